What follows belongs to an exercise in optimizing a design on an open flow for small area; a production flow would make more cautious choices. Function was checked by simulation only, so behaviour that the tests miss may differ from the original. Runs are listed by start time; runs that overlapped did not see each other's results, and the first one shown may already differ from the original design. Some runs may be left out. An edit can pass the tests and still lose a function that they never use. Power is estimated from default activity; no workload was simulated.

**flow/config.mk**
```make
export PLATFORM = sky130hd
export DESIGN_NAME = flappy_core
export DESIGN_NICKNAME = flappy_core
export VERILOG_FILES = /design/flow/design.v
export SDC_FILE = /design/flow/constraint.sdc
export NUM_CORES = 4
export LEC_CHECK = 0
export CAP_MARGIN = 20
export CORE_MARGIN = 2
export CORE_UTILIZATION = 40
export SLEW_MARGIN = 20
```
**flow/constraint.sdc**
```tcl
create_clock -name core_clock -period 10.0 [get_ports {clk}]
set_input_delay 2.0000 -clock core_clock [delete_from_list [all_inputs] [get_ports {clk}]]
set_output_delay 2.0000 -clock core_clock [all_outputs]
set_load 0.01 [all_outputs]
```
**flow/design.v**
```verilog
`timescale 1ns / 1ps
module flappy_core(
	input clk,                   
	input rst,                   
	input clrn,                  
	input tick,                  
	input ps2_clk,               
	input ps2_data,              
	input [11:0] back_data,      
	input [11:0] bird_data,      
	output [18:0] rom_addr,      
	output hs,                   
	output vs,                   
	output [3:0] r,              
	output [3:0] g,              
	output [3:0] b,              
	output death,                
	output [11:0] wintime        
    );
	wire [8:0]vga_row;       
	wire [9:0]vga_col;       
	wire [9:0]getkey;        
	wire [11:0] vga_data;    
	wire rdn;
	wire ready;
	pic outpic(
		.clk(clk),.rst(rst),.tick(tick),.clrn(clrn),.rowaddr(vga_row),.coladdr(vga_col),.keydata(getkey),
		.bird(bird_data),.back(back_data),.romaddr(rom_addr),
		.outRGB(vga_data),.death(death),.wintime(wintime)
			);
	vgac forvga (
		.vga_clk(clk), .rst(rst), .d_in(vga_data), .row_addr(vga_row), .col_addr(vga_col), .rdn(rdn), .r(r), .g(g), .b(b), .hs(hs), .vs(vs)
	);
	ps2_ver2 outkey(.clk(clk),.rst(rst),.ps2_clk(ps2_clk),.ps2_data(ps2_data),.data_out(getkey),.ready(ready));
endmodule
`timescale 1ns / 1ps
module pic(
	input clk,
	input rst,                       
	input tick,                      
	input clrn,                      
	input wire [8:0]rowaddr,         
	input wire [9:0]coladdr,         
	input wire [9:0]keydata,         
	input wire [11:0]bird,           
	input wire [11:0]back,           
	output wire [18:0]romaddr,       
	output wire [11:0]outRGB,        
	output death,                    
	output wire [11:0]wintime        
    );
	reg judgedeath;
	reg [11:0]recordwintime;         
	reg [19:0]forcol;                
	reg [19:0]addr;                  
	reg [11:0] RGB;                  
	reg isbird;                      
	reg [11:0]birdy;                 
	reg [19:0]movepic;               
	reg [2:0]judgerestart;           
	reg judgepause;                  
	assign outRGB=RGB;
	assign wintime=recordwintime;
	assign death=judgedeath;
	assign romaddr=addr[18:0];
	always @(posedge clk) begin
		if(rst) begin
			birdy<=12'd0;
		end
		else if(tick) begin : birdmove
			reg [11:0] y;
			y=birdy;
			if(y==450) begin
				y=0;
			end
			else if(judgepause==0)begin
				y=y+1;           
			end
			if(keydata==10'b00_0001_1101) begin
				if(y>=10) begin
					y=y-3;       
				end
			end
			if(clrn==0||judgerestart==1) begin
				y=200;               
			end
			birdy<=y;
		end
	end
	always @(posedge clk) begin
		if(rst) begin
			RGB<=12'd0;
		end
		else if(isbird==1) begin
			RGB<=bird;
		end
		else begin
			RGB<=back;
		end
	end
	always @(posedge clk) begin
		if(rst) begin
			movepic<=20'd0;
		end
		else if(tick) begin : scroll
			reg [19:0] m;
			m=movepic;
			if(m==1920) begin
				m=0;						 
			end
			else if(judgepause==0)begin
				m=m+1'b1;			 
			end
			if(clrn==0||judgerestart==1) begin
				m=0;               
			end
			movepic<=m;
		end
	end
	always @(posedge clk) begin
		if(rst) begin
			forcol<=20'd0;
			addr<=20'd0;
			isbird<=1'b0;
		end
		else begin : pixaddr
			reg [19:0] forrow;
			reg [19:0] fc;
			reg [19:0] a;
			reg ib;
			forrow=20'd0;
			fc=forcol;
			a=addr;
			ib=isbird;
			if(judgerestart==1) begin
				forrow={11'b000_0000_0000,rowaddr/2};
				fc={10'b00_0000_0000,coladdr};
				forrow=forrow*320;
				a=forrow+fc/2;
				a=a+307200;
			end
			else if(judgedeath==1) begin
				forrow={11'b000_0000_0000,rowaddr/2};
				fc={10'b00_0000_0000,coladdr};
				forrow=forrow*320;
				a=forrow+fc/2;
				a=a+230402;
			end
			else begin
				if(coladdr>=0&&coladdr<=32&&rowaddr>=birdy&&rowaddr<birdy+32) begin
					if(bird!=12'hcc4) begin
						a[9:0]=({1'b0,rowaddr}-birdy)*32+coladdr%32;
						ib=1;
					end
					else begin
						forrow={11'b000_0000_0000,rowaddr/2};
						fc={10'b00_0000_0000,coladdr}+movepic;
						ib=0;
						if(fc>=19'd1280&&fc<19'd1920) begin
							fc=fc-19'd1280;
							forrow=forrow*320;
							a=forrow+fc/2;
							a=a+153600;
						end
						else if(fc>=19'd640&&fc<19'd1280) begin
							fc=fc-19'd640;
							forrow=forrow*320;
							a=forrow+fc/2;
							a=a+76800;
						end
						else if(fc>=19'd1920) begin
							fc=fc-19'd1920;
							forrow=forrow*320;
							a=forrow+fc/2;
						end
						else if(fc<19'd640) begin
							forrow=forrow*320;
							a=forrow+fc/2;
						end
					end
				end
				else begin
					forrow={11'b000_0000_0000,rowaddr/2};
					fc={10'b00_0000_0000,coladdr}+movepic;
					ib=0;
					if(fc>=19'd1280&&fc<19'd1920) begin
						fc=fc-19'd1280;
						forrow=forrow*320;
						a=forrow+fc/2;
						a=a+153600;
					end
					else if(fc>=19'd640&&fc<19'd1280) begin
						fc=fc-19'd640;
						forrow=forrow*320;
						a=forrow+fc/2;
						a=a+76800;
					end
					else if(fc>=19'd1920) begin
						fc=fc-19'd1920;
						forrow=forrow*320;
						a=forrow+fc/2;
					end
					else if(fc<19'd640) begin
						forrow=forrow*320;
						a=forrow+fc/2;
					end
				end
			end
			forcol<=fc;
			addr<=a;
			isbird<=ib;
		end
	end
	always @(posedge clk) begin
		if(rst) begin
			judgedeath<=1'b0;
			recordwintime<=12'd0;
			judgerestart<=3'd0;
			judgepause<=1'b0;
		end
		else begin : judge
			reg [19:0] judgecol;
			reg jd;
			reg [11:0] wt;
			reg [2:0] jr;
			reg jp;
			jd=judgedeath;
			wt=recordwintime;
			jr=judgerestart;
			jp=judgepause;
			judgecol={10'b00_0000_0000,coladdr}+movepic;
			if(coladdr>=0&&coladdr<32) begin
				if(judgecol>=19'd1280&&judgecol<19'd1920) begin
					judgecol=judgecol-19'd1280;
					if(judgecol>=120&&judgecol<=195) begin
						if((birdy+30>=360)||(birdy+2<=280))
								jd=1'b1;
					end
					if(forcol>=440&&forcol<=520)begin
						if((birdy+30>=400)||(birdy+2<=320))
							jd=1'b1;
					end
					if((judgecol==200||judgecol==520)&&rowaddr==1&&jd==0)begin
						wt=wt+1;
					end
				end
				else if(judgecol>=19'd640&&judgecol<19'd1280) begin
					judgecol=judgecol-19'd640;
					if(judgecol>=110&&judgecol<=200) begin
						if((birdy+30>=180)||(birdy+2<=100))
								jd=1'b1;
					end
					if(forcol>=440&&forcol<=520)begin
							if((birdy+30>=140)||(birdy+2<=60))
								jd=1'b1;
					end
					if((judgecol==200||judgecol==520)&&rowaddr==1&&jd==0)begin
						wt=wt+1;
					end
				end
				else if(judgecol>=19'd1920)begin
					judgecol=judgecol-19'd1920;
					if(judgecol>=120&&judgecol<=195)begin
						if((birdy+30>=280)||(birdy+2<=200))
							jd=1'b1;
					end
					if(judgecol>=440&&judgecol<=520)begin
						if((birdy+30>=340)||(birdy+2<=240))
							jd=1'b1;
					end
					if((judgecol==200||judgecol==520)&&rowaddr==1&&jd==0)begin
						wt=wt+1;
					end
				end
				else if(judgecol<19'd640) begin
					if(judgecol>=120&&judgecol<=195)begin
						if((birdy+30>=280)||(birdy+2<=200))
							jd=1'b1;
					end
					if(judgecol>=440&&judgecol<=520)begin
						if((birdy+30>=340)||(birdy+2<=240))
							jd=1'b1;
					end
					if((judgecol==200||judgecol==520)&&rowaddr==1&&jd==0)begin
						wt=wt+1;
				 end
				end
			end
			if(keydata==10'b00_0001_1011||clrn==0) begin
				wt=0;
				jd=1'b0;
				if(clrn==0) begin
					jr=1;
				end
			end
			if(keydata==10'b00_0001_1100) begin
				jr=0;
			end
			if(keydata==10'b00_0100_1101) begin
				jp=~jp;
			end
			judgedeath<=jd;
			recordwintime<=wt;
			judgerestart<=jr;
			judgepause<=jp;
		end
	end
endmodule
`timescale 1ns / 1ps
module vgac (vga_clk,rst,d_in,row_addr,col_addr,rdn,r,g,b,hs,vs);  
   input     [11:0] d_in;      
   input            vga_clk;   
   input            rst;       
   output reg [8:0] row_addr;  
   output reg [9:0] col_addr;  
   output reg [3:0] r,g,b;  
   output reg       rdn;       
   output reg       hs,vs;     
   reg [9:0] h_count;  
   always @ (posedge vga_clk) begin
       if (rst) begin
           h_count <= 10'h0;
       end else if (h_count == 10'd799) begin
           h_count <= 10'h0;
       end else begin
           h_count <= h_count + 10'h1;
       end
   end
   reg [9:0] v_count;  
   always @ (posedge vga_clk) begin
       if (rst) begin
           v_count <= 10'h0;
       end else if (h_count == 10'd799) begin
           if (v_count == 10'd524) begin
               v_count <= 10'h0;
           end else begin
               v_count <= v_count + 10'h1;
           end
       end
   end
    wire  [9:0] row    =  v_count - 10'd35;      
    wire  [9:0] col    =  h_count - 10'd153;     
    wire        h_sync = (h_count > 10'd95);     
    wire        v_sync = (v_count > 10'd1);      
    wire        read   = (h_count > 10'd142) &&  
                         (h_count < 10'd783) &&  
                         (v_count > 10'd34)  &&  
                         (v_count < 10'd515);    
    always @ (posedge vga_clk) begin
        row_addr <=  row[8:0];  
        col_addr <=  col;       
        rdn      <= ~read;      
        hs       <=  h_sync;    
        vs       <=  v_sync;    
        r        <=  rdn ? 4'h0 : d_in[3:0];  
        g        <=  rdn ? 4'h0 : d_in[7:4];  
        b        <=  rdn ? 4'h0 : d_in[11:8];  
    end
endmodule
`timescale 1ns / 1ps
module ps2_ver2 (
				input clk,
				input rst,
				input ps2_clk,
				input ps2_data,
				output [9:0] data_out,
				output ready
    );
    reg ps2_clk_flag0, ps2_clk_flag1, ps2_clk_flag2, ps2_clk_flag3;
    wire negedge_ps2_clk;
	always @ (posedge clk) begin
        if(rst) begin
            ps2_clk_flag0 <= 1'b0;
            ps2_clk_flag1 <= 1'b0;
            ps2_clk_flag2 <= 1'b0; 
				ps2_clk_flag3 <= 1'b0; 
        end
        else begin
            ps2_clk_flag0 <= ps2_clk;	
            ps2_clk_flag1 <= ps2_clk_flag0;
            ps2_clk_flag2 <= ps2_clk_flag1; 
				ps2_clk_flag3 <= ps2_clk_flag2;  
        end
    end  
    assign negedge_ps2_clk = !ps2_clk_flag0 & !ps2_clk_flag1 & ps2_clk_flag2 & ps2_clk_flag3;
    reg [3:0] num;
	 always @(posedge clk) begin
        if(rst)
            num <= 4'd0;
        else if(num == 4'd11)
            num <= 4'd0;
        else if(negedge_ps2_clk)
            num <= num + 1'b1;
    end
    reg negedge_ps2_clk_shift;
    always @ (posedge clk) begin
        negedge_ps2_clk_shift <= negedge_ps2_clk;
    end
    reg [7:0] temp_data;
    always @ (posedge clk) begin
        if(rst)
            temp_data <= 8'd0;
        else if(negedge_ps2_clk_shift) begin
            case(num)
                4'd2 : temp_data[0] <= ps2_data;
                4'd3 : temp_data[1] <= ps2_data;
                4'd4 : temp_data[2] <= ps2_data;
                4'd5 : temp_data[3] <= ps2_data;
                4'd6 : temp_data[4] <= ps2_data;
                4'd7 : temp_data[5] <= ps2_data;
                4'd8 : temp_data[6] <= ps2_data;
                4'd9 : temp_data[7] <= ps2_data;
                default : temp_data <= temp_data;
            endcase 
        end else
            temp_data <= temp_data;
    end
    reg data_break, data_done, data_expand;
    reg [9:0] data;
    always @ (posedge clk) begin
        if(rst) begin
            data_break <= 1'b0;
            data <= 10'd0;
            data_done <= 1'b0;
            data_expand <= 1'b0;
        end 
		  else if(num == 4'd11) begin
            if(temp_data == 8'hE0)
                data_expand <= 1'b1;
            else if(temp_data == 8'hF0)
                data_break <= 1'b1;
            else begin
                data <= {data_expand, data_break, temp_data};
                data_done <= 1'b1;
                data_expand <= 1'b0;
                data_break <= 1'b0;
            end  
        end 
		  else begin
            data <= data;
            data_done <= 1'b0;
            data_expand <= data_expand;
            data_break <= data_break;
        end
    end
    assign data_out = data;
    assign ready = data_done;
endmodule
```
**flow/run.sh**
```bash
#!/bin/bash
# synth_recipe.tcl (not shown) runs the flow's synth.tcl, then flattens the netlist and writes it again
# the make line also repeats each setting of config.mk as NAME=value (left out here)
make -C /OpenROAD-flow-scripts/flow DESIGN_CONFIG=/design/flow/config.mk WORK_HOME=/design/flow/orfs CLKGATE_MAP_FILE= SYNTH_SCRIPT=/design/flow/synth_recipe.tcl finish
```
==> results of run 1 <==
[kinds of logic (layout without fill, tap and decap cells)]
group,count (synthesis),in the layout,synth area share
and+or+nand+nor,719,719,0.2384
AOI/OAI and AO/OA,444,444,0.1974
xor gates and xnor gates,199,199,0.1191
DFF,182,182,0.2383
buffers and inverters,185,222,0.04869
adders and majority gates,149,149,0.1252
muxes,50,50,0.03281
[through the flow]
step                cell area [µm²]  setup WS, ns
floorplan                     15290         4.281
global placement              16440         3.498
detailed placement            16440         3.308
CTS                           17040         3.256
global route                  17050         2.534
finish                        17050         3.125
[worst max-delay path: cells and delay by family (launching register included)]
kind            cells  cell delay (ns)
flops               1             0.36
simple gates        3             0.81
compound gates     10             2.25
fa+ha+maj           5             1.67
xor+xnor            4             1.18
buf+inv             3             0.50
[Yosys cell counts (all sizes together) (13+ instances only)]
cell type | instances | area share
nor2 | 202 | 0.050
dfxtp | 182 | 0.24
nand2 | 154 | 0.038
ha | 137 | 0.11
a21oi | 128 | 0.043
xnor2 | 126 | 0.076
inv | 93 | 0.023
o21ai | 84 | 0.028
nand3 | 77 | 0.026
xor2 | 73 | 0.043
clkbuf | 60 | 0.015
nor3 | 55 | 0.020
mux2i | 49 | 0.032
nor2b | 34 | 0.014
a21o | 33 | 0.016
nand4 | 31 | 0.014
buf | 29 | 0.010
nor4 | 28 | 0.016
or3 | 27 | 0.011
a31oi | 26 | 0.011
nand2b | 25 | 0.010
and3 | 24 | 0.0098
a211oi | 20 | 0.012
o211ai | 15 | 0.0077
o31ai | 15 | 0.0083
o21bai | 14 | 0.0069
and2 | 13 | 0.0053
[metal layers]
layer,vias to the layer above,global-route usage
met4,0,0.08834
met3,109,0.03662
met5,-,0
li1,6954,-
met2,505,0.4153
met1,6856,0.3210
[sequential cells by signal, indices dropped and copies added (netlist names), 4 cells and up]
register / cells
forvga.b: 4
outpic.recordwintime: 12
outpic.forcol: 20
outpic.birdy: 12
forvga.col_addr: 10
forvga.g: 4
forvga.h_count: 10
forvga.row_addr: 9
forvga.r: 4
forvga.v_count: 10
outkey.num: 4
outpic.movepic: 20
outkey.temp_data: 8
outkey.data: 10
outpic.addr: 19
outpic.RGB: 12
[area by class of cell]
cell class,instances,area (µm²)
multi-input combinational,1561,10920
tap,511,639.4
inverter,96,360.3
clock buffer,17,425.4
clock inverter,15,172.7
sequential,182,3643
fill,3830,20620
timing repair buffer,94,888.4
[where the power goes]
group	internal (mW)	total (mW)	switching, mW	leakage (nW)
combinational	0.0617	0.149	0.0870	4.86
clock	0.339	0.699	0.360	0.289
sequential	0.742	0.760	0.0177	1.48
[path summary, 6_finish.rpt]
check | start | to | slack (ns)
setup / recovery | outpic.movepic[0]$_SDFFE_PP0P_ | outpic.addr[17]$_SDFFE_PP0P_ | 3.13
hold / removal | outpic.RGB[9]$_SDFF_PP0_ | forvga.b[1]$_SDFF_PP0_ | 0.44
setup reg to reg | outpic.movepic[0]$_SDFFE_PP0P_ | outpic.addr[17]$_SDFFE_PP0P_ | 3.13
hold reg to reg | outpic.RGB[9]$_SDFF_PP0_ | forvga.b[1]$_SDFF_PP0_ | 0.44
==> flow_metrics.py, run 1 <==
metrics = {
    "global_route": {
        "grt_pass1_wl_um": 76530,
        "antenna_found_initial": 0,
        "track_usage": 0.2471,
        "grt-ovfl-total": 0,
        "first_global_vias": 13720,
        "grt_max_degree": 48,
    },
    "min_path": {
        "hp-class": "reg2reg",
        "min_path_cells": 1,
    },
    "sta": {
        "relSlewSlack": 0.2577,
        "hold_viol": 0,
        "slew_viol_final": 0,
        "fmaxAchievable_mhz": 145.5,
        "finClkSkew_ns": 0.01465,
        "setup_viol": 0,
        "fin_crit_sh": 0.6875,
        "hold_ws_ns": 0.4409,
        "period_needed_ns": 6.875,
        "rsz0062_at_grt": "no",
        "final.setup.tns_ns": 0,
        "worstMarginPinSlew_ns": 1.109,
    },
    "synthesis": {
        "yosysUniqueCellTypes": 102,
        "synth-seq-cells": 182,
        "synth.cell_area_um2": 15290,
        "syn_inst": 1928,
        "avgSynthCellArea_um2": 7.931,
        "synth_warnings": 3,
        "yosysSeqAreaShare": 0.2383,
        "syn_nets": 2103,
        "synth_ff_type": "dfxtp_1",
        "synth_edf_count": 0,
        "synthArstFlopShare": 0,
    },
    "placement": {
        "port_buffers": 75,
        "hpwlAfterDp_um": 37160,
        "dp_cells": 2444,
        "finalWeightedCongestion": 0.9669,
    },
    "worst_setup_path": {
        "max_stage_delay_ns": 0.61,
        "crit_path_end_kind": "register",
        "path_max_fanout": 13,
        "cp.required_ns": 10.36,
        "crit_type": "reg2reg",
        "reg2reg_depth": 25,
        "cpMaxStageDelayCell": "xor2_1",
        "startpoint_type": "register",
        "critPathMostFrequentCell": "ha_1",
        "cp.arrival_ns": 7.24,
    },
    "clock_tree": {
        "cts_buffers": 17,
        "clk_pin_slew_ns": 0.09,
        "cts_setup_buffers": 0,
        "hold_buffers": 0,
        "cts_resized": 0,
        "worstSkewPairLatency_ns": 0.46,
        "cts-root-buf": "clkbuf_16",
        "htreeDepth": 4,
        "cts_sinks": 182,
        "cts_tree": "built",
        "clockBufferDepth": 2,
    },
    "routing": {
        "wl_met1_um": 21470,
        "wl_um": 48580,
        "wl_met2_um": 22700,
        "via_per_inst": 5.826,
        "via_count": 14420,
        "drcViolationCount": 0,
        "wl_per_cell_um": 19.62,
        "drt_iter0_drc": 1184,
        "ant_nets": 0,
        "met3_length_um": 2704,
        "top_layer": "met4",
        "drtPass1Iterations": 6,
    },
    "floorplan": {
        "core_area_um2": 37670,
        "die_w_um": 199.5,
        "initial_utilization": 0.4060,
        "ios": 76,
        "rows": 71,
        "die_area_um2": 39810,
        "fp.dieH_um": 199.5,
    },
    "cells_and_area": {
        "fin_util": 0.4526,
        "final_cell_mix": "nor2_1 (200), dfxtp_1 (182), nand2_1 (154)",
        "drive_gt1_frac": 0.05751,
        "n_antenna_cell": 0,
        "syn2layout_area_growth_pct": 11.49,
        "layoutNonFillerInstCount": 2476,
        "nets": 2127,
        "final_common_cell": "nor2_1",
    },
    "power_and_ir_drop": {
        "p_total_mw": 1.607,
        "vdd_ir_drop_max_uv": 103.6,
        "power_density_nw_per_um2": 94.27,
        "p_leak_nw": 6.633,
    },
    "run": {
        "cap_violations": 0,
    },
    "run_status": {
        "status": "timing/DRC/antenna clean",
    },
}
==> run 2, diff against run 1 <==
==> flow/design.v (replaced) <==
`timescale 1ns / 1ps
module flappy_core(
	input clk,                   
	input rst,                   
	input clrn,                  
	input tick,                  
	input ps2_clk,               
	input ps2_data,              
	input [11:0] back_data,      
	input [11:0] bird_data,      
	output [18:0] rom_addr,      
	output hs,                   
	output vs,                   
	output [3:0] r,              
	output [3:0] g,              
	output [3:0] b,              
	output death,                
	output [11:0] wintime        
    );
	wire [8:0] vga_row;
	wire [9:0] vga_col;
	wire [11:0] vga_data;
	wire kw, ks, ka, kp;
	pic outpic(
		.clk(clk), .rst(rst), .tick(tick), .clrn(clrn), .rowaddr(vga_row), .coladdr(vga_col),
		.kw(kw), .ks(ks), .ka(ka), .kp(kp),
		.bird(bird_data), .back(back_data), .romaddr(rom_addr),
		.outRGB(vga_data), .death(death), .wintime(wintime)
	);
	vgac forvga(
		.vga_clk(clk), .rst(rst), .d_in(vga_data), .row_addr(vga_row), .col_addr(vga_col),
		.r(r), .g(g), .b(b), .hs(hs), .vs(vs)
	);
	ps2_ver2 outkey(
		.clk(clk), .rst(rst), .ps2_clk(ps2_clk), .ps2_data(ps2_data),
		.kw(kw), .ks(ks), .ka(ka), .kp(kp)
	);
endmodule
`timescale 1ns / 1ps
module pic(
	input clk,
	input rst,
	input tick,
	input clrn,
	input [8:0] rowaddr,
	input [9:0] coladdr,
	input kw, ks, ka, kp,
	input [11:0] bird,
	input [11:0] back,
	output reg [18:0] romaddr,
	output reg [11:0] outRGB,
	output reg death,
	output reg [11:0] wintime
);
	reg [8:0]  by;        
	reg [10:0] mp;        
	reg jr, jp;           
	reg isbird;
	reg ff;               
	wire clr = !clrn || jr;
	always @(posedge clk) begin
		if (rst) begin
			by <= 9'd0;
			mp <= 11'd0;
		end else if (tick) begin : step
			reg [8:0] y;
			y = (by == 9'd450) ? 9'd0 : by + {8'd0, !jp};
			if (kw && y >= 9'd10) y = y - 9'd3;
			by <= clr ? 9'd200 : y;
			mp <= clr ? 11'd0 : (mp == 11'd1920) ? 11'd0 : mp + {10'd0, !jp};
		end
	end
	always @(posedge clk) outRGB <= isbird ? bird : back;
	wire [11:0] S = {2'b0, coladdr} + {1'b0, mp};
	wire [1:0] j = (S < 12'd640) ? 2'd0 : (S < 12'd1280) ? 2'd1 : (S < 12'd1920) ? 2'd2 : 2'd3;
	wire [9:0] xg = S - {j, 7'd0} * 12'd5;
	wire c32 = (coladdr < 10'd32);
	wire in_a = (j == 2'd2) ? (xg >= 10'd120 && xg <= 10'd195) :
	            (j == 2'd1) ? (xg >= 10'd110 && xg <= 10'd200) :
	                          (xg >= 10'd120 && xg <= 10'd195);
	wire y_a  = (j == 2'd2) ? (by >= 9'd330 || by <= 9'd278) :
	            (j == 2'd1) ? (by >= 9'd150 || by <= 9'd98) :
	                          (by >= 9'd250 || by <= 9'd198);
	wire in_b = (j == 2'd0 || j == 2'd3) ? (xg >= 10'd440 && xg <= 10'd520) : ff;
	wire y_b  = (j == 2'd2) ? (by >= 9'd370 || by <= 9'd318) :
	            (j == 2'd1) ? (by >= 9'd110 || by <= 9'd58) :
	                          (by >= 9'd310 || by <= 9'd238);
	wire hit = c32 && ((in_a && y_a) || (in_b && y_b));
	wire jd = death || hit;
	wire sc = c32 && !jd && rowaddr == 9'd1 && (xg == 10'd200 || xg == 10'd520);
	wire clear = ks || !clrn;
	always @(posedge clk) begin
		if (rst) begin
			death <= 1'b0;
			wintime <= 12'd0;
			jr <= 1'b0;
			jp <= 1'b0;
		end else begin
			death <= clear ? 1'b0 : jd;
			wintime <= clear ? 12'd0 : wintime + {11'd0, sc};
			jr <= ka ? 1'b0 : (!clrn ? 1'b1 : jr);
			jp <= jp ^ kp;
		end
	end
	wire game = !jr && !death;
	wire [9:0] D = {1'b0, rowaddr} - {1'b0, by};
	wire birdpix = game && coladdr <= 10'd32 && D[9:5] == 5'd0 && bird != 12'hcc4;
	wire [9:0] src = game ? xg : coladdr;
	wire [2:0] k = jr ? 3'd4 : death ? 3'd3 : (j == 2'd3) ? 3'd0 : {1'b0, j};
	wire [9:0] T = {1'b0, src[9:1]} + {8'd0, !jr && death, 1'b0};
	wire [18:0] A = {rowaddr[8:1], 8'd0} + {rowaddr[8:1], 6'd0} + k * 19'd76800 + {9'd0, T};
	always @(posedge clk) begin
		if (rst) begin
			romaddr <= 19'd0;
		end else if (birdpix) begin
			romaddr[9:0] <= {D[4:0], coladdr[4:0]};
		end else begin
			romaddr <= A;
		end
	end
	always @(posedge clk) begin
		if (birdpix) begin
			isbird <= 1'b1;
		end else begin
			if (game) isbird <= 1'b0;
			ff <= (src >= 10'd440 && src <= 10'd520);
		end
	end
endmodule
`timescale 1ns / 1ps
module vgac(
	input            vga_clk,
	input            rst,
	input     [11:0] d_in,
	output     [8:0] row_addr,
	output reg [9:0] col_addr,
	output reg [3:0] r, g, b,
	output           hs, vs
);
	reg [9:0] row;
	reg first;                  
	always @(posedge vga_clk) first <= rst;
	wire eol = (col_addr == 10'd646);
	always @(posedge vga_clk) begin
		if (rst) begin
			col_addr <= 10'd871;
			row      <= 10'd989;
		end else begin
			if (!first) col_addr <= eol ? 10'd871 : col_addr + 10'd1;
			if (eol)
				row <= (row == 10'd489) ? 10'd989 : row + 10'd1;
		end
	end
	assign row_addr = row[8:0];
	assign hs = !(col_addr >= 10'd871 && col_addr <= 10'd966);
	assign vs = !(row == 10'd989 || row == 10'd990);
	wire rdn = !((col_addr >= 10'd1014 || col_addr <= 10'd629) && row <= 10'd479);
	always @(posedge vga_clk) begin
		r <= rdn ? 4'h0 : d_in[3:0];
		g <= rdn ? 4'h0 : d_in[7:4];
		b <= rdn ? 4'h0 : d_in[11:8];
	end
endmodule
`timescale 1ns / 1ps
module ps2_ver2(
	input clk,
	input rst,
	input ps2_clk,
	input ps2_data,
	output reg kw, ks, ka, kp
);
	reg [3:0] f;
	always @(posedge clk) begin
		if (rst) f <= 4'd0;
		else     f <= {f[2:0], ps2_clk};
	end
	wire ne = !f[0] & !f[1] & f[2] & f[3];
	reg [3:0] num;
	always @(posedge clk) begin
		if (rst)              num <= 4'd0;
		else if (num == 4'd11) num <= 4'd0;
		else if (ne)           num <= num + 4'd1;
	end
	reg ne1;
	always @(posedge clk) ne1 <= ne;
	reg [7:0] temp;
	always @(posedge clk) begin
		if (ne1 && num >= 4'd2 && num <= 4'd9)
			temp <= {ps2_data, temp[7:1]};
	end
	reg brk, ext;
	always @(posedge clk) begin
		if (rst) begin
			brk <= 1'b0; ext <= 1'b0;
			kw <= 1'b0; ks <= 1'b0; ka <= 1'b0; kp <= 1'b0;
		end else if (num == 4'd11) begin
			if (temp == 8'hE0) ext <= 1'b1;
			else if (temp == 8'hF0) brk <= 1'b1;
			else begin
				kw <= !ext && !brk && temp == 8'h1D;
				ks <= !ext && !brk && temp == 8'h1B;
				ka <= !ext && !brk && temp == 8'h1C;
				kp <= !ext && !brk && temp == 8'h4D;
				ext <= 1'b0; brk <= 1'b0;
			end
		end
	end
endmodule
==> flow_metrics.py, run 2 <==
metrics = {
    "global_route": {
        "track_usage": 0.1991,
        "first_global_vias": 6619,
        "grt_max_degree": 51,
        "grt_pass1_wl_um": 34330,
        "grt-ovfl-total": 0,
        "antenna_found_initial": 0,
    },
    "synthesis": {
        "syn_inst": 982,
        "synth_edf_count": 9,
        "netlist.area_leader.share": 0.2852,
        "synth_ff_type": "dfxtp_1",
        "yosysSeqAreaShare": 0.3187,
        "synth.area.top_cells": "dfxtp_1 (29%), ha_1 (9.3%), xnor2_1 (4.9%)",
        "syn_nets": 1076,
        "yosysMostFrequentCell": "dfxtp_1",
        "avgSynthCellArea_um2": 8.219,
        "synthArstFlopShare": 0,
        "yosysUniqueCellTypes": 78,
        "yosysTopAreaCell": "dfxtp_1",
        "synth-seq-cells": 124,
        "synth_warnings": 3,
        "synthTopCellsByCount": "dfxtp_1 (115), nor2_1 (103), nand2_1 (98)",
        "synth.cell_area_um2": 8071,
    },
    "floorplan": {
        "die_area_um2": 21330,
        "die_w_um": 146.1,
        "initial_utilization": 0.4107,
        "ios": 76,
        "core_area_um2": 19650,
        "fp.dieH_um": 146.1,
        "rows": 51,
    },
    "min_path": {
        "min-delay-start": "outpic.outRGB[11]$_DFF_P_",
        "hp-class": "reg2reg",
        "hold-path-endpoint": "forvga.b[3]$_SDFF_PN0_",
        "min_path_cells": 1,
    },
    "cells_and_area": {
        "regMostFlops": "outpic.romaddr",
        "syn2layout_area_growth_pct": 18.51,
        "largest_reg_flops": 19,
        "nets": 1129,
        "reg.largest.list": "outpic.romaddr (19), outpic.outRGB (12), outpic.wintime (12)",
        "drive_gt1_frac": 0.07450,
        "final_common_cell": "dfxtp_1",
        "final_cell_mix": "dfxtp_1 (115), nor2_1 (103), nand2_1 (98)",
        "design_area_um2": 9565,
        "n_antenna_cell": 0,
    },
    "clock_tree": {
        "cts_resized": 0,
        "cts_sinks": 124,
        "hold_buffers": 0,
        "htreeDepth": 4,
        "clk_pin_slew_ns": 0.06,
        "cts_buffers": 17,
        "cts_tree": "built",
        "cts-root-buf": "clkbuf_16",
        "worstSkewPairLatency_ns": 0.43,
        "clockBufferDepth": 2,
        "cts_setup_buffers": 0,
    },
    "sta": {
        "relSlewSlack": 0.4798,
        "slew_viol_final": 0,
        "period_needed_ns": 5.891,
        "fin_crit_sh": 0.5891,
        "fin_ws_ns": 4.109,
        "setup_viol": 0,
        "rsz0062_at_grt": "no",
        "worstMarginPinSlew_ns": 0.7703,
        "final.setup.tns_ns": 0,
        "finClkSkew_ns": 0.01709,
        "fmaxAchievable_mhz": 169.7,
        "hold_viol": 0,
    },
    "worst_setup_path": {
        "cp.arrival_ns": 6.21,
        "reg2reg_depth": 24,
        "crit_type": "reg2reg",
        "r2r-end": "outpic.romaddr[16]$_SDFFE_PP0N_",
        "startpoint_type": "register",
        "ff2ff_setup_slack_ns": 4.11,
        "path_max_fanout": 8,
        "r2r_start": "forvga.col_addr[0]$_SDFFE_PP1N_",
        "cp.required_ns": 10.32,
        "crit_path_end_kind": "register",
    },
    "routing": {
        "ant_nets": 0,
        "wl_per_cell_um": 16.15,
        "drt_iter0_drc": 545,
        "via_count": 7207,
        "via_per_inst": 5.493,
        "drcViolationCount": 0,
        "drtPass1Iterations": 5,
        "wl_um": 21180,
    },
    "run": {
        "cap_violations": 0,
    },
    "power_and_ir_drop": {
        "vdd_ir_drop_max_uv": 109.3,
        "power_density_nw_per_um2": 132.2,
        "p_leak_nw": 3.724,
    },
    "placement": {
        "finalWeightedCongestion": 0.8750,
        "port_buffers": 75,
        "place_worst_setup_slack_ns": 4.261,
        "dpl_cell_area_um2": 8991,
        "hpwlAfterDp_um": 15540,
    },
    "run_status": {
        "status": "timing/DRC/antenna clean",
    },
}
run 2: worst max-delay path, stage by stage (launching register included):
cell       delay [ns]
dfxtp_1          0.39
ha_1             0.26
fa_1             0.47
a21oi_1          0.25
o2bb2ai_1        0.13
o21a_1           0.20
a21oi_1          0.16
o21bai_1         0.09
xor2_1           0.23
maj3_1           0.24
o221a_2          0.21
inv_1            0.06
ha_1             0.19
fa_1             0.37
xor2_1           0.22
mux2_2           0.35
ha_1             0.22
and3_1           0.17
o21ai_0          0.38
nand2_1          0.15
a21o_1           0.20
a21oi_1          0.18
a311oi_1         0.16
nor4b_1          0.18
a311o_1          0.34
run 2: power by group:
| part | internal [mW] | leakage, nW | total [mW] | switching, mW |
|---|---|---|---|---|
| combinational | 0.0640 | 2.44 | 0.139 | 0.0749 |
| clock | 0.356 | 0.265 | 0.597 | 0.241 |
| sequential | 0.513 | 1.02 | 0.530 | 0.0162 |
run 2: routing by layer:
layer / part of all wire / vias up / wire (µm) / global-route usage
li1: - / 3640 / - / -
met1: 0.49 / 3359 / 10350 / 0.2829
met2: 0.44 / 179 / 9389 / 0.3031
met3: 0.043 / 29 / 905 / 0.03438
met4: 0.025 / 0 / 537 / 0.07330
met5: 0 / - / 0 / 0
run 2: logic make-up after synthesis:
family / Yosys count / synth area share
flip-flops: 124 / 0.3187
adder cells (fa/ha/maj): 65 / 0.1042
buffers and inverters: 90 / 0.04325
AO/OA/AOI/OAI: 200 / 0.1676
XOR/XNOR: 77 / 0.08355
multiplexers: 25 / 0.03364
AND/OR/NAND/NOR: 401 / 0.2491
run 2: worst max path at each step:
stage / from / to / slack [ns] / cells past startpoint
5_1_grt: forvga.col_addr[0]$_SDFFE_PP1N_ / outpic.romaddr[16]$_SDFFE_PP0N_ / 3.68 / 24
2_1_floorplan: forvga.col_addr[0]$_SDFFE_PP1N_ / outpic.romaddr[16]$_SDFFE_PP0N_ / 4.78 / 24
6_report: forvga.col_addr[0]$_SDFFE_PP1N_ / outpic.romaddr[16]$_SDFFE_PP0N_ / 4.11 / 24
4_1_cts: forvga.col_addr[0]$_SDFFE_PP1N_ / outpic.romaddr[16]$_SDFFE_PP0N_ / 4.22 / 24
3_5_place_dp: forvga.col_addr[0]$_SDFFE_PP1N_ / outpic.romaddr[16]$_SDFFE_PP0N_ / 4.26 / 24
3_3_place_gp: forvga.col_addr[0]$_SDFFE_PP1N_ / outpic.romaddr[16]$_SDFFE_PP0N_ / 4.39 / 24
run 2: metrics by stage:
| stage | hold WS, ns | std cells | utilization | power [mW] |
|---|---|---|---|---|
| after floorplan | 0.4011 | 982 | - | 0.6245 |
| after global placement | 0.4081 | 1281 | 0.4575 | 0.6765 |
| after detailed placement | 0.4113 | 1281 | 0.4575 | 0.6775 |
| after CTS | 0.4242 | 1312 | 0.4864 | 1.279 |
| after global routing | 0.4457 | 1312 | 0.4867 | 1.317 |
| final | 0.4234 | 1312 | 0.4867 | 1.265 |
run 2: final cells by class:
type,count,area [µm²]
Inverter,47,176.4
Tap cell,265,331.6
Multi-Input combinational cell,768,5155
Sequential cell,124,2572
Fill cell,1940,10090
Clock buffer,20,456.7
Timing Repair Buffer,77,760.7
Clock inverter,11,112.6
==> run 3, diff against run 2 <==
--- a/flow/design.v
+++ b/flow/design.v
@@ -52,43 +52,72 @@
 	output reg death,
 	output reg [11:0] wintime
 );
+	function automatic [12:0] radd(input [12:0] a, input [12:0] b, input ci);
+		integer i; reg c;
+		begin
+			c = ci;
+			for (i = 0; i < 13; i = i + 1) begin
+				radd[i] = a[i] ^ b[i] ^ c;
+				c = (a[i] & b[i]) | (a[i] & c) | (b[i] & c);
+			end
+		end
+	endfunction
+	function automatic ge(input [11:0] x, input [11:0] k);
+		integer i; reg c;
+		begin
+			c = 1'b1;
+			for (i = 0; i < 12; i = i + 1)
+				c = k[i] ? (x[i] & c) : (x[i] | c);
+			ge = c;
+		end
+	endfunction
 	reg [8:0]  by;        
 	reg [10:0] mp;        
 	reg jr, jp;           
 	reg isbird;
 	reg ff;               
 	wire clr = !clrn || jr;
+	wire by450 = (by == 9'd450);
+	wire up = kw && (jp ? ge({3'd0, by}, 12'd10) : ge({3'd0, by}, 12'd9)) && !by450;
+	wire [8:0] byn = radd({4'd0, by}, {4'd0, {7{up}}, up & !jp, !(jp ^ up)}, 1'b0);
+	wire mp1920 = (mp == 11'd1920);
+	wire [10:0] mpn = radd({2'd0, mp}, 13'd0, !jp);
 	always @(posedge clk) begin
 		if (rst) begin
 			by <= 9'd0;
 			mp <= 11'd0;
-		end else if (tick) begin : step
-			reg [8:0] y;
-			y = (by == 9'd450) ? 9'd0 : by + {8'd0, !jp};
-			if (kw && y >= 9'd10) y = y - 9'd3;
-			by <= clr ? 9'd200 : y;
-			mp <= clr ? 11'd0 : (mp == 11'd1920) ? 11'd0 : mp + {10'd0, !jp};
+		end else if (tick) begin
+			by <= clr ? 9'd200 : by450 ? 9'd0 : byn;
+			mp <= (clr || mp1920) ? 11'd0 : mpn;
 		end
 	end
 	always @(posedge clk) outRGB <= isbird ? bird : back;
-	wire [11:0] S = {2'b0, coladdr} + {1'b0, mp};
-	wire [1:0] j = (S < 12'd640) ? 2'd0 : (S < 12'd1280) ? 2'd1 : (S < 12'd1920) ? 2'd2 : 2'd3;
-	wire [9:0] xg = S - {j, 7'd0} * 12'd5;
-	wire c32 = (coladdr < 10'd32);
-	wire in_a = (j == 2'd2) ? (xg >= 10'd120 && xg <= 10'd195) :
-	            (j == 2'd1) ? (xg >= 10'd110 && xg <= 10'd200) :
-	                          (xg >= 10'd120 && xg <= 10'd195);
-	wire y_a  = (j == 2'd2) ? (by >= 9'd330 || by <= 9'd278) :
-	            (j == 2'd1) ? (by >= 9'd150 || by <= 9'd98) :
-	                          (by >= 9'd250 || by <= 9'd198);
-	wire in_b = (j == 2'd0 || j == 2'd3) ? (xg >= 10'd440 && xg <= 10'd520) : ff;
-	wire y_b  = (j == 2'd2) ? (by >= 9'd370 || by <= 9'd318) :
-	            (j == 2'd1) ? (by >= 9'd110 || by <= 9'd58) :
-	                          (by >= 9'd310 || by <= 9'd238);
+	wire game = !jr && !death;
+	wire dm = !jr && death;
+	wire [10:0] M = dm ? 11'd4 : mp;
+	wire [11:0] S = radd({3'd0, coladdr}, {2'd0, M}, 1'b0);
+	wire ge640 = ge(S, 12'd640), ge1280 = ge(S, 12'd1280), ge1920 = ge(S, 12'd1920);
+	wire [1:0] j = ge1920 ? 2'd3 : ge1280 ? 2'd2 : ge640 ? 2'd1 : 2'd0;
+	wire [4:0] xh = radd({8'd0, S[11:7]}, {8'd0, ~({j, 2'b0} + {3'd0, j})}, 1'b1);
+	wire [9:0] xg = {xh, S[6:0]};    
+	wire c32 = (coladdr[9:5] == 5'd0);
+	wire x120_195 = ge({2'd0, xg}, 12'd120) && !ge({2'd0, xg}, 12'd196);
+	wire x110_200 = ge({2'd0, xg}, 12'd110) && !ge({2'd0, xg}, 12'd201);
+	wire x440_520 = ge({2'd0, xg}, 12'd440) && !ge({2'd0, xg}, 12'd521);
+	wire [11:0] b12 = {3'd0, by};
+	wire in_a = (j == 2'd1) ? x110_200 : x120_195;
+	wire y_a  = (j == 2'd2) ? (ge(b12, 12'd330) || !ge(b12, 12'd279)) :
+	            (j == 2'd1) ? (ge(b12, 12'd150) || !ge(b12, 12'd99)) :
+	                          (ge(b12, 12'd250) || !ge(b12, 12'd199));
+	wire in_b = j[0] ^ j[1] ? ff : x440_520;
+	wire y_b  = (j == 2'd2) ? (ge(b12, 12'd370) || !ge(b12, 12'd319)) :
+	            (j == 2'd1) ? (ge(b12, 12'd110) || !ge(b12, 12'd59)) :
+	                          (ge(b12, 12'd310) || !ge(b12, 12'd239));
 	wire hit = c32 && ((in_a && y_a) || (in_b && y_b));
 	wire jd = death || hit;
 	wire sc = c32 && !jd && rowaddr == 9'd1 && (xg == 10'd200 || xg == 10'd520);
 	wire clear = ks || !clrn;
+	wire [11:0] wtn = radd({1'd0, wintime}, 13'd0, sc);
 	always @(posedge clk) begin
 		if (rst) begin
 			death <= 1'b0;
@@ -97,18 +126,21 @@
 			jp <= 1'b0;
 		end else begin
 			death <= clear ? 1'b0 : jd;
-			wintime <= clear ? 12'd0 : wintime + {11'd0, sc};
+			wintime <= clear ? 12'd0 : wtn;
 			jr <= ka ? 1'b0 : (!clrn ? 1'b1 : jr);
 			jp <= jp ^ kp;
 		end
 	end
-	wire game = !jr && !death;
-	wire [9:0] D = {1'b0, rowaddr} - {1'b0, by};
+	wire [9:0] D = radd({4'd0, rowaddr}, ~{4'd0, by}, 1'b1);    
 	wire birdpix = game && coladdr <= 10'd32 && D[9:5] == 5'd0 && bird != 12'hcc4;
-	wire [9:0] src = game ? xg : coladdr;
+	wire [9:0] fsrc = game ? xg : coladdr;               
+	wire [10:0] src = dm ? S[10:0] : {1'b0, fsrc};
 	wire [2:0] k = jr ? 3'd4 : death ? 3'd3 : (j == 2'd3) ? 3'd0 : {1'b0, j};
-	wire [9:0] T = {1'b0, src[9:1]} + {8'd0, !jr && death, 1'b0};
-	wire [18:0] A = {rowaddr[8:1], 8'd0} + {rowaddr[8:1], 6'd0} + k * 19'd76800 + {9'd0, T};
+	wire [8:0] k75 = (k == 3'd1) ? 9'd75 : (k == 3'd2) ? 9'd150 : (k == 3'd3) ? 9'd225 : (k == 3'd4) ? 9'd300 : 9'd0;
+	wire [7:0] row2 = rowaddr[8:1];
+	wire [12:0] ahi = radd(radd({3'd0, row2, 2'd0}, {5'd0, row2}, 1'b0), {k75, src[10:7]}, 1'b0);
+	wire [18:0] A = {ahi, src[6:1]};
+	wire ff_n = ge({2'd0, fsrc}, 12'd440) && !ge({2'd0, fsrc}, 12'd521);
 	always @(posedge clk) begin
 		if (rst) begin
 			romaddr <= 19'd0;
@@ -123,7 +155,7 @@
 			isbird <= 1'b1;
 		end else begin
 			if (game) isbird <= 1'b0;
-			ff <= (src >= 10'd440 && src <= 10'd520);
+			ff <= ff_n;
 		end
 	end
 endmodule
@@ -137,24 +169,43 @@
 	output reg [3:0] r, g, b,
 	output           hs, vs
 );
+	function automatic [9:0] inc10(input [9:0] x);
+		integer i; reg c;
+		begin
+			c = 1'b1;
+			for (i = 0; i < 10; i = i + 1) begin
+				inc10[i] = x[i] ^ c;
+				c = x[i] & c;
+			end
+		end
+	endfunction
+	function automatic ge(input [9:0] x, input [9:0] k);
+		integer i; reg c;
+		begin
+			c = 1'b1;
+			for (i = 0; i < 10; i = i + 1)
+				c = k[i] ? (x[i] & c) : (x[i] | c);
+			ge = c;
+		end
+	endfunction
 	reg [9:0] row;
-	reg first;                  
-	always @(posedge vga_clk) first <= rst;
 	wire eol = (col_addr == 10'd646);
 	always @(posedge vga_clk) begin
 		if (rst) begin
-			col_addr <= 10'd871;
+			col_addr <= 10'd870;
 			row      <= 10'd989;
 		end else begin
-			if (!first) col_addr <= eol ? 10'd871 : col_addr + 10'd1;
+			col_addr <= eol ? 10'd871 : inc10(col_addr);
 			if (eol)
-				row <= (row == 10'd489) ? 10'd989 : row + 10'd1;
+				row <= (row == 10'd489) ? 10'd989 : inc10(row);
 		end
 	end
 	assign row_addr = row[8:0];
-	assign hs = !(col_addr >= 10'd871 && col_addr <= 10'd966);
-	assign vs = !(row == 10'd989 || row == 10'd990);
-	wire rdn = !((col_addr >= 10'd1014 || col_addr <= 10'd629) && row <= 10'd479);
+	assign hs = !(col_addr[9] && col_addr[8] && !ge({2'd0, col_addr[7:0]}, 10'd199));    
+	assign vs = !(row[9:2] == 8'd247 && row[0] != row[1]);         
+	wire rdh = !ge(col_addr, 10'd630) || ge(col_addr, 10'd1014);
+	wire rdv = !row[9] && !(row[8] && row[7] && row[6] && row[5]);            
+	wire rdn = !(rdh && rdv);
 	always @(posedge vga_clk) begin
 		r <= rdn ? 4'h0 : d_in[3:0];
 		g <= rdn ? 4'h0 : d_in[7:4];
==> flow_metrics.py, run 3 <==
metrics = {
    "run_status": {
        "status": "timing/DRC/antenna clean",
    },
    "worst_setup_path": {
        "max_stage_delay_ns": 0.55,
        "crit_buf_inv": 8,
        "cp.depth": 42,
        "startpoint_type": "register",
        "crit_path_end": "outpic.romaddr[17]$_SDFFE_PP0N_",
        "ff2ff_setup_slack_ns": 0.37,
        "crit_family": "adder cells",
        "r2r_start": "outpic.jr$_SDFFE_PP0N_",
        "crit_path_end_kind": "register",
        "cp.required_ns": 10.28,
        "path_max_fanout": 6,
        "cp.arrival_ns": 9.91,
        "reg2reg_depth": 42,
        "r2r-end": "outpic.romaddr[17]$_SDFFE_PP0N_",
        "critPathMostFrequentCell": "fa_2",
        "cpMaxStageDelayCell": "fa_2",
        "crit_start": "outpic.jr$_SDFFE_PP0N_",
        "crit_type": "reg2reg",
    },
    "routing": {
        "drcViolationCount": 0,
        "wl_um": 15970,
        "via_count": 5354,
        "wl_per_cell_um": 15.73,
        "drtPass1Iterations": 5,
        "drt_iter0_drc": 372,
        "ant_nets": 0,
        "via_per_inst": 5.275,
    },
    "cells_and_area": {
        "regMostFlops": "outpic.romaddr",
        "fin_util": 0.5220,
        "reg.largest.list": "outpic.romaddr (19), outpic.outRGB (12), outpic.wintime (12)",
        "syn2layout_area_growth_pct": 26.70,
        "largest_reg_flops": 19,
        "final_common_cell": "dfxtp_1",
        "final_cell_mix": "dfxtp_1 (113), nor2_1 (78), clkdlybuf4s50_1 (74)",
        "drive_gt1_frac": 0.1572,
        "n_antenna_cell": 0,
        "nets": 910,
    },
    "sta": {
        "finClkSkew_ns": 0.01093,
        "hold_viol": 0,
        "fmaxAchievable_mhz": 103.8,
        "rsz0062_at_grt": "no",
        "final.setup.tns_ns": 0,
        "period_needed_ns": 9.634,
        "worstMarginPinSlew_ns": 0.9169,
        "slew_viol_final": 0,
        "setup_viol": 0,
        "hold_ws_ns": 0.4198,
        "fin_ws_ns": 0.3658,
        "fin_crit_sh": 0.9634,
        "relSlewSlack": 0.3864,
    },
    "clock_tree": {
        "worstSkewPairLatency_ns": 0.41,
        "cts_tree": "built",
        "cts_sinks": 123,
        "clockBufferDepth": 2,
        "clk_pin_slew_ns": 0.06,
        "cts_buffers": 17,
        "hold_buffers": 0,
        "cts-root-buf": "clkbuf_16",
        "htreeDepth": 4,
    },
    "floorplan": {
        "initial_utilization": 0.4120,
        "fp.dieH_um": 134.9,
        "die_w_um": 134.9,
        "rows": 47,
        "ios": 76,
        "core_area_um2": 16640,
        "die_area_um2": 18200,
    },
    "min_path": {
        "min-delay-start": "outpic.outRGB[6]$_DFF_P_",
        "hp-class": "reg2reg",
    },
    "global_route": {
        "track_usage": 0.1847,
        "antenna_found_initial": 0,
        "grt_pass1_wl_um": 26630,
        "first_global_vias": 5349,
        "grt_max_degree": 64,
        "grt-ovfl-total": 0,
    },
    "run": {
        "cap_violations": 0,
    },
    "synthesis": {
        "yosysTopAreaCell": "dfxtp_1",
        "avgSynthCellArea_um2": 9.726,
        "synth.area.top_cells": "dfxtp_1 (33%), fa_1 (12%), ha_1 (11%)",
        "syn_inst": 705,
        "synth_warnings": 3,
        "synth.cell_area_um2": 6857,
        "synth_edf_count": 9,
        "yosysMostFrequentCell": "dfxtp_1",
        "synthTopCellsByCount": "dfxtp_1 (114), nor2_1 (80), ha_1 (58), inv_1 (58), nand2_1 (41)",
        "synth-seq-cells": 123,
        "netlist.area_leader.share": 0.3328,
        "syn_nets": 833,
        "yosysSeqAreaShare": 0.3723,
        "synth_ff_type": "dfxtp_1",
        "synthArstFlopShare": 0,
        "yosysUniqueCellTypes": 66,
    },
    "power_and_ir_drop": {
        "vdd_ir_drop_max_uv": 131.5,
        "power_density_nw_per_um2": 152.5,
        "p_total_mw": 1.324,
        "p_leak_nw": 3.547,
    },
    "placement": {
        "finalWeightedCongestion": 0.8756,
        "hpwlAfterDp_um": 11990,
        "port_buffers": 75,
        "place_worst_setup_slack_ns": -0.06939,
    },
}
run 3: power by group:
| group | total (mW) | internal (mW) | switching, mW |
|---|---|---|---|
| Combinational | 0.0947 | 0.0476 | 0.0472 |
| Clock | 0.709 | 0.481 | 0.228 |
| Sequential | 0.521 | 0.509 | 0.0119 |
| Total | 1.32 | 1.04 | 0.288 |
run 3: cells by family (layout without fill, tap and decap cells):
| group | count (synthesis) | in the layout | synth area share |
|---|---|---|---|
| compound gates | 113 | 113 | 0.1119 |
| mux | 24 | 24 | 0.03796 |
| simple gates | 250 | 250 | 0.1942 |
| buf+inv | 89 | 179 | 0.05091 |
| flops | 123 | 123 | 0.3723 |
| xor+xnor | 8 | 8 | 0.01022 |
| fa+ha+maj | 98 | 98 | 0.2226 |
run 3: routing by layer:
metal,share of wire,vias up,track usage
met2,0.46,157,0.3023
met4,0.017,0,0.06199
met1,0.46,2571,0.2399
met5,0,-,0
li1,-,2604,-
met3,0.060,22,0.04429
run 3: worst reg2reg max path, delay by kind of cell (launching register included):
kind / cells / cell delay, ns
AOI/OAI and AO/OA: 4 / 0.51
adders and majority gates: 24 / 7.69
buffers and inverters: 8 / 0.42
DFF: 1 / 0.32
muxes: 1 / 0.13
and+or+nand+nor: 5 / 0.41
run 3: area by class of cell:
| cell class | instances | area, µm² |
|---|---|---|
| fill | 1458 | 7955 |
| multi-input combinational | 493 | 4096 |
| sequential | 123 | 2554 |
| timing repair buffer | 88 | 847.1 |
| clock buffer | 21 | 491.7 |
| tap | 220 | 275.3 |
| inverter | 59 | 221.5 |
| clock inverter | 11 | 201.4 |
run 3: timing repair:
| action | in CTS | in global routing |
|---|---|---|
| cloned | 0 | 0 |
| gates resized for setup | 2 | 27 |
| endpoints found under the setup margin | 2 | 3 |
| pin swaps | 1 | 5 |
| setup buffers | 0 | 2 |
run 3: how the worst min path moves through the flow:
stage                                         to  cells after the start  slack (ns)
final                     forvga.g[2]$_SDFF_PN0_                      1        0.42
after floorplan           outpic.jr$_SDFFE_PP0N_                      1        0.40
after CTS                 forvga.g[2]$_SDFF_PN0_                      1        0.42
after global routing      forvga.g[2]$_SDFF_PN0_                      1        0.43
after detailed placement  forvga.b[1]$_SDFF_PN0_                      1        0.41
after global placement    forvga.r[3]$_SDFF_PN0_                      1        0.41
run 3: per-stage QoR:
stage                     instances  instance area, µm²
after CTS                      1013                8593
final                          1015                8687
after floorplan                 705                6928
after detailed placement        981                7894
after global routing           1015                8687
after global placement          981                7894
==> run 4, diff against run 3 <==
--- a/flow/design.v
+++ b/flow/design.v
@@ -21,15 +21,16 @@
 	wire [9:0] vga_col;
 	wire [11:0] vga_data;
 	wire kw, ks, ka, kp;
+	wire vis;
 	pic outpic(
 		.clk(clk), .rst(rst), .tick(tick), .clrn(clrn), .rowaddr(vga_row), .coladdr(vga_col),
 		.kw(kw), .ks(ks), .ka(ka), .kp(kp),
-		.bird(bird_data), .back(back_data), .romaddr(rom_addr),
+		.bird(bird_data), .back(back_data), .vis(vis), .romaddr(rom_addr),
 		.outRGB(vga_data), .death(death), .wintime(wintime)
 	);
 	vgac forvga(
 		.vga_clk(clk), .rst(rst), .d_in(vga_data), .row_addr(vga_row), .col_addr(vga_col),
-		.r(r), .g(g), .b(b), .hs(hs), .vs(vs)
+		.r(r), .g(g), .b(b), .hs(hs), .vs(vs), .vis(vis)
 	);
 	ps2_ver2 outkey(
 		.clk(clk), .rst(rst), .ps2_clk(ps2_clk), .ps2_data(ps2_data),
@@ -47,6 +48,7 @@
 	input kw, ks, ka, kp,
 	input [11:0] bird,
 	input [11:0] back,
+	input vis,
 	output reg [18:0] romaddr,
 	output reg [11:0] outRGB,
 	output reg death,
@@ -91,7 +93,7 @@
 			mp <= (clr || mp1920) ? 11'd0 : mpn;
 		end
 	end
-	always @(posedge clk) outRGB <= isbird ? bird : back;
+	always @(posedge clk) outRGB <= !vis ? 12'd0 : isbird ? bird : back;
 	wire game = !jr && !death;
 	wire dm = !jr && death;
 	wire [10:0] M = dm ? 11'd4 : mp;
@@ -133,14 +135,13 @@
 	end
 	wire [9:0] D = radd({4'd0, rowaddr}, ~{4'd0, by}, 1'b1);    
 	wire birdpix = game && coladdr <= 10'd32 && D[9:5] == 5'd0 && bird != 12'hcc4;
-	wire [9:0] fsrc = game ? xg : coladdr;               
-	wire [10:0] src = dm ? S[10:0] : {1'b0, fsrc};
+	wire [10:0] src = game ? {1'b0, xg} : jr ? {1'b0, coladdr} : S[10:0];
 	wire [2:0] k = jr ? 3'd4 : death ? 3'd3 : (j == 2'd3) ? 3'd0 : {1'b0, j};
 	wire [8:0] k75 = (k == 3'd1) ? 9'd75 : (k == 3'd2) ? 9'd150 : (k == 3'd3) ? 9'd225 : (k == 3'd4) ? 9'd300 : 9'd0;
 	wire [7:0] row2 = rowaddr[8:1];
 	wire [12:0] ahi = radd(radd({3'd0, row2, 2'd0}, {5'd0, row2}, 1'b0), {k75, src[10:7]}, 1'b0);
 	wire [18:0] A = {ahi, src[6:1]};
-	wire ff_n = ge({2'd0, fsrc}, 12'd440) && !ge({2'd0, fsrc}, 12'd521);
+	wire ff_n = game && x440_520;
 	always @(posedge clk) begin
 		if (rst) begin
 			romaddr <= 19'd0;
@@ -167,7 +168,8 @@
 	output     [8:0] row_addr,
 	output reg [9:0] col_addr,
 	output reg [3:0] r, g, b,
-	output           hs, vs
+	output           hs, vs,
+	output           vis
 );
 	function automatic [9:0] inc10(input [9:0] x);
 		integer i; reg c;
@@ -203,13 +205,13 @@
 	assign row_addr = row[8:0];
 	assign hs = !(col_addr[9] && col_addr[8] && !ge({2'd0, col_addr[7:0]}, 10'd199));    
 	assign vs = !(row[9:2] == 8'd247 && row[0] != row[1]);         
-	wire rdh = !ge(col_addr, 10'd630) || ge(col_addr, 10'd1014);
+	wire rdh = !ge(col_addr, 10'd629) || ge(col_addr, 10'd1013);
 	wire rdv = !row[9] && !(row[8] && row[7] && row[6] && row[5]);            
-	wire rdn = !(rdh && rdv);
+	assign vis = rdh && rdv;
 	always @(posedge vga_clk) begin
-		r <= rdn ? 4'h0 : d_in[3:0];
-		g <= rdn ? 4'h0 : d_in[7:4];
-		b <= rdn ? 4'h0 : d_in[11:8];
+		r <= d_in[3:0];
+		g <= d_in[7:4];
+		b <= d_in[11:8];
 	end
 endmodule
 `timescale 1ns / 1ps
==> flow/flow/run.sh (new file) <==
#!/bin/bash
# Layout flow: the standard flow (standard.sh, with its unchanged
# synthesis), with these settings changed:
#  - each port's buffer is the smallest buffer cell (buf_1),
#  - the clock tree uses clkbuf_4 (clkbuf_8 at the root) and no dummy loads,
#  - core utilisation 60 %, placement density 0.75,
#  - power recovery (downsizing of non-critical cells) after global routing.
# make's output goes to flow.log here; ORFS keeps each step's full log under
# orfs/logs/.
set -euo pipefail
bash standard.sh \
  "BUFFER_PORTS_ARGS=-buffer_cell sky130_fd_sc_hd__buf_1" \
  "CTS_ARGS=-sink_clustering_enable -repair_clock_nets -root_buf sky130_fd_sc_hd__clkbuf_8 -buf_list sky130_fd_sc_hd__clkbuf_4 -dont_use_dummy_load" \
  CORE_UTILIZATION=60 PLACE_DENSITY=0.75 \
  RECOVER_POWER=100 MATCH_CELL_FOOTPRINT=0 \
  finish > flow.log 2>&1
==> flow/standard.sh (new file) <==
#!/bin/bash
# synth_recipe.tcl (not shown) runs the flow's synth.tcl, then flattens the netlist and writes it again
# the make line also repeats each setting of config.mk as NAME=value (left out here)
make -C /OpenROAD-flow-scripts/flow DESIGN_CONFIG=/design/flow/config.mk WORK_HOME=/design/flow/orfs CLKGATE_MAP_FILE= SYNTH_SCRIPT=/design/flow/synth_recipe.tcl "${@:-finish}"
removed: flow/run.sh
==> flow_metrics.py, run 4 <==
metrics = {
    "synthesis": {
        "synth_edf_count": 9,
        "synth_compound_area_frac": 0.1088,
        "synth_top_family_by_area": "adder cells",
        "synth-simple-area-share": 0.1896,
        "syn_inst": 697,
        "yosysTopAreaCell": "dfxtp_1",
        "synth-seq-cells": 123,
        "synth_xor_area_frac": 0.01035,
        "yosysMostFrequentCell": "dfxtp_1",
        "synthTopCellsByCount": "dfxtp_1 (114), nor2_1 (84), inv_1 (61)",
        "yosysSeqAreaShare": 0.3769,
        "synth-adder-area-share": 0.2254,
        "syn_nets": 825,
        "synth_warnings": 3,
        "yosysUniqueCellTypes": 71,
        "avgSynthCellArea_um2": 9.715,
        "synth_ff_type": "dfxtp_1",
        "synthArstFlopShare": 0,
        "netlist.area_leader.share": 0.3370,
        "synth_mux_area_frac": 0.03751,
        "synth.area.top_cells": "dfxtp_1 (34%), fa_1 (12%), ha_1 (11%)",
        "synth.cell_area_um2": 6771,
    },
    "power_and_ir_drop": {
        "vdd_ir_drop_max_uv": 110.7,
        "p_switching_mw": 0.2042,
        "p_leak_nw": 3.039,
        "swShare": 0.2483,
        "clockPowerShare": 0.285,
        "p_int_mw": 0.6183,
        "combPwrFrac": 0.088,
        "power_density_nw_per_um2": 109.8,
        "pwr-share-seq": 0.627,
    },
    "routing": {
        "drtPass1Iterations": 4,
        "via_per_inst": 5.732,
        "wl_um": 14780,
        "ant_nets": 0,
        "drt_iter0_drc": 338,
        "wl_per_cell_um": 16.17,
        "via_count": 5239,
        "drcViolationCount": 0,
    },
    "cells_and_area": {
        "design_area_um2": 7490,
        "final_cell_mix": "dfxtp_1 (113), nor2_1 (84), buf_1 (74)",
        "largest_reg_flops": 19,
        "syn2layout_area_growth_pct": 10.61,
        "layoutNonFillerInstCount": 914,
        "reg.largest.list": "outpic.romaddr (19), outpic.outRGB (12), outpic.wintime (12)",
        "n_antenna_cell": 0,
        "drive_gt1_frac": 0.1137,
        "fillers": 889,
        "nets": 904,
        "multi_input_area_um2": 4021,
        "regArea_um2": 2554,
        "regMostFlops": "outpic.romaddr",
        "final_common_cell": "dfxtp_1",
    },
    "sta": {
        "setup_viol": 0,
        "hold_viol": 0,
        "relSlewSlack": 0.4725,
        "slew_viol_final": 0,
        "finClkSkew_ns": 0.03208,
        "worstMarginPinSlew_ns": 0.7913,
        "period_needed_ns": 9.730,
        "fin_ws_ns": 0.2698,
        "fin_crit_sh": 0.9730,
        "final.setup.tns_ns": 0,
        "rsz0062_at_grt": "yes",
        "fmaxAchievable_mhz": 102.8,
    },
    "run_status": {
        "status": "timing/DRC/antenna clean",
    },
    "worst_setup_path": {
        "cp.required_ns": 10.28,
        "cpMaxStageDelayCell": "fa_1",
        "crit_path_end": "outpic.romaddr[17]$_SDFFE_PP0N_",
        "crit_type": "reg2reg",
        "startpoint_type": "register",
        "r2r_start": "outpic.jr$_SDFFE_PP0N_",
        "cp.depth": 43,
        "crit_start": "outpic.jr$_SDFFE_PP0N_",
        "reg2reg_depth": 43,
        "critPathMostFrequentCell": "fa_2",
        "ff2ff_setup_slack_ns": 0.27,
        "path_max_fanout": 5,
        "r2r-end": "outpic.romaddr[17]$_SDFFE_PP0N_",
        "crit_path_end_kind": "register",
        "crit_buf_inv": 8,
        "max_stage_delay_ns": 0.56,
        "cp.arrival_ns": 10.01,
        "crit_family": "adder cells",
    },
    "global_route": {
        "grt_max_degree": 58,
        "grt-ovfl-total": 0,
        "antenna_found_initial": 0,
        "first_global_vias": 5071,
        "track_usage": 0.2578,
        "grt_pass1_wl_um": 23960,
    },
    "floorplan": {
        "ios": 76,
        "rows": 38,
        "initial_utilization": 0.6192,
        "die_area_um2": 12150,
        "core_area_um2": 10940,
        "die_w_um": 110.2,
        "fp.dieH_um": 110.2,
    },
    "placement": {
        "finalWeightedCongestion": 0.8751,
        "dpl_cell_area_um2": 7243,
        "port_buffers": 75,
        "place_worst_setup_slack_ns": -0.1162,
        "dp_cells": 895,
        "hpwlAfterDp_um": 11060,
    },
    "clock_tree": {
        "cts_tree": "built",
        "htreeDepth": 4,
        "clk_pin_slew_ns": 0.10,
        "hold_buffers": 0,
        "cts_sinks": 123,
        "clockBufferDepth": 2,
        "worstSkewPairLatency_ns": 0.42,
        "cts-root-buf": "clkbuf_8",
        "cts_buffers": 17,
    },
    "run": {
        "cap_violations": 0,
    },
    "min_path": {
        "hp-class": "reg2reg",
    },
}
run 4: through the flow:
step                      power [mW]  utilization  hold slack (ns)
after global routing          0.8610       0.6849           0.3408
after global placement        0.5952       0.6624           0.3098
final                         0.8225       0.6849           0.3347
after detailed placement      0.5973       0.6624           0.3121
after CTS                     0.8282       0.6754           0.3340
after floorplan               0.5722            -           0.3096
run 4: cells by family after synthesis:
group,count (synthesis)
xor+xnor,8
compound gates,105
simple gates,249
mux,25
flops,123
fa+ha+maj,98
buf+inv,89
run 4: area by class of cell:
class	count	share of cell area
Tap cell	140	0.02339
Timing Repair Buffer	87	0.04978
Inverter	62	0.03107
Multi-Input combinational cell	485	0.5369
Sequential cell	123	0.3410
Clock buffer	17	0.01787
run 4: power groups by stage:
stage	Clock, mW	Combinational [mW]	Sequential (mW)
2_1_floorplan	0	0.0464	0.526
3_3_place_gp	0	0.0685	0.527
3_5_place_dp	0	0.0703	0.527
4_1_cts	0.242	0.0707	0.516
5_1_grt	0.261	0.0821	0.518
6_report	0.234	0.0723	0.516
run 4: worst min-delay path by stage:
stage	cells past startpoint	from	to	slack [ns]
5_1_grt	0	outpic.outRGB[4]$_SDFF_PN0_	forvga.g[0]$_DFF_P_	0.34
3_5_place_dp	0	outpic.outRGB[2]$_SDFF_PN0_	forvga.r[2]$_DFF_P_	0.31
3_3_place_gp	0	outpic.outRGB[3]$_SDFF_PN0_	forvga.r[3]$_DFF_P_	0.31
2_1_floorplan	0	outpic.outRGB[8]$_SDFF_PN0_	forvga.b[0]$_DFF_P_	0.31
4_1_cts	0	outpic.outRGB[4]$_SDFF_PN0_	forvga.g[0]$_DFF_P_	0.33
6_report	0	outpic.outRGB[4]$_SDFF_PN0_	forvga.g[0]$_DFF_P_	0.33
run 4: timing repair:
action / 4_1_cts / 5_1_grt
gates resized for setup: 3 / 29
pin swaps: 0 / 12
endpoints found under the setup margin: 2 / 3
setup buffers: 0 / 2
endpoints found under the hold margin: 0 / 0
run 4: layer usage:
metal | GRT usage | part of all wire | vias up
met1 | 0.3397 | 0.44 | 2505
met4 | 0.08393 | 0.016 | 0
li1 | - | - | 2551
met3 | 0.06349 | 0.064 | 19
met2 | 0.4181 | 0.48 | 164
met5 | 0 | 0 | -
==> run 5, diff against run 4 <==
==> flow/flow/run.sh (replaced) <==
#!/bin/bash
# Layout flow: the standard flow (standard.sh) with these changes:
#  - synthesis is the standard flow's (synth_recipe.tcl, registers mapped as in the
#    standard synthesis), but ABC maps the combinational logic with
#    flow/abc_area.script, an area-oriented script (see flow/synth_area.tcl),
#  - each port's buffer is the smallest buffer cell (buf_1),
#  - the clock tree uses clkbuf_4 (clkbuf_8 at the root) and no dummy loads,
#  - core utilisation 60 %, placement density 0.75,
#  - power recovery (downsizing of non-critical cells) after global routing.
# make's output goes to flow.log here; ORFS keeps each step's full log under
# orfs/logs/.
set -euo pipefail
export OWN_WORK="$PWD"
export OWN_ABC_SCRIPT="$PWD/flow/abc_area.script"
bash standard.sh \
  "SYNTH_SCRIPT=$PWD/flow/synth_area.tcl" \
  "BUFFER_PORTS_ARGS=-buffer_cell sky130_fd_sc_hd__buf_1" \
  "CTS_ARGS=-sink_clustering_enable -repair_clock_nets -root_buf sky130_fd_sc_hd__clkbuf_8 -buf_list sky130_fd_sc_hd__clkbuf_4 -dont_use_dummy_load" \
  CORE_UTILIZATION=60 PLACE_DENSITY=0.75 \
  RECOVER_POWER=100 MATCH_CELL_FOOTPRINT=0 \
  finish > flow.log 2>&1
==> flow/flow/abc_area.script (new file) <==
&get -n
&st
&dch
&nf -R 1000
&st
&syn2
&if -g -K 6
&synch2
&nf -R 1000
&st
&syn2
&if -g -K 6
&synch2
&nf -R 1000
&st
&syn2
&if -g -K 6
&synch2
&nf -R 1000
&st
&dch -f
&nf -a -R 1000
&put
topo
dnsize -c
==> flow/flow/synth_area.tcl (new file) <==
# The standard flow's synthesis (synth_recipe.tcl, unchanged) with one difference: ABC maps
# the combinational logic with flow/abc_area.script, an area-oriented script,
# instead of ORFS's abc_speed.script. Registers are mapped before ABC runs,
# so they are the standard synthesis's.
proc abc {args} {
  set i [lsearch -exact $args -script]
  if {$i >= 0} { lset args [expr {$i + 1}] $::env(OWN_ABC_SCRIPT) }
  yosys abc {*}$args
}
source $::env(OWN_WORK)/synth_recipe.tcl
==> flow_metrics.py, run 5 <==
metrics = {
    "floorplan": {
        "core_area_um2": 10420,
        "die_w_um": 107.8,
        "fp.dieH_um": 107.8,
        "rows": 37,
        "initial_utilization": 0.6208,
        "ios": 76,
        "die_area_um2": 11620,
    },
    "synthesis": {
        "yosysMostFrequentCell": "dfxtp_1",
        "synth.cell_area_um2": 6466,
        "yosysUniqueCellTypes": 49,
        "avgSynthCellArea_um2": 9.782,
        "synth.area.top_cells": "dfxtp_1 (35%), fa_1 (12%), ha_1 (11%)",
        "synth_edf_count": 9,
        "yosysTopAreaCell": "dfxtp_1",
        "synthTopCellsByCount": "dfxtp_1 (114), nor2_1 (96), clkinv_1 (60)",
        "netlist.area_leader.share": 0.3529,
        "syn_nets": 789,
        "synth_warnings": 3,
        "yosysSeqAreaShare": 0.3947,
        "synth_ff_type": "dfxtp_1",
        "synth-seq-cells": 123,
        "synthArstFlopShare": 0,
        "syn_inst": 661,
    },
    "worst_setup_path": {
        "crit_path_end_kind": "register",
        "cp.required_ns": 10.28,
        "path_max_fanout": 13,
        "reg2reg_depth": 38,
        "critPathMostFrequentCell": "fa_2",
        "startpoint_type": "register",
        "cpMaxStageDelayCell": "fa_1",
        "cp.arrival_ns": 9.91,
        "crit_type": "reg2reg",
        "max_stage_delay_ns": 0.49,
        "r2r_start": "outpic.jr$_SDFFE_PP0N_",
        "r2r-end": "outpic.romaddr[17]$_SDFFE_PP0N_",
        "ff2ff_setup_slack_ns": 0.37,
    },
    "power_and_ir_drop": {
        "p_leak_nw": 2.733,
        "vdd_ir_drop_max_uv": 88.28,
        "power_density_nw_per_um2": 114.1,
    },
    "cells_and_area": {
        "drive_gt1_frac": 0.07320,
        "fin_util": 0.6927,
        "syn2layout_area_growth_pct": 11.59,
        "reg.largest.list": "outpic.romaddr (19), outpic.outRGB (12), outpic.wintime (12)",
        "fillers": 851,
        "largest_reg_flops": 19,
        "final_cell_mix": "dfxtp_1 (113), nor2_1 (96), buf_1 (74)",
        "final_common_cell": "dfxtp_1",
        "multi_input_area_um2": 3766,
        "nets": 895,
        "regArea_um2": 2556,
        "layoutNonFillerInstCount": 901,
        "n_antenna_cell": 0,
        "regMostFlops": "outpic.romaddr",
    },
    "global_route": {
        "grt_pass1_wl_um": 24290,
        "track_usage": 0.2716,
        "grt-ovfl-total": 0,
        "first_global_vias": 5081,
        "grt_max_degree": 62,
        "antenna_found_initial": 0,
    },
    "sta": {
        "slew_viol_final": 13,
        "worstMarginPinSlew_ns": 2.039,
        "setup_viol": 0,
        "period_needed_ns": 9.630,
        "relSlewSlack": -0.3772,
        "rsz0062_at_grt": "no",
        "finClkSkew_ns": 0.02453,
        "hold_ws_ns": 0.3301,
        "hold_viol": 0,
        "fmaxAchievable_mhz": 103.8,
        "final.setup.tns_ns": 0,
        "fin_crit_sh": 0.9630,
    },
    "clock_tree": {
        "cts_buffers": 17,
        "cts_sinks": 123,
        "hold_buffers": 0,
        "worstSkewPairLatency_ns": 0.42,
        "cts-root-buf": "clkbuf_8",
        "clk_pin_slew_ns": 0.09,
        "cts_tree": "built",
        "clockBufferDepth": 2,
        "htreeDepth": 4,
    },
    "routing": {
        "ant_nets": 0,
        "drcViolationCount": 0,
        "wl_um": 14470,
        "wl_per_cell_um": 16.06,
        "via_per_inst": 5.687,
        "via_count": 5124,
        "drtPass1Iterations": 8,
        "drt_iter0_drc": 329,
    },
    "min_path": {
        "hold-path-endpoint": "forvga.g[0]$_DFF_P_",
        "min-delay-start": "outpic.outRGB[4]$_SDFF_PN0_",
        "hp-class": "reg2reg",
        "min_path_cells": 0,
    },
    "run": {
        "cap_violations": 1,
    },
    "run_status": {
        "check.faults": "max-capacitance violations, max-slew violations",
        "status": "finished with violations",
    },
    "placement": {
        "finalWeightedCongestion": 0.9328,
        "hpwlAfterDp_um": 11210,
        "dp_cells": 882,
        "port_buffers": 75,
    },
}
[run 5: cell count changes after synthesis, sizes merged, moves of 6 or more]
cell	previous run	this run
clkinv	0	60
clkbuf	18	0
or2	7	1
mux2i	22	15
nor4	6	12
inv	62	0
nand2b	13	6
nor2	86	96
a211oi	10	18
buf	9	0
[run 5: critical path, delay by kind of cell, from the launching register on]
family | cells | cell delay [ns]
fa+ha+maj | 24 | 7.88
simple gates | 3 | 0.27
buf+inv | 8 | 0.62
compound gates | 2 | 0.25
flops | 1 | 0.34
mux | 1 | 0.14
[run 5: metal layers]
| layer | track usage | routed length [µm] |
|---|---|---|
| met5 | 0 | 0 |
| met4 | 0.09249 | 219 |
| met3 | 0.06416 | 775 |
| met2 | 0.4519 | 7081 |
| met1 | 0.3474 | 6391 |
[run 5: logic make-up after synthesis]
| logic type | after synthesis | share of synthesized area |
|---|---|---|
| fa+ha+maj | 99 | 0.2376 |
| simple gates | 238 | 0.1778 |
| mux | 17 | 0.02670 |
| compound gates | 115 | 0.1161 |
| buf+inv | 60 | 0.03483 |
| flops | 123 | 0.3947 |
| xor+xnor | 9 | 0.01219 |
[run 5: how the worst max path moves through the flow]
| stage | from | endpoint | slack, ns | cells past startpoint |
|---|---|---|---|---|
| after floorplan | outpic.jr$_SDFFE_PP0N_ | outpic.romaddr[17]$_SDFFE_PP0N_ | 0.002 | 39 |
| after global placement | outpic.jr$_SDFFE_PP0N_ | outpic.romaddr[17]$_SDFFE_PP0N_ | 0.05 | 39 |
| after detailed placement | outpic.jr$_SDFFE_PP0N_ | outpic.romaddr[17]$_SDFFE_PP0N_ | -0.12 | 39 |
| after CTS | outpic.jr$_SDFFE_PP0N_ | outpic.romaddr[17]$_SDFFE_PP0N_ | 0.06 | 39 |
| after global routing | outpic.jr$_SDFFE_PP0N_ | outpic.romaddr[17]$_SDFFE_PP0N_ | 0.03 | 39 |
| final | outpic.jr$_SDFFE_PP0N_ | outpic.romaddr[17]$_SDFFE_PP0N_ | 0.37 | 38 |
[run 5: stage by stage]
step | power (mW) | worst slack [ns] | instance area, µm²
3_5_place_dp | 0.6045 | -0.1238 | 7067
4_1_cts | 0.8326 | 0.05954 | 7218
6_report | 0.8236 | 0.3697 | 7216
5_1_grt | 0.8658 | 0.02858 | 7216
3_3_place_gp | 0.6007 | 0.05438 | 7062
2_1_floorplan | 0.5728 | 0.002407 | 6526
[run 5: power by group]
| part | internal [mW] | switching [mW] |
|---|---|---|
| registers | 0.506 | 0.0109 |
| logic | 0.0302 | 0.0475 |
| clock network | 0.0831 | 0.146 |
| total | 0.619 | 0.205 |
[run 5: layout make-up]
class                   count  area share
multi-input cells         478      0.5219
flip-flops and latches    123      0.3543
repair buffers             87     0.05046
inverters                  60     0.03121
well taps                 136     0.02358
clock buffers              17     0.01855
[run 5: timing repair]
item,4_1_cts,5_1_grt
setup buffers,1,1
setup endpoints to repair,2,3
gates resized for setup,7,10
pin swaps,10,7
cloned,0,0
==> run 6, diff against run 5 <==
--- a/flow/flow/run.sh
+++ b/flow/flow/run.sh
@@ -5,8 +5,7 @@
 #    flow/abc_area.script, an area-oriented script (see flow/synth_area.tcl),
 #  - each port's buffer is the smallest buffer cell (buf_1),
 #  - the clock tree uses clkbuf_4 (clkbuf_8 at the root) and no dummy loads,
-#  - core utilisation 60 %, placement density 0.75,
-#  - power recovery (downsizing of non-critical cells) after global routing.
+#  - core utilisation 60 %, placement density 0.75.
 # make's output goes to flow.log here; ORFS keeps each step's full log under
 # orfs/logs/.
 set -euo pipefail
@@ -17,5 +16,5 @@
   "BUFFER_PORTS_ARGS=-buffer_cell sky130_fd_sc_hd__buf_1" \
   "CTS_ARGS=-sink_clustering_enable -repair_clock_nets -root_buf sky130_fd_sc_hd__clkbuf_8 -buf_list sky130_fd_sc_hd__clkbuf_4 -dont_use_dummy_load" \
   CORE_UTILIZATION=60 PLACE_DENSITY=0.75 \
-  RECOVER_POWER=100 MATCH_CELL_FOOTPRINT=0 \
+  MATCH_CELL_FOOTPRINT=0 \
   finish > flow.log 2>&1
==> flow/flow/abc_area.script (replaced) <==
&get -n
&st
&dc2
&dch -f
&nf -R 1000
&st
&dc2
&dch -f
&nf -R 1000
&st
&dch -f
&nf -R 1000
&put
topo
dnsize -c
==> flow_metrics.py, run 6 <==
metrics = {
    "run_status": {
        "status": "timing/DRC/antenna clean",
    },
    "power_and_ir_drop": {
        "combPwrFrac": 0.086,
        "p_leak_nw": 2.728,
        "vdd_ir_drop_max_uv": 79.16,
        "power_density_nw_per_um2": 114.2,
        "p_switching_mw": 0.2069,
        "p_int_mw": 0.6170,
        "clockPowerShare": 0.289,
        "p_total_mw": 0.8240,
        "pwr-share-seq": 0.625,
        "swShare": 0.2511,
    },
    "floorplan": {
        "die_w_um": 107.6,
        "core_area_um2": 10370,
        "ios": 76,
        "initial_utilization": 0.6213,
        "fp.dieH_um": 107.6,
        "rows": 37,
        "die_area_um2": 11580,
    },
    "synthesis": {
        "avgSynthCellArea_um2": 9.732,
        "syn_inst": 662,
        "synthTopCellsByCount": "dfxtp_1 (114), nor2_1 (108), clkinv_1 (58), ha_1 (58), fa_1 (40)",
        "yosysMostFrequentCell": "dfxtp_1",
        "synthArstFlopShare": 0,
        "synth.area.top_cells": "dfxtp_1 (35%), fa_1 (12%), ha_1 (11%)",
        "yosysTopAreaCell": "dfxtp_1",
        "yosysSeqAreaShare": 0.3962,
        "synth.cell_area_um2": 6442,
        "synth_edf_count": 9,
        "synth_warnings": 3,
        "netlist.area_leader.share": 0.3542,
        "yosysUniqueCellTypes": 48,
        "synth_ff_type": "dfxtp_1",
        "syn_nets": 790,
        "synth-seq-cells": 123,
    },
    "min_path": {
        "hp-class": "reg2reg",
        "hold-path-endpoint": "forvga.b[1]$_DFF_P_",
        "min_path_cells": 0,
        "min-delay-start": "outpic.outRGB[9]$_SDFF_PN0_",
    },
    "worst_setup_path": {
        "startpoint_type": "register",
        "crit_path_end_kind": "register",
        "critPathMostFrequentCell": "fa_2",
        "reg2reg_depth": 39,
        "max_stage_delay_ns": 0.56,
        "cpMaxStageDelayCell": "fa_1",
        "cp.required_ns": 10.25,
        "r2r-end": "outpic.romaddr[17]$_SDFFE_PP0N_",
        "crit_buf_inv": 7,
        "cp.arrival_ns": 10.03,
        "crit_type": "reg2reg",
        "r2r_start": "outpic.jr$_SDFFE_PP0N_",
        "path_max_fanout": 5,
        "crit_family": "adder cells",
        "ff2ff_setup_slack_ns": 0.22,
    },
    "cells_and_area": {
        "multi_input_area_um2": 3769,
        "regArea_um2": 2556,
        "largest_reg_flops": 19,
        "drive_gt1_frac": 0.07582,
        "n_antenna_cell": 0,
        "fillers": 854,
        "nets": 895,
        "final_cell_mix": "dfxtp_1 (113), nor2_1 (108), buf_1 (74)",
        "fin_util": 0.6955,
        "reg.largest.list": "outpic.romaddr (19), outpic.outRGB (12), outpic.wintime (12)",
        "final_common_cell": "dfxtp_1",
        "syn2layout_area_growth_pct": 11.94,
        "regMostFlops": "outpic.romaddr",
    },
    "routing": {
        "drt_iter0_drc": 327,
        "drtPass1Iterations": 5,
        "wl_um": 14320,
        "via_per_inst": 5.754,
        "drcViolationCount": 0,
        "wl_per_cell_um": 15.89,
        "ant_nets": 0,
        "via_count": 5184,
    },
    "clock_tree": {
        "hold_buffers": 0,
        "cts_sinks": 123,
        "worstSkewPairLatency_ns": 0.41,
        "clockBufferDepth": 2,
        "clk_pin_slew_ns": 0.09,
        "cts_buffers": 17,
        "cts-root-buf": "clkbuf_8",
        "cts_tree": "built",
        "htreeDepth": 4,
    },
    "run": {
        "cap_violations": 0,
    },
    "sta": {
        "slew_viol_final": 0,
        "fmaxAchievable_mhz": 102.3,
        "worstMarginPinSlew_ns": 0.8581,
        "fin_crit_sh": 0.9779,
        "finClkSkew_ns": 0.03641,
        "hold_ws_ns": 0.3372,
        "relSlewSlack": 0.4198,
        "hold_viol": 0,
        "period_needed_ns": 9.779,
        "rsz0062_at_grt": "yes",
        "setup_viol": 0,
    },
    "global_route": {
        "busiest_layer": "met2",
        "antenna_found_initial": 0,
        "first_global_vias": 5111,
        "track_usage": 0.2583,
        "use_met3": 0.05872,
        "grtUsageMet2": 0.4272,
        "grt_pass1_wl_um": 23490,
        "grt_max_degree": 55,
        "grt-ovfl-total": 0,
        "use_met1": 0.3322,
    },
    "placement": {
        "hpwlAfterDp_um": 10840,
        "finalWeightedCongestion": 0.9231,
        "port_buffers": 75,
    },
}
## run 6: layout make-up
| type | instances | share of cell area |
|---|---|---|
| tap | 136 | 0.02359 |
| timing repair buffer | 86 | 0.05066 |
| sequential | 123 | 0.3544 |
| multi-input combinational | 481 | 0.5226 |
| inverter | 58 | 0.03019 |
| clock buffer | 17 | 0.01856 |
## run 6: kinds of logic (layout without fill, tap and decap cells)
kind of cell	count (synthesis)	in the layout	synth area share
adders and majority gates	98	98	0.2369
xor gates and xnor gates	9	9	0.01224
and+or+nand+nor	245	245	0.1812
AOI/OAI and AO/OA	112	112	0.1128
muxes	17	17	0.02680
DFF	123	123	0.3962
buffers and inverters	58	161	0.03379
## run 6: how the worst max path moves through the flow
stage | start | end | slack, ns | depth (start not counted)
after floorplan | outpic.jr$_SDFFE_PP0N_ | outpic.romaddr[18]$_SDFFE_PP0N_ | 0.01 | 40
after global placement | outpic.jr$_SDFFE_PP0N_ | outpic.romaddr[17]$_SDFFE_PP0N_ | 0.16 | 40
after detailed placement | outpic.jr$_SDFFE_PP0N_ | outpic.romaddr[17]$_SDFFE_PP0N_ | 0.007 | 40
after CTS | outpic.jr$_SDFFE_PP0N_ | outpic.romaddr[17]$_SDFFE_PP0N_ | 0.01 | 40
after global routing | outpic.jr$_SDFFE_PP0N_ | outpic.romaddr[17]$_SDFFE_PP0N_ | -0.11 | 39
final | outpic.jr$_SDFFE_PP0N_ | outpic.romaddr[17]$_SDFFE_PP0N_ | 0.22 | 39
## run 6: worst reg2reg max path: cells and delay by family, from the launching register on
family	cells	cell delay, ns
muxes	1	0.14
buffers and inverters	7	0.38
and+or+nand+nor	5	0.54
adders and majority gates	23	7.66
DFF	1	0.35
AOI/OAI and AO/OA	3	0.55
## run 6: power by group through the flow
stage	Combinational [mW]	Clock (mW)	Sequential [mW]
2_1_floorplan	0.0402	0	0.528
3_3_place_gp	0.0681	0	0.526
3_5_place_dp	0.0694	0	0.526
4_1_cts	0.0700	0.245	0.515
5_1_grt	0.0806	0.264	0.516
6_report	0.0711	0.238	0.515
## run 6: repair_timing
item | 4_1_cts | 5_1_grt
setup endpoints to repair | 2 | 4
pin swaps | 1 | 5
resized for setup | 0 | 11
hold endpoints to repair | 0 | 0
buffers inserted | 0 | 2
## run 6: through the flow
step	setup TNS [ns]	worst slack (ns)	std cells	area, µm²
2_1_floorplan	0	0.01237	662	6492
3_5_place_dp	0	0.006854	882	7020
4_1_cts	0	0.01115	899	7154
5_1_grt	-0.1802	-0.1051	901	7212
6_report	0	0.2213	901	7212
3_3_place_gp	0	0.1621	882	7020
## run 6: layer usage
metal | part of all wire | up-vias | wire length, µm
li1 | - | 2514 | -
met5 | 0 | - | 0
met4 | 0.019 | 0 | 276
met2 | 0.48 | 167 | 6866
met1 | 0.45 | 2475 | 6417
met3 | 0.053 | 28 | 755

[separate check: timing with driven ports]
Ports are ideal in the flow. The routed layouts listed here were re-timed in OpenROAD.
Step 1 sets driving cells, clkbuf_16 on the clock port and buf_2 on the other inputs (assumed; they add their load-dependent delay and slew).
Step 2 times the ports against the registers' clock, not the clock port: input delays grow and output delays shrink by t, the midpoint of the rising clock arrivals with the driver on.
Three values: no drivers, after step 1, after step 2; two values: the first two.
run	t, ns	setup slack, ns	worst setup path at the end	clock arrival spread, ns	cell pins on the clock port's net
run 1	0.505	3.125 / 3.125 / 3.125	register to register	0.016 / 0.016	1
run 2	0.470	4.109 / 4.109 / 4.109	register to register	0.017 / 0.017	1
run 3	0.447	0.366 / 0.366 / 0.366	register to register	0.011 / 0.011	1
run 4	0.433	0.270 / 0.270 / 0.270	register to register	0.032 / 0.032	1
run 5	0.439	0.370 / 0.370 / 0.370	register to register	0.024 / 0.025	1
run 6	0.425	0.221 / 0.221 / 0.221	register to register	0.036 / 0.037	1
